What follows belongs to an exercise in optimizing a design on an open flow for small area; a production flow would make more cautious choices.
Function was checked by simulation only, so behaviour that the tests miss may differ from the original.
Order is by start time. A run may have started before the one above it ended, and the first run may already hold edits.
The series may have gaps, and a smaller design here may also do less where the tests do not look.
In runs 5 to 9 the design's own scripts or RTL, not TritonCTS, make the clock network.
The clock input has no modelled driver; a real chip could not lean on it and would need a root buffer or a full tree.
Power and IR drop assume default switching activity.

===== flow/config.mk =====
export PLATFORM = sky130hd
export DESIGN_NAME = Signal_generator
export DESIGN_NICKNAME = Signal_generator
export VERILOG_FILES = /design/flow/design.v
export SDC_FILE = /design/flow/constraint.sdc
export NUM_CORES = 8
export LEC_CHECK = 0
export CAP_MARGIN = 20
export CORE_MARGIN = 2
export CORE_UTILIZATION = 30
export PLACE_DENSITY = 0.5
export SLEW_MARGIN = 20

===== flow/constraint.sdc =====
create_clock -name core_clock -period 5.0 [get_ports {CLOCK_50}]
set_input_delay 1.0000 -clock core_clock [delete_from_list [all_inputs] [get_ports {CLOCK_50}]]
set_output_delay 1.0000 -clock core_clock [all_outputs]
set_load 0.01 [all_outputs]

===== flow/design.v =====
module  Signal_generator(
CLOCK_50,
rst,
data,
signal	);
input CLOCK_50;
input rst;
input [7:0] data;
output [15:0] signal;
reg[7:0] sinAddr;
reg[15:0] sine; 
parameter integer nb=256;
integer nb_count;
reg[7:0] bit_ctl;
reg [15:0] signal;  
always@(posedge CLOCK_50)
begin
if(rst)
	begin
	nb_count<=0;
	bit_ctl<=8'd0;
	sinAddr<=8'd0;
	signal<=16'd32768;
	end
else if(bit_ctl<8'd8)
	begin
	if(nb_count==nb-1)
		begin
		nb_count<=0;
		bit_ctl<=bit_ctl +1;
		end
	else
		begin
		nb_count=nb_count + 1;
		end
	if(data[bit_ctl]==1'b1)
		begin
		sinAddr <= sinAddr + 1;
		end
	if(data[bit_ctl]==1'b0)
		begin
		sinAddr <= sinAddr + 2;
		end
		signal<= sine;
	end
else
	begin
	signal<= 16'd32768;
	if(nb_count==nb-1)
		begin
		nb_count<=0;
		bit_ctl<=0;
		end
	else
		begin
		nb_count<= nb_count +1;
		end
	end
end
always@(sinAddr)
	begin
		case(sinAddr)
			8'd0: sine = 16'd32768 ;
			8'd1: sine = 16'd33572 ;
			8'd2: sine = 16'd34376 ;
			8'd3: sine = 16'd35179 ;
			8'd4: sine = 16'd35980 ;
			8'd5: sine = 16'd36779 ;
			8'd6: sine = 16'd37576 ;
			8'd7: sine = 16'd38370 ;
			8'd8: sine = 16'd39161;
			8'd9: sine = 16'd39948 ;
			8'd10: sine = 16'd40730 ;
			8'd11: sine = 16'd41508 ;
			8'd12: sine = 16'd42280 ;
			8'd13: sine = 16'd43047 ;
			8'd14: sine = 16'd43807 ;
			8'd15: sine = 16'd44561 ;
			8'd16: sine = 16'd45308 ;
			8'd17: sine = 16'd46047 ;
			8'd18: sine = 16'd46778 ;
			8'd19: sine = 16'd47501;
			8'd20: sine = 16'd48215;
			8'd21: sine = 16'd48919 ;
			8'd22: sine = 16'd49614 ;
			8'd23: sine = 16'd50299 ;	
			8'd24: sine = 16'd50973 ;
			8'd25: sine = 16'd51636 ;
			8'd26: sine = 16'd52288 ;
			8'd27: sine = 16'd52928 ;
			8'd28: sine = 16'd53556 ;
			8'd29: sine = 16'd54171 ;
			8'd30: sine = 16'd54774 ;
			8'd31: sine = 16'd55363 ;			
			8'd32: sine = 16'd55938;
			8'd33: sine = 16'd56500 ;
			8'd34: sine = 16'd57047 ;
			8'd35: sine = 16'd57580 ;
			8'd36: sine = 16'd58098 ;
			8'd37: sine = 16'd58601 ;
			8'd38: sine = 16'd59088 ;
			8'd39: sine = 16'd59559 ;		
			8'd40: sine = 16'd60014;
			8'd41: sine = 16'd60452 ;
			8'd42: sine = 16'd60874 ;
			8'd43: sine = 16'd61279;
			8'd44: sine = 16'd61667;
			8'd45: sine = 16'd62037 ;
			8'd46: sine = 16'd62390 ;
			8'd47: sine = 16'd62725 ;	
			8'd48: sine = 16'd63042 ;
			8'd49: sine = 16'd63340 ;
			8'd50: sine = 16'd63621 ;
			8'd51: sine = 16'd63882 ;
			8'd52: sine = 16'd64125 ;
			8'd53: sine = 16'd64349 ;
			8'd54: sine = 16'd64554 ;
			8'd55: sine = 16'd64740 ;
			8'd56: sine = 16'd64906;
			8'd57: sine = 16'd65054 ;
			8'd58: sine = 16'd65181 ;
			8'd59: sine = 16'd65290 ;
			8'd60: sine = 16'd65378 ;
			8'd61: sine = 16'd65447 ;
			8'd62: sine = 16'd65497 ;
			8'd63: sine = 16'd65526 ;
			8'd64: sine = 16'd65535 ;
			8'd65: sine = 16'd65526 ;
			8'd66: sine = 16'd65497 ;
			8'd67: sine = 16'd65447;
			8'd68: sine = 16'd65378;
			8'd69: sine = 16'd65290 ;
			8'd70: sine = 16'd65181 ;
			8'd71: sine = 16'd65054 ;
			8'd72: sine = 16'd64906 ;
			8'd73: sine = 16'd64740 ;
			8'd74: sine = 16'd64554 ;
			8'd75: sine = 16'd64349 ;
			8'd76: sine = 16'd64125 ;
			8'd77: sine = 16'd63882 ;
			8'd78: sine = 16'd63621 ;
			8'd79: sine = 16'd63340 ;
			8'd80: sine = 16'd63042;
			8'd81: sine = 16'd62725;
			8'd82: sine = 16'd62390 ;
			8'd83: sine = 16'd62037 ;
			8'd84: sine = 16'd61667 ;
			8'd85: sine = 16'd61279 ;
			8'd86: sine = 16'd60874 ;
			8'd87: sine = 16'd60452 ;
			8'd88: sine = 16'd60014;
			8'd89: sine = 16'd59559 ;
			8'd90: sine = 16'd59088 ;		
			8'd91: sine = 16'd58601;
			8'd92: sine = 16'd58098;
			8'd93: sine = 16'd57580;
			8'd94: sine = 16'd57047 ;
			8'd95: sine = 16'd56500 ;
			8'd96: sine = 16'd55938 ;
			8'd97: sine = 16'd55363 ;
			8'd98: sine = 16'd54774 ;
			8'd99: sine = 16'd54171 ;
			8'd100: sine =16'd53556 ;
			8'd101: sine =16'd52928 ;
			8'd102: sine =16'd52288 ;
			8'd103: sine =16'd51636 ;
			8'd104: sine =16'd50973;
			8'd105: sine =16'd50299 ;
			8'd106: sine =16'd49614 ;
			8'd107: sine = 16'd48919 ;	
			8'd108: sine = 16'd48215 ;
			8'd109: sine = 16'd47501 ;
			8'd110: sine = 16'd46778 ;
			8'd111: sine = 16'd46047 ;
			8'd112: sine = 16'd45308 ;
			8'd113: sine = 16'd44561 ;
			8'd114: sine = 16'd43807 ;
			8'd115: sine = 16'd43047;
			8'd116: sine = 16'd42280;
			8'd117: sine = 16'd41508 ;
			8'd118: sine = 16'd40730 ;
			8'd119: sine = 16'd39948 ;
			8'd120: sine = 16'd39161 ;
			8'd121: sine = 16'd38370 ;
			8'd122: sine = 16'd37576 ;
			8'd123: sine = 16'd36779 ;
			8'd124: sine = 16'd35980 ;
			8'd125: sine = 16'd35179 ;
			8'd126: sine = 16'd34376 ;
			8'd127: sine = 16'd33572 ;
			8'd128: sine = 16'd32768;
			8'd129: sine = 16'd31964 ;
			8'd130: sine = 16'd31160 ;
			8'd131: sine = 16'd30357 ;
			8'd132: sine = 16'd29556 ;
			8'd133: sine = 16'd28757 ;
			8'd134: sine = 16'd27960 ;
			8'd135: sine = 16'd27166 ;
			8'd136: sine = 16'd26375;
			8'd137: sine = 16'd25588 ;
			8'd138: sine = 16'd24806 ;
			8'd139: sine = 16'd24028;
			8'd140: sine = 16'd23256;
			8'd141: sine = 16'd22489 ;
			8'd142: sine = 16'd21729 ;
			8'd143: sine = 16'd20975 ;
			8'd144: sine = 16'd20228 ;
			8'd145: sine = 16'd19489 ;
			8'd146: sine = 16'd18758 ;
			8'd147: sine = 16'd18035 ;
			8'd148: sine = 16'd17321 ;
			8'd149: sine = 16'd16617 ;
			8'd150: sine = 16'd15922 ;
			8'd151: sine = 16'd15237 ;	
			8'd152: sine = 16'd14563;
			8'd153: sine = 16'd13900 ;
			8'd154: sine = 16'd13248 ;
			8'd155: sine = 16'd12608 ;
			8'd156: sine = 16'd11980 ;
			8'd157: sine = 16'd11365 ;
			8'd158: sine = 16'd10762 ;
			8'd159: sine = 16'd10173 ;
			8'd160: sine = 16'd9598 ;
			8'd161: sine = 16'd9036 ;
			8'd162: sine = 16'd8489 ;
			8'd163: sine = 16'd7956;
			8'd164: sine = 16'd7438;
			8'd165: sine = 16'd6935 ;
			8'd166: sine = 16'd6448 ;
			8'd167: sine = 16'd5977 ;
			8'd168: sine = 16'd5522 ;
			8'd169: sine = 16'd5084 ;
			8'd170: sine = 16'd4662 ;
			8'd171: sine = 16'd4257 ;
			8'd172: sine = 16'd3869 ;
			8'd173: sine = 16'd3499 ;
			8'd174: sine = 16'd3146 ;
			8'd175: sine = 16'd2811 ;
			8'd176: sine = 16'd2494;
			8'd177: sine = 16'd2196;
			8'd178: sine = 16'd1915 ;
			8'd179: sine = 16'd1654 ;
			8'd180: sine = 16'd1411 ;
			8'd181: sine = 16'd1187 ;
			8'd182: sine = 16'd982 ;
			8'd183: sine = 16'd796 ;	
			8'd184: sine = 16'd630;
			8'd185: sine = 16'd482 ;
			8'd186: sine = 16'd355 ;		
			8'd187: sine = 16'd246;
			8'd188: sine = 16'd158;
			8'd189: sine = 16'd89;
			8'd190: sine = 16'd39 ;
			8'd191: sine = 16'd10 ;	
			8'd192: sine = 16'd0 ;
			8'd193: sine = 16'd10 ;
			8'd194: sine = 16'd39 ;
			8'd195: sine = 16'd89 ;
			8'd196: sine = 16'd158 ;
			8'd197: sine = 16'd246 ;
			8'd198: sine = 16'd355 ;
			8'd199: sine = 16'd482 ;
			8'd200: sine = 16'd630;
			8'd201: sine = 16'd796 ;
			8'd202: sine = 16'd982 ;
			8'd203: sine = 16'd1187 ;
			8'd204: sine = 16'd1411 ;
			8'd205: sine = 16'd1654 ;
			8'd206: sine = 16'd1915 ;
			8'd207: sine = 16'd2196 ;
			8'd208: sine = 16'd2494 ;
			8'd209: sine = 16'd2811 ;
			8'd210: sine = 16'd3146 ;
			8'd211: sine = 16'd3499;
			8'd212: sine = 16'd3869;
			8'd213: sine = 16'd4257 ;
			8'd214: sine = 16'd4662 ;
			8'd215: sine = 16'd5084 ;
			8'd216: sine = 16'd5522 ;
			8'd217: sine = 16'd5977 ;
			8'd218: sine = 16'd6448 ;
			8'd219: sine = 16'd6935;
			8'd220: sine = 16'd7438 ;
			8'd221: sine = 16'd7956 ;
			8'd222: sine = 16'd8489 ;
			8'd223: sine = 16'd9036 ;	
			8'd224: sine = 16'd9598;
			8'd225: sine = 16'd10173 ;
			8'd226: sine = 16'd10762;
			8'd227: sine = 16'd11365 ;
			8'd228: sine = 16'd11980 ;
			8'd229: sine = 16'd12608 ;
			8'd230: sine = 16'd13248 ;
			8'd231: sine = 16'd13900 ;
			8'd232: sine = 16'd14563;
			8'd233: sine = 16'd15237 ;
			8'd234: sine = 16'd15922 ;
			8'd235: sine = 16'd16617;
			8'd236: sine = 16'd17321;
			8'd237: sine = 16'd18035 ;
			8'd238: sine = 16'd18758 ;
			8'd239: sine = 16'd19489 ;	
			8'd240: sine = 16'd20228 ;
			8'd241: sine = 16'd20975 ;
			8'd242: sine = 16'd21729 ;
			8'd243: sine = 16'd22489 ;
			8'd244: sine = 16'd23256 ;
			8'd245: sine = 16'd24028 ;
			8'd246: sine = 16'd24806 ;
			8'd247: sine = 16'd25588 ;
			8'd248: sine = 16'd26375;
			8'd249: sine = 16'd27166 ;
			8'd250: sine = 16'd27960 ;
			8'd251: sine = 16'd28757 ;
			8'd252: sine = 16'd29556 ;
			8'd253: sine = 16'd30357 ;
			8'd254: sine = 16'd31160 ;
			8'd255: sine = 16'd31964 ;
			default: sine = 16'd0;
		endcase
	end	
endmodule

===== flow/run.sh =====
#!/bin/bash
# synth_recipe.tcl (not shown) runs the flow's synth.tcl, then flattens the netlist and writes it again
# the make line also repeats each setting of config.mk as NAME=value (left out here)
make -C /OpenROAD-flow-scripts/flow DESIGN_CONFIG=/design/flow/config.mk WORK_HOME=/design/flow/orfs CLKGATE_MAP_FILE= SYNTH_SCRIPT=/design/flow/synth_recipe.tcl finish

==> results by group, run 1 <==
Run status
  • Status: complete, no violations

STA
  • Worst Tran Pin Value: 0.9771 ns
  • Final setup viols: 0
  • Max Transition Viols Final: 0
  • Final Cycle Share: 0.7013
  • Max_slew headroom: 0.3473
  • Setup Skew: 0.009939 ns
  • Max Clk Rate: 285.2 MHz
  • Min Tclk post-route: 3.507 ns
  • Unrepaired setup endpoints after global routing: false
  • Setup Total Neg Slack: 0 ns
  • Hold Fails Final Rpt: 0

Routing
  • DRT Wirelength: 36300 um
  • DRC Markers: 0
  • WL per Instance: 26.61 um
  • Detailed router's first-iteration violation count: 1852
  • Post-DRT Antenna Nets: 0
  • Detailed-route via count: 9184
  • Initial DRT Pass Iterations: 7
  • Via density: 6.733

Yosys
  • Synth cell types: 74
  • Synth Area in Compound Gates: 0.3600
  • Post-Syn Instances: 1077
  • Primary FF master, synth: dfxtp_1
  • Multiplexer area fraction after synthesis: 0.02646
  • Synth top area cells: dfxtp_1, o21ai_0, nor2_1
  • Area leader, netlist: dfxtp_1
  • Yosys warnings: 1
  • Number of synthesized flops with an enable pin: 0
  • Top-count cell post-synth: nor2_1
  • Adder-Cell Fraction of Synth Area: 0.04268
  • Top-area cell type share of the netlist area: 0.1748
  • Syn nets: 1112
  • Async set or reset register ratio after synthesis: 0
  • Post-synthesis cell area: 7330 um^2
  • Synth Area in XOR/XNOR: 0.03465
  • Mean area per synthesized cell: 6.806 um^2
  • Post-synthesis simple-gate area fraction: 0.2818
  • Seq cells post-synth: 64
  • Main combinational cell family by area after synthesis: compound AO/OA/AOI/OAI gates
  • Sequential area share after synthesis: 0.1748
  • Post-synth top cells: nor2_1, nand2_1, o21ai_0, a21oi_1, dfxtp_1

Critical path
  • Crit end category: flip-flop
  • Setup crit start kind: flip-flop
  • Req. time, crit path: 5.28 ns
  • Critical path class: flip-flop to flip-flop
  • CP Max Fanout: 20
  • Crit path DAT: 3.78 ns

Floorplanning
  • Die Width: 160.3 um
  • Core Region: 24180 um^2
  • Die ar.: 25700 um^2
  • Starting density of the core: 0.3032
  • Die H: 160.3 um
  • Top Ports: 26
  • Placement row count: 57

Worst hold path
  • Worst hold path class: flip-flop to flip-flop

Finish
  • Final instance area: 8103 um^2
  • Antenna fix cells: 0
  • Filler cell count: 2630
  • Area delta synth->final: 10.55%
  • Final net count: 1070
  • Layout cell share with drive strength beyond 1: 0.07500

Global route
  • First-pass GRT wire length: 54830 um
  • Global route overflow: 0
  • Vias in the first global route: 8370
  • GRT Total Usage: 0.2774
  • Antenna violations before repair: 1
  • Pin count of the biggest net entering global routing: 95

Clocking
  • Skew-Pair Late Insertion Delay: 0.34 ns
  • CTS resizes: 0
  • Clk slew on worst S/H paths: 0.06 ns
  • H-tree depth: 3
  • # hold bufs at CTS: 0
  • Num CTS Buffers: 9
  • Longest Clk Path Bufs: 2
  • Root Driver: clkbuf_16
  • Clock sink total: 64
  • Post-CTS Setup Inserts: 0
  • CTS tree: built

Pwr
  • Power Density: 255.7 nW/um^2
  • Lkg Pwr: 2.596 nW
  • Worst vdd ir: 0.1736 mV

Place
  • # port buffers: 25
  • Instance area after placement: 7772 um^2
  • HPWL Detailed: 24900 um
  • Placer Congestion: 1.044

Flow run
  • MaxCap Viol Count: 0
-- worst max-delay path: stages (launching register included) --
cell and delay [ns]:
dfxtp_1 0.31, inv_1 0.37, ha_1 0.87, and2_1 0.42
nor3_1 0.08, a311oi_1 0.79, a2111oi_0 0.18, nor3_1 0.26
a31o_2 0.15
-- metal layers --
metal	up-vias	GRT usage	wire length [um]
met1	4192	0.3782	14250
met3	203	0.09427	5453
met4	0	0.1609	2654
met2	832	0.3762	13940
met5	-	0	0
li1	3957	-	-
-- metrics by stage --
stage          worst slack (ns)  cells  hold slack [ns]  utilization  total power, W
3_3_place_gp              1.548   1348           0.4357       0.3212        0.001345
6_report                  1.493   1364           0.4458       0.3351        0.002072
5_1_grt                   1.434   1364           0.4789       0.3351        0.002144
4_1_cts                   1.858   1364           0.4486       0.3350        0.002039
3_5_place_dp              1.555   1348           0.4383       0.3215        0.001320
2_1_floorplan             2.255   1077           0.4176            -        0.001059
-- logic make-up after synthesis --
group,Yosys count
xor+xnor,29
compound gates,393
buf+inv,133
simple gates,420
flops,64
fa+ha+maj,25
mux,13
-- flip-flops by register name, summed over array words and instances (netlist names) --
name	cells
nb_count	32
signal	16
bit_ctl	8
sinAddr	8
-- worst paths after layout --
kind | start | endpoint | slack (ns) | depth (start not counted)
min | nb_count[0] | nb_count[0] | 0.45 | 1
min reg2reg | nb_count[0] | nb_count[0] | 0.45 | 1
max reg2reg | sinAddr[1] | signal[11] | 1.49 | 8
max | sinAddr[1] | signal[11] | 1.49 | 8
-- placed cells by master (no fill, tap or decap), types with 7 or more instances in the layout --
| master | n |
|---|---|
| o21ai_0 | 100 |
| o211ai_1 | 19 |
| clkbuf_16 | 9 |
| nand4_1 | 11 |
| nor2_1 | 106 |
| xor2_1 | 14 |
| a311o_1 | 7 |
| and2_1 | 16 |
| o31ai_1 | 8 |
| dfxtp_1 | 61 |
| a21oi_1 | 79 |
| buf_4 | 35 |
| nand2b_1 | 32 |
| nand3_1 | 32 |
| inv_1 | 19 |
| o221ai_1 | 8 |
| o311ai_0 | 14 |
| a211oi_1 | 23 |
| a311oi_1 | 18 |
| nor2b_1 | 29 |
| or3_1 | 13 |
| ha_1 | 25 |
| a31oi_1 | 28 |
| a2111oi_0 | 12 |
| nand2_1 | 100 |
| a221oi_1 | 16 |
| and3_1 | 7 |
| nor3_1 | 34 |
| xnor2_1 | 15 |
| o22ai_1 | 7 |
| clkdlybuf4s50_1 | 25 |
| nor4_1 | 12 |
-- final cells by class --
class	instances	area [um^2]	share of cell area
clock buffer	9	225.2	0.02779
clock inverter	7	102.6	0.01266
inverter	19	71.32	0.008802
multi-input combinational	880	5475	0.6757
sequential	64	1290	0.1592
tap	324	405.4	0.05003
timing repair buffer	61	533.0	0.06578
-- power by group --
group	total (W)	leakage, nW	switching, W	internal (W)
Sequential	0.000562	0.520	0.0000368	0.000526
Combinational	0.000801	1.92	0.000538	0.000263
Clock	0.000708	0.157	0.000266	0.000442
==> run 2, diff against run 1 <==
==> flow/design.v (replaced) <==
module Signal_generator(
CLOCK_50,
rst,
data,
signal	);
input CLOCK_50;
input rst;
input [7:0] data;
output [15:0] signal;
reg [15:0] signal;
reg [7:0] nb_count;    
reg [3:0] bit_ctl;     
reg [7:0] sinAddr;
wire idle = bit_ctl[3];
wire bit_val = data[bit_ctl[2:0]];
wire half = sinAddr[7];
wire [6:0] q = sinAddr[6:0];
wire [6:0] k = q[6] ? (7'd0 - q) : q;
reg [14:0] s;
always @(*)
	begin
	case (k)
		7'd0: s = 15'd0;
		7'd1: s = 15'd804;
		7'd2: s = 15'd1608;
		7'd3: s = 15'd2411;
		7'd4: s = 15'd3212;
		7'd5: s = 15'd4011;
		7'd6: s = 15'd4808;
		7'd7: s = 15'd5602;
		7'd8: s = 15'd6393;
		7'd9: s = 15'd7180;
		7'd10: s = 15'd7962;
		7'd11: s = 15'd8740;
		7'd12: s = 15'd9512;
		7'd13: s = 15'd10279;
		7'd14: s = 15'd11039;
		7'd15: s = 15'd11793;
		7'd16: s = 15'd12540;
		7'd17: s = 15'd13279;
		7'd18: s = 15'd14010;
		7'd19: s = 15'd14733;
		7'd20: s = 15'd15447;
		7'd21: s = 15'd16151;
		7'd22: s = 15'd16846;
		7'd23: s = 15'd17531;
		7'd24: s = 15'd18205;
		7'd25: s = 15'd18868;
		7'd26: s = 15'd19520;
		7'd27: s = 15'd20160;
		7'd28: s = 15'd20788;
		7'd29: s = 15'd21403;
		7'd30: s = 15'd22006;
		7'd31: s = 15'd22595;
		7'd32: s = 15'd23170;
		7'd33: s = 15'd23732;
		7'd34: s = 15'd24279;
		7'd35: s = 15'd24812;
		7'd36: s = 15'd25330;
		7'd37: s = 15'd25833;
		7'd38: s = 15'd26320;
		7'd39: s = 15'd26791;
		7'd40: s = 15'd27246;
		7'd41: s = 15'd27684;
		7'd42: s = 15'd28106;
		7'd43: s = 15'd28511;
		7'd44: s = 15'd28899;
		7'd45: s = 15'd29269;
		7'd46: s = 15'd29622;
		7'd47: s = 15'd29957;
		7'd48: s = 15'd30274;
		7'd49: s = 15'd30572;
		7'd50: s = 15'd30853;
		7'd51: s = 15'd31114;
		7'd52: s = 15'd31357;
		7'd53: s = 15'd31581;
		7'd54: s = 15'd31786;
		7'd55: s = 15'd31972;
		7'd56: s = 15'd32138;
		7'd57: s = 15'd32286;
		7'd58: s = 15'd32413;
		7'd59: s = 15'd32522;
		7'd60: s = 15'd32610;
		7'd61: s = 15'd32679;
		7'd62: s = 15'd32729;
		7'd63: s = 15'd32758;
		7'd64: s = 15'd32767;
		default: s = 15'bx;
	endcase
	end
wire [15:0] sine = half ? ((k == 7'd64) ? 16'd0 : (16'd32768 - {1'b0, s})) : {1'b1, s};
always @(posedge CLOCK_50)
begin
if (rst)
	begin
	nb_count <= 8'd0;
	bit_ctl <= 4'd0;
	sinAddr <= 8'd0;
	signal <= 16'd32768;
	end
else
	begin
	nb_count <= nb_count + 8'd1;
	if (&nb_count)
		bit_ctl <= idle ? 4'd0 : bit_ctl + 4'd1;
	if (idle)
		signal <= 16'd32768;
	else
		begin
		signal <= sine;
		sinAddr <= sinAddr + (bit_val ? 8'd1 : 8'd2);
		end
	end
end
endmodule
--- a/flow/config.mk
+++ b/flow/config.mk
@@ -7,6 +7,7 @@
 export LEC_CHECK = 0
+export ABC_AREA = 1
 export CAP_MARGIN = 20
 export CORE_MARGIN = 2
-export CORE_UTILIZATION = 30
-export PLACE_DENSITY = 0.5
+export CORE_UTILIZATION = 60
+export PLACE_DENSITY = 0.7
 export SLEW_MARGIN = 20
==> run 2 against run 1 <==
Sequential power fell by 44%. Via count fell by 54%. Combinational power fell by about 40%. Routed wire length fell by 70%. Worst hold slack improved by 0.021 ns. Synthesized cell count fell by 43%. Global-route usage rose by 6.9 points. Die area fell by 75%. Non-clock buffer count fell by 34. Synthesized area fell by 53%. Largest cell class unchanged. Highest routed layer unchanged.
==> results by group, run 2 <==
Yosys
  • Number of synthesized flops with an enable pin: 0 (unchanged)
  • Sequential area share after synthesis: 0.2075 (+0.03269)
  • Area leader, netlist: nand2_1
  • Mean area per synthesized cell: 5.657 um^2 (-17%)
  • Post-synth top cells: nand2_1, nand3_1, nor2_1, inv_1, dfxtp_1
  • Synth top area cells: nand2_1, dfxtp_1, nand3_1
  • Seq cells post-synth: 36 (-44%)
  • Synth cell types: 32 (-57%)
  • Top-area cell type share of the netlist area: 0.2194 (+0.04458)
  • Yosys warnings: 1 (unchanged)
  • Syn nets: 645 (-42%)
  • Top-count cell post-synth: nand2_1
  • Post-Syn Instances: 614 (-43%)
  • Async set or reset register ratio after synthesis: 0 (unchanged)
  • Primary FF master, synth: dfxtp_1
  • Post-synthesis cell area: 3473 um^2 (-53%)

Floorplanning
  • Die H: 80.09 um (-50%)
  • Die Width: 80.09 um (-50%)
  • Top Ports: 26 (unchanged)
  • Core Region: 5540 um^2 (-77%)
  • Starting density of the core: 0.6269 (+0.3238)
  • Die ar.: 6414 um^2 (-75%)
  • Placement row count: 27 (-53%)

Global route
  • First-pass GRT wire length: 17540 um (-68%)
  • GRT Total Usage: 0.3459 (+0.06854)
  • Global route overflow: 0 (unchanged)
  • Vias in the first global route: 3940 (-53%)
  • Pin count of the biggest net entering global routing: 50 (-47%)
  • Antenna violations before repair: 0 (-1)

Critical path
  • Crit path DAT: 4.32 ns (+0.54 ns)
  • Req. time, crit path: 5.20 ns (-0.08 ns)
  • Setup crit start kind: flip-flop
  • Critical path class: flip-flop to flip-flop
  • CP Max Fanout: 24 (+20%)
  • Crit end category: flip-flop

Finish
  • Most common cell after layout, fill and taps aside: nand2_1
  • Max reg flops: 16 (-50%)
  • Layout cell share with drive strength beyond 1: 0.06061 (-0.01439)
  • Final net count: 657 (-39%)
  • Final core occ: 0.6872 (+0.3521)
  • Most flops, register: signal
  • Top flop regs: signal: 16 flops, nb_count: 8 flops, sinAddr: 8 flops
  • Most frequent cells in the layout: nand2_1, nand3_1, nor2_1
  • Filler cell count: 532 (-80%)
  • Antenna fix cells: 0 (unchanged)
  • Area delta synth->final: 9.618%

STA
  • Max_slew headroom: 0.4379 (+0.09058)
  • Final setup viols: 0 (unchanged)
  • Setup Skew: 0.008394 ns (-0.001545 ns)
  • Max Clk Rate: 242.6 MHz (-15%)
  • Max Transition Viols Final: 0 (unchanged)
  • Setup Total Neg Slack: 0 ns (unchanged)
  • Fin worst setup slack: 0.8783 ns (-0.6151 ns)
  • Hold Fails Final Rpt: 0 (unchanged)
  • Min Tclk post-route: 4.122 ns (+0.6151 ns)
  • Worst Tran Pin Value: 0.8412 ns (-0.1359 ns)
  • Final Cycle Share: 0.8243 (+0.1230)
  • Unrepaired setup endpoints after global routing: false

Clocking
  • Root Driver: clkbuf_8
  • Skew-Pair Late Insertion Delay: 0.30 ns (-0.04 ns)
  • # hold bufs at CTS: 0 (unchanged)
  • CTS tree: built
  • Clk slew on worst S/H paths: 0.08 ns (+0.02 ns)
  • Post-CTS Setup Inserts: 0 (unchanged)
  • H-tree depth: 2 (-1)
  • Num CTS Buffers: 5 (-4)
  • CTS resizes: 0 (unchanged)
  • Clock sink total: 36 (-44%)
  • Longest Clk Path Bufs: 2 (unchanged)

Place
  • HPWL Detailed: 8119 um (-67%)
  • Placer Congestion: 1.037 (-0.64%)
  • Place WS: 1.049 ns (-0.5061 ns)
  • # port buffers: 25 (unchanged)

Routing
  • Post-DRT Antenna Nets: 0 (unchanged)
  • Detailed-route via count: 4214 (-54%)
  • Detailed router's first-iteration violation count: 508 (-73%)
  • Initial DRT Pass Iterations: 5 (-2)
  • Via density: 6.029 (-10%)
  • DRC Markers: 0 (unchanged)
  • WL per Instance: 15.40 um (-42%)
  • DRT Wirelength: 10760 um (-70%)

Worst hold path
  • Worst hold path class: flip-flop to flip-flop

Flow run
  • MaxCap Viol Count: 0 (unchanged)

Pwr
  • Pwr Total: 0.001054 W (-49%)
  • Lkg Pwr: 1.925 nW (-26%)
  • Power Density: 276.7 nW/um^2 (+8.2%)
  • Worst vdd ir: 0.1803 mV (+3.8%)

Run status
  • Status: complete, no violations
## run 2: metal layers
layer / share of wire / GRT usage / vias up
met4: 0.040 / 0.1661 / 0
met1: 0.40 / 0.4038 / 1921
met3: 0.075 / 0.07079 / 48
li1: - / - / 2013
met2: 0.48 / 0.6008 / 232
met5: 0 / 0 / -
## run 2: layout make-up
type / count / area, um^2 / share of cell area
Multi-Input combinational cell: 496 / 2399 / 0.6300
Tap cell: 72 / 90.09 / 0.02366
Clock inverter: 2 / 35.03 / 0.009201
Sequential cell: 36 / 720.7 / 0.1893
Inverter: 60 / 225.2 / 0.05915
Timing Repair Buffer: 27 / 265.3 / 0.06967
Clock buffer: 6 / 72.57 / 0.01906
## run 2: critical path, stage by stage, from the launching register on
cell and delay (ns):
dfxtp_1 0.55, inv_2 0.19, ha_1 0.25, inv_1 0.08, nand2_1 0.06, nand2_1 0.31
nand2_1 0.60, nand2_1 0.41, nand2_1 0.08, nand2_1 0.09, nand2_1 0.06, o21ai_1 0.19
nand2_1 0.09, a21oi_2 0.19, ha_1 0.21, nand3_1 0.14, nor2_4 0.19, nand3_1 0.12
a21oi_1 0.14, nor2_1 0.07
## run 2: power breakdown
group / switching (W) / internal, W
logic: 0.000320 / 0.000159
clock network: 0.000112 / 0.000148
registers: 0.0000117 / 0.000304
## run 2: through the flow
| step | instances | hold slack (ns) | instance area [um^2] |
|---|---|---|---|
| floorplan | 614 | 0.4175 | 3473 |
| global placement | 691 | 0.4289 | 3700 |
| detailed placement | 691 | 0.4527 | 3700 |
| CTS | 699 | 0.4657 | 3807 |
| global route | 699 | 0.4789 | 3807 |
| finish | 699 | 0.4669 | 3807 |
## run 2: worst paths after layout
kind	cells past startpoint	endpoint	slack, ns	from
setup / recovery	19	signal[14]	0.88	sinAddr[0]
setup reg to reg	19	signal[14]	0.88	sinAddr[0]
hold / removal	1	nb_count[0]	0.47	nb_count[0]
hold reg to reg	1	nb_count[0]	0.47	nb_count[0]
## run 2: logic make-up (layout without fill, tap and decap cells)
| group | Yosys count | count (layout) | synth area share |
|---|---|---|---|
| adders and majority gates | 21 | 21 | 0.07781 |
| buffers and inverters | 82 | 95 | 0.1019 |
| AOI/OAI and AO/OA | 71 | 71 | 0.1102 |
| and+or+nand+nor | 402 | 402 | 0.4975 |
| DFF | 36 | 36 | 0.2075 |
| xor gates and xnor gates | 2 | 2 | 0.005044 |
==> run 3, diff against run 2 <==
==> flow/flow/run.sh (new file) <==
#!/bin/bash
# Own flow: the standard flow, with a stronger ABC script in synthesis (no
# adder extraction) and single-strength port buffers. Each tool's output goes to
# a log file of its own in this folder.
set -euo pipefail
W=$PWD
rm -rf "$W/scripts_mod"
cp -r "$FLOW_HOME/scripts" "$W/scripts_mod"
cp "$W/flow/abc.script" "$W/scripts_mod/abc_area.script"
bash standard.sh SCRIPTS_DIR="$W/scripts_mod" ADDER_MAP_FILE= synth > "$W/synth.log" 2>&1
bash standard.sh BUFFER_PORTS_ARGS="-buffer_cell sky130_fd_sc_hd__buf_1" > "$W/layout.log" 2>&1
==> flow/flow/abc.script (new file) <==
strash
&get -n
&deepsyn -T 60
&dch
&nf -p
&put
print_stats
==> flow/standard.sh (new file) <==
#!/bin/bash
# synth_recipe.tcl (not shown) runs the flow's synth.tcl, then flattens the netlist and writes it again
# the make line also repeats each setting of config.mk as NAME=value (left out here)
make -C /OpenROAD-flow-scripts/flow DESIGN_CONFIG=/design/flow/config.mk WORK_HOME=/design/flow/orfs CLKGATE_MAP_FILE= SYNTH_SCRIPT=/design/flow/synth_recipe.tcl "${@:-finish}"
--- a/flow/config.mk
+++ b/flow/config.mk
@@ -10,4 +10,5 @@
 export CORE_MARGIN = 2
-export CORE_UTILIZATION = 60
-export PLACE_DENSITY = 0.7
+export CORE_UTILIZATION = 70
+export GPL_TIMING_DRIVEN = 0
+export PLACE_DENSITY = 0.8
 export SLEW_MARGIN = 20
removed: flow/run.sh
==> run 3 against run 2 <==
Combinational power fell by 55%. Sequential share of layout area grew 8.3 points. Worst hold slack improved by 0.026 ns. Cell count is 43% lower. Clock skew down 0.0026 ns. Maximum frequency decreased by 13%. Final area down 30%. Largest cell class unchanged. Clock power fell by 36%. Sequential cell count did not move. First-iteration DRC count decreased by 1.2%. Global-route usage is 2.5 points higher.
==> results by group, run 3 <==
Run status
  • Status: complete, no violations

Yosys
  • Async set or reset register ratio after synthesis: 0 (unchanged)
  • Post-synthesis cell area: 2313 um^2 (-33%)
  • Syn nets: 331 (-49%)
  • Sequential area share after synthesis: 0.3115 (+0.1040)
  • Top-area cell type share of the netlist area: 0.3115 (+0.09214)
  • Number of synthesized flops with an enable pin: 0 (unchanged)
  • Seq cells post-synth: 36 (unchanged)
  • Primary FF master, synth: dfxtp_1
  • Post-synth top cells: nor2_1, dfxtp_1, a21oi_1, nand2_1, o21ai_0
  • Top-count cell post-synth: nor2_1
  • Post-Syn Instances: 321 (-48%)
  • Yosys warnings: 1 (unchanged)
  • Area leader, netlist: dfxtp_1
  • Mean area per synthesized cell: 7.207 um^2 (+27%)
  • Synth cell types: 36 (+13%)
  • Synth top area cells: dfxtp_1, nor2_1, a21oi_1

Critical path
  • CP Max Fanout: 19 (-21%)
  • Crit path DAT: 5.02 ns (+0.70 ns)
  • Critical path origin: sinAddr[0]
  • Req. time, crit path: 5.26 ns (+0.06 ns)
  • Setup crit start kind: flip-flop
  • Critical path class: flip-flop to flip-flop
  • R2r startpoint: sinAddr[0]
  • Crit end category: flip-flop

Floorplanning
  • Die H: 61.49 um (-23%)
  • Top Ports: 26 (unchanged)
  • Core Region: 3103 um^2 (-44%)
  • Die Width: 61.49 um (-23%)
  • Starting density of the core: 0.7456 (+0.1186)
  • Placement row count: 20 (-26%)
  • Die ar.: 3781 um^2 (-41%)

STA
  • Final setup viols: 0 (unchanged)
  • Final Cycle Share: 0.9507 (+0.1264)
  • Max_slew headroom: 0.2948 (-0.1430)
  • Hold Fails Final Rpt: 0 (unchanged)
  • Fin worst setup slack: 0.2465 ns (-0.6318 ns)
  • Unrepaired setup endpoints after global routing: false
  • WHS: 0.4926 ns (+0.02569 ns)
  • Max Transition Viols Final: 0 (unchanged)
  • Setup Total Neg Slack: 0 ns (unchanged)
  • Setup Skew: 0.005806 ns (-0.002588 ns)
  • Max Clk Rate: 210.4 MHz (-13%)
  • Min Tclk post-route: 4.753 ns (+0.6318 ns)
  • Worst Tran Pin Value: 1.047 ns (+0.2055 ns)

Global route
  • First-pass GRT wire length: 10480 um (-40%)
  • GRT Total Usage: 0.3712 (+0.02529)
  • Vias in the first global route: 2340 (-41%)
  • Antenna violations before repair: 0 (unchanged)
  • Pin count of the biggest net entering global routing: 21 (-58%)
  • Global route overflow: 0 (unchanged)

Clocking
  • # hold bufs at CTS: 0 (unchanged)
  • H-tree depth: 2 (unchanged)
  • Clk slew on worst S/H paths: 0.11 ns (+0.03 ns)
  • CTS tree: built
  • Num CTS Buffers: 5 (unchanged)
  • Clock sink total: 36 (unchanged)
  • Longest Clk Path Bufs: 2 (unchanged)
  • Skew-Pair Late Insertion Delay: 0.34 ns (+0.04 ns)
  • Root Driver: clkbuf_4

Place
  • Place WS: -0.6505 ns (-1.699 ns)
  • HPWL Detailed: 4434 um (-45%)
  • Placer Congestion: 1.118 (+7.8%)
  • # port buffers: 25 (unchanged)

Pwr
  • P_int: 0.0004464 W (-27%)
  • Pwr Total: 0.0006999 W (-34%)
  • Sw Pwr: 0.0002535 W (-43%)
  • Worst vdd ir: 0.1775 mV (-1.5%)
  • Power Density: 263.7 nW/um^2 (-4.7%)
  • Sw frac: 0.3622 (-0.05845)
  • Lkg Pwr: 0.9572 nW (-50%)
  • Clock power share: 0.237 (-0.010)
  • Comb pwr share: 0.305 (-0.149)
  • Reg power frac: 0.458 (+0.159)

Finish
  • Filler cell count: 186 (-65%)
  • Most common cell after layout, fill and taps aside: nor2_1
  • Most frequent cells in the layout: nor2_1, dfxtp_1, a21oi_1
  • Antenna fix cells: 0 (unchanged)
  • Area delta synth->final: 14.71%
  • Multi-input logic area: 1687 um^2 (-30%)
  • Register Area: 721.9 um^2 (+0.17%)
  • Most flops, register: signal
  • Max reg flops: 16 (unchanged)
  • Top flop regs: signal: 16 flops, nb_count: 8 flops, sinAddr: 8 flops
  • Layout cell share with drive strength beyond 1: 0.06162 (+0.001019)
  • Final net count: 366 (-44%)

Routing
  • Post-DRT Antenna Nets: 0 (unchanged)
  • Detailed-route via count: 2763 (-34%)
  • WL per Instance: 17.02 um (+11%)
  • Initial DRT Pass Iterations: 12 (+7)
  • Via density: 6.890 (+14%)
  • DRT Wirelength: 6826 um (-37%)
  • DRC Markers: 0 (unchanged)
  • Detailed router's first-iteration violation count: 502 (-1.2%)

Worst hold path
  • Hold_sp: nb_count[6]
  • Worst hold path class: flip-flop to flip-flop

Flow run
  • MaxCap Viol Count: 0 (unchanged)
==> run 3: area by class of cell <==
| type | instances | share of cell area |
|---|---|---|
| Multi-Input combinational cell | 281 | 0.6355 |
| Tap cell | 44 | 0.02074 |
| Sequential cell | 36 | 0.2720 |
| Inverter | 5 | 0.007072 |
| Clock buffer | 7 | 0.02074 |
| Clock inverter | 1 | 0.002829 |
| Timing Repair Buffer | 27 | 0.04102 |
==> run 3: repair_timing <==
item                                    4_1_cts  5_1_grt
endpoints found under the setup margin       11       11
resized for setup                             4        8
pin swaps                                     2        0
cloned                                        1        0
buffers inserted                              2        0
==> run 3: path summary, 6_finish.rpt <==
| path | end | slack (ns) | cells after the start |
|---|---|---|---|
| worst min-delay path | nb_count[6] | 0.49 | 2 |
| worst max-delay path | signal[14] | 0.25 | 12 |
| worst max register to register | signal[14] | 0.25 | 12 |
| worst min register to register | nb_count[6] | 0.49 | 2 |
==> run 3: layer usage <==
layer  GRT usage  up-vias  wire length, um
met5           0        -                0
met4      0.1702        0              351
met3      0.1282       70              920
met2      0.5579      232             2995
met1      0.4783     1197             2558
li1            -     1264                -
==> run 3: power groups by stage <==
stage               sequential [W]  clock (W)  combinational (W)
CTS                       0.000318   0.000163           0.000197
finish                    0.000320   0.000166           0.000214
floorplan                 0.000326          0           0.000138
detailed placement        0.000324          0           0.000192
global placement          0.000323          0           0.000188
global route              0.000323   0.000177           0.000228
==> run 3: metrics by stage <==
| step | cell area (um^2) | instances | utilization |
|---|---|---|---|
| 2_1_floorplan | 2313 | 321 | - |
| 3_3_place_gp | 2462 | 390 | 0.7935 |
| 3_5_place_dp | 2485 | 390 | 0.8008 |
| 4_1_cts | 2600 | 401 | 0.8379 |
| 5_1_grt | 2654 | 401 | 0.8552 |
| 6_report | 2654 | 401 | 0.8552 |
==> run 3: worst max-delay path: stages (launching register included) <==
cell	delay, ns
dfxtp_2	0.46
nor3_1	0.63
nand3b_1	0.29
o21ai_0	0.45
xnor2_1	0.51
a221oi_1	0.17
a311o_1	0.42
a21oi_1	0.23
o2111ai_1	0.20
o21ai_0	0.58
a31oi_4	0.33
xor2_1	0.25
nor3_1	0.16
==> run 3: cells by family (layout without fill, tap and decap cells) <==
group | after synthesis | after routing | share of synthesized area
xor+xnor | 23 | 24 | 0.09302
buf+inv | 5 | 40 | 0.008113
mux | 1 | 1 | 0.004327
flops | 36 | 36 | 0.3115
simple gates | 143 | 143 | 0.2764
compound gates | 113 | 113 | 0.3067
==> run 4, diff against run 3 <==
--- a/flow/design.v
+++ b/flow/design.v
@@ -15,5 +15,15 @@
 wire bit_val = data[bit_ctl[2:0]];
-wire half = sinAddr[7];
+wire slot_end = &nb_count;
+wire [7:0] nb_next = nb_count + 8'd1;
+wire z = rst | idle;
 wire [6:0] q = sinAddr[6:0];
-wire [6:0] k = q[6] ? (7'd0 - q) : q;
+wire [6:0] below;      
+assign below[0] = 1'b0;
+genvar j;
+generate for (j = 1; j < 7; j = j + 1) begin : g_below
+	assign below[j] = below[j-1] | q[j-1];
+end endgenerate
+wire [6:0] kf = {q[6] & ~below[6], q[5:0] ^ ({6{q[6]}} & below[5:0])};
+wire [6:0] k = kf & {7{~z}};
+wire h = sinAddr[7] & ~z;
 reg [14:0] s;
@@ -90,5 +100,13 @@
 	end
-wire [15:0] sine = half ? ((k == 7'd64) ? 16'd0 : (16'd32768 - {1'b0, s})) : {1'b1, s};
+wire k26_27 = (k[6:1] == 6'd13);
+wire c7 = |k;
+wire c5 = c7 & ~k26_27;
+wire c4 = c5 & (k != 7'd38);
+wire c3 = c4 & (k != 7'd2) & (k != 7'd6) & (k != 7'd12);
+wire c2 = s[0] | s[1];
+wire [14:0] flip = {{8{h & c7}}, h & c5, h & c5, h & c4, h & c3, h & c2, h & s[0], 1'b0};
+wire [15:0] sine = {~(h & c7), (s ^ flip) & {14'h3fff, ~(h & k[6])}};
 always @(posedge CLOCK_50)
 begin
+signal <= sine;
 if (rst)
@@ -98,3 +116,2 @@
 	sinAddr <= 8'd0;
-	signal <= 16'd32768;
 	end
@@ -102,12 +119,7 @@
 	begin
-	nb_count <= nb_count + 8'd1;
-	if (&nb_count)
+	nb_count <= nb_next;
+	if (slot_end)
 		bit_ctl <= idle ? 4'd0 : bit_ctl + 4'd1;
-	if (idle)
-		signal <= 16'd32768;
-	else
-		begin
-		signal <= sine;
+	if (!idle)
 		sinAddr <= sinAddr + (bit_val ? 8'd1 : 8'd2);
-		end
 	end
==> flow/flow/run.sh (replaced) <==
#!/bin/bash
# Own flow: the standard flow (standard.sh), with two changes:
#  - synthesis uses flow/abc.script (a deepsyn-based ABC script) instead of
#    ORFS's area script, with no adder extraction; it is run for several
#    deepsyn seeds and the smallest netlist with enough setup slack is kept;
#  - the port buffers are sky130_fd_sc_hd__buf_1.
# Each tool's output goes to a log file of its own in this folder.
set -euo pipefail
W=$PWD
export PLATFORM_DIR="$FLOW_HOME/platforms/sky130hd"
SEEDS="1 2 3 4 5 6 7 8"
MIN_WNS=1.0e-9

mkdir -p "$W/cand"
for s in $SEEDS; do
  (
    C="$W/cand/s$s"
    rm -rf "$C"; mkdir -p "$C"
    cp -r "$FLOW_HOME/scripts" "$C/scripts_mod"
    sed "s/@SEED@/$s/" "$W/flow/abc.script" > "$C/scripts_mod/abc_area.script"
    bash standard.sh WORK_HOME="$C/orfs" SCRIPTS_DIR="$C/scripts_mod" ADDER_MAP_FILE= NUM_CORES=1 synth > "$W/synth_s$s.log" 2>&1 || true
  ) &
done
wait

best=""; best_area=""
for s in $SEEDS; do
  NET="$W/cand/s$s/orfs/results/sky130hd/Signal_generator/base/1_2_yosys.v"
  [[ -f "$NET" ]] || continue
  area=$(grep -A3 "Chip area" "$W/cand/s$s/orfs/reports/sky130hd/Signal_generator/base/synth_stat.txt" | grep -o "Chip area for module[^:]*: [0-9.]*" | awk '{print $NF}' | head -1)
  CAND_NETLIST="$NET" openroad -no_init -exit "$W/flow/sta.tcl" > "$W/sta_s$s.log" 2>&1 || true
  wns=$(grep "^CAND_WNS" "$W/sta_s$s.log" | awk '{print $2}')
  echo "seed $s area $area wns $wns" >> "$W/candidates.log"
  [[ -n "$area" && -n "$wns" ]] || continue
  if python3 -c "import sys; sys.exit(0 if float('$wns') >= $MIN_WNS else 1)"; then
    if [[ -z "$best" ]] || python3 -c "import sys; sys.exit(0 if float('$area') < float('$best_area') else 1)"; then
      best=$s; best_area=$area
    fi
  fi
done
[[ -n "$best" ]] || best=1
echo "chosen seed $best area $best_area" >> "$W/candidates.log"

rm -rf "$W/scripts_mod"
cp -r "$FLOW_HOME/scripts" "$W/scripts_mod"
sed "s/@SEED@/$best/" "$W/flow/abc.script" > "$W/scripts_mod/abc_area.script"
bash standard.sh SCRIPTS_DIR="$W/scripts_mod" ADDER_MAP_FILE= synth > "$W/synth.log" 2>&1
rm -rf "$W/cand"
bash standard.sh BUFFER_PORTS_ARGS="-buffer_cell sky130_fd_sc_hd__buf_1" > "$W/layout.log" 2>&1
==> flow/flow/abc.script (replaced) <==
strash
&get -n
&deepsyn -J 100 -S @SEED@
&nf -p -R 100
&put
==> flow/flow/sta.tcl (new file) <==
# Pre-layout setup slack of a synthesized netlist (no wires), for choosing among candidates.
read_lef $::env(PLATFORM_DIR)/lef/sky130_fd_sc_hd.tlef
read_lef $::env(PLATFORM_DIR)/lef/sky130_fd_sc_hd_merged.lef
read_liberty $::env(PLATFORM_DIR)/lib/sky130_fd_sc_hd__tt_025C_1v80.lib
read_verilog $::env(CAND_NETLIST)
link_design $::env(FLOW_TOP)
read_sdc $::env(FLOW_SDC)
puts "CAND_WNS [sta::worst_slack_cmd max]"
--- a/flow/config.mk
+++ b/flow/config.mk
@@ -10,5 +10,5 @@
 export CORE_MARGIN = 2
-export CORE_UTILIZATION = 70
+export CORE_UTILIZATION = 60
 export GPL_TIMING_DRIVEN = 0
-export PLACE_DENSITY = 0.8
+export PLACE_DENSITY = 0.7
 export SLEW_MARGIN = 20
==> run 4 against run 3 <==
Setup slack better by 0.20 ns. Clock skew hardly changed. Sequential share of layout area increased by 1.6 points. Largest cell class unchanged. Largest power group unchanged.
==> results by group, run 4 <==
Clocking
  • Post-CTS Setup Inserts: 0 (-2)
  • H-tree depth: 2 (unchanged)
  • CTS tree: built
  • Num CTS Buffers: 5 (unchanged)
  • Skew-Pair Late Insertion Delay: 0.30 ns (-0.04 ns)
  • Clock sink total: 36 (unchanged)
  • CTS resizes: 0 (-4)
  • Longest Clk Path Bufs: 2 (unchanged)
  • Root Driver: clkbuf_8
  • Clk slew on worst S/H paths: 0.07 ns (-0.04 ns)
  • # hold bufs at CTS: 0 (unchanged)

Pwr
  • Lkg Pwr: 0.9655 nW (+0.86%)
  • Worst vdd ir: 0.1699 mV (-4.3%)
  • Power Density: 256.4 nW/um^2 (-2.8%)

Routing
  • WL per Instance: 17.90 um (+5.2%)
  • DRC Markers: 0 (unchanged)
  • Met3 WL post-DR: 908 um (-1.3%)
  • Via density: 6.879 (-0.17%)
  • DRT Wirelength: 6947 um (+1.8%)
  • Wire length on met1: 2693 um (+5.3%)
  • Initial DRT Pass Iterations: 7 (-5)
  • Detailed-route via count: 2669 (-3.4%)
  • Detailed router's first-iteration violation count: 369 (-26%)
  • Post-DRT Antenna Nets: 0 (unchanged)
  • Max Used Layer: met4
  • Metal2 WL: 2963 um (-1.1%)

STA
  • Setup Total Neg Slack: 0 ns (unchanged)
  • Setup Skew: 0.005909 ns (+0.0001029 ns)
  • Max Clk Rate: 219.5 MHz (+4.3%)
  • WHS: 0.4913 ns (-0.001307 ns)
  • Worst Tran Pin Value: 1.008 ns (-0.03872 ns)
  • Hold Fails Final Rpt: 0 (unchanged)
  • Final setup viols: 0 (unchanged)
  • Final Cycle Share: 0.9113 (-0.03938)
  • Max_slew headroom: 0.3209 (+0.02609)
  • Fin worst setup slack: 0.4434 ns (+0.1969 ns)
  • Unrepaired setup endpoints after global routing: false
  • Max Transition Viols Final: 0 (unchanged)
  • Min Tclk post-route: 4.557 ns (-0.1969 ns)

Worst hold path
  • Hold_sp: nb_count[0]
  • Worst hold path class: flip-flop to flip-flop
  • Min-Delay Endpoint: nb_count[0]
  • WHS Path Cells: 1 (-1)

Finish
  • Multi-input logic area: 1519 um^2 (-9.9%)
  • Area delta synth->final: 12.18%
  • Antenna fix cells: 0 (unchanged)
  • Max reg flops: 16 (unchanged)
  • Final net count: 349 (-4.6%)
  • Most frequent cells in the layout: nor2_1, dfxtp_1, a21oi_1
  • Most flops, register: signal
  • Filler cell count: 318 (+71%)
  • Most common cell after layout, fill and taps aside: nor2_1
  • Layout cell share with drive strength beyond 1: 0.04412 (-0.01751)
  • Top flop regs: signal: 16 flops, nb_count: 8 flops, sinAddr: 8 flops
  • Register Area: 720.7 um^2 (-0.17%)

Yosys
  • Post-synth top cells: nor2_1, dfxtp_1, a21oi_1, nand2_1, o21ai_0
  • Yosys warnings: 1 (unchanged)
  • Seq cells post-synth: 36 (unchanged)
  • Area leader, netlist: dfxtp_1
  • Synth cell types: 40 (+11%)
  • Top-count cell post-synth: nor2_1
  • Number of synthesized flops with an enable pin: 0 (unchanged)
  • Mean area per synthesized cell: 7.306 um^2 (+1.4%)
  • Async set or reset register ratio after synthesis: 0 (unchanged)
  • Sequential area share after synthesis: 0.3234 (+0.01189)
  • Post-Syn Instances: 305 (-5.0%)
  • Top-area cell type share of the netlist area: 0.3234 (+0.01189)
  • Primary FF master, synth: dfxtp_1
  • Syn nets: 315 (-4.8%)
  • Post-synthesis cell area: 2228 um^2 (-3.7%)
  • Synth top area cells: dfxtp_1, nor2_1, a21oi_1

Place
  • HPWL Detailed: 5058 um (+14%)
  • # port buffers: 25 (unchanged)
  • Place WS: 0.3892 ns (+1.040 ns)
  • Placer Congestion: 1.108 (-0.95%)

Critical path
  • Critical-path top delay cell: nor2_1
  • CP cell instances: buf_1 > nor2_1 > o21ai_0 > nor2_1 > nor2_1 > o21ai_0 > nor2_1 > nor3_1 > nor3_1 > o311ai_0 > xor2_1
  • CP Max Fanout: 22 (+3)
  • Reg2reg end: signal[2]
  • Worst path bufs/invs: 1 (+1)
  • Worst path most repeated cell: nor2_1
  • Cell count along the critical path: 11 (-1)
  • Worst path max stage delay: 0.68 ns (+0.05 ns)
  • R2R cell count: 11 (-1)
  • Req. time, crit path: 5.16 ns (-0.10 ns)
  • Crit path DAT: 4.72 ns (-0.30 ns)
  • R2R setup slack: 0.70 ns (+0.45 ns)
  • CP delay by family, top: simple AND/OR/NAND/NOR gates
  • Crit end category: flip-flop
  • Setup crit start kind: primary input
  • R2r startpoint: sinAddr[0]
  • Critical path class: primary input to flip-flop

Global route
  • First-pass GRT wire length: 11410 um (+8.8%)
  • Pin count of the biggest net entering global routing: 25 (+19%)
  • Global route overflow: 0 (unchanged)
  • Vias in the first global route: 2361 (+0.90%)
  • GRT Total Usage: 0.3548 (-0.01639)
  • Antenna violations before repair: 0 (unchanged)

Floorplanning
  • Top Ports: 26 (unchanged)
  • Placement row count: 22 (+10%)
  • Die Width: 64.94 um (+5.6%)
  • Die H: 64.94 um (+5.6%)
  • Die ar.: 4217 um^2 (+12%)
  • Core Region: 3606 um^2 (+16%)
  • Starting density of the core: 0.6180 (-0.1276)

Run status
  • Status: complete, no violations

Flow run
  • MaxCap Viol Count: 0 (unchanged)
run 4: cell count changes in the layout (fill, tap and decap cells not counted), sizes merged, moves of 4 or more:
cell | previous run | this run
a211oi | 7 | 1
a22o | 4 | 0
nand2b | 1 | 5
nand3 | 3 | 8
nor2 | 58 | 47
o21a | 9 | 5
xnor2 | 14 | 9
run 4: worst max path at each step:
stage	start	endpoint
3_3_place_gp	rst	signal[3]
3_5_place_dp	rst	signal[2]
2_1_floorplan	rst	signal[3]
4_1_cts	rst	signal[2]
6_report	rst	signal[2]
5_1_grt	rst	signal[2]
run 4: worst register-to-register path, cell delays in order, from the launching register on:
cell and delay (ns):
dfxtp_1 0.79, or3_1 0.26, nand2_1 0.10, xnor2_1 0.68, nand2_1 0.57, a21oi_1 0.54, o21ai_0 0.22, nor2_1 0.29
nor3_1 0.12, nor3_1 0.18, o311ai_0 0.21, xor2_1 0.21
run 4: kinds of logic (layout without fill, tap and decap cells):
logic type / Yosys count / after routing / share of synthesized area
AOI/OAI and AO/OA: 101 / 101 / 0.2723
xor gates and xnor gates: 20 / 20 / 0.07861
buffers and inverters: 1 / 36 / 0.001683
DFF: 36 / 36 / 0.3234
muxes: 4 / 4 / 0.02976
and+or+nand+nor: 143 / 143 / 0.2942
run 4: power by group:
group	total (W)	switching [W]	internal (W)
Combinational	0.000118	0.0000783	0.0000401
Sequential	0.000312	0.0000112	0.000301
Clock	0.000211	0.000114	0.0000970
Total	0.000641	0.000203	0.000438
run 4: through the flow:
| stage | power, W | area, um^2 | instances | utilization |
|---|---|---|---|---|
| 2_1_floorplan | 0.0003958 | 2228 | 305 | - |
| 3_3_place_gp | 0.0004297 | 2382 | 378 | 0.6607 |
| 3_5_place_dp | 0.0004312 | 2412 | 380 | 0.6690 |
| 4_1_cts | 0.0006380 | 2500 | 388 | 0.6933 |
| 5_1_grt | 0.0006678 | 2500 | 388 | 0.6933 |
| 6_report | 0.0006410 | 2500 | 388 | 0.6933 |
run 4: layout make-up:
cell class              instances  share of cell area
clock buffers                   5             0.02753
clock inverters                 3            0.007508
inverters                       1            0.001502
multi-input cells             268              0.6076
flip-flops and latches         36              0.2883
well taps                      48             0.02402
repair buffers                 27             0.04354
run 4: per-layer routing:
layer | global-route usage | vias up
met3 | 0.08507 | 51
li1 | - | 1204
met4 | 0.2207 | 0
met5 | 0 | -
met2 | 0.5335 | 216
met1 | 0.4547 | 1198
==> run 5, diff against run 4 <==
--- a/flow/flow/run.sh
+++ b/flow/flow/run.sh
@@ -5,3 +5,5 @@
 #    deepsyn seeds and the smallest netlist with enough setup slack is kept;
-#  - the port buffers are sky130_fd_sc_hd__buf_1.
+#  - the port buffers are sky130_fd_sc_hd__buf_1;
+#  - clock distribution is one clock buffer driving all registers
+#    (flow/clock_buffer.tcl, run in place of TritonCTS in ORFS's cts step).
 # Each tool's output goes to a log file of its own in this folder.
@@ -48,2 +50,10 @@
 rm -rf "$W/cand"
-bash standard.sh BUFFER_PORTS_ARGS="-buffer_cell sky130_fd_sc_hd__buf_1" > "$W/layout.log" 2>&1
+PORTBUF="-buffer_cell sky130_fd_sc_hd__buf_1"
+export CLOCK_BUFFER_CELL=${CLOCK_BUFFER_CELL:-sky130_fd_sc_hd__clkbuf_16} CLOCK_BUFFER_GROUPS=${CLOCK_BUFFER_GROUPS:-1}
+bash standard.sh BUFFER_PORTS_ARGS="$PORTBUF" place > "$W/place.log" 2>&1
+rm -rf "$W/scripts_cts"
+cp -r "$FLOW_HOME/scripts" "$W/scripts_cts"
+sed -i "s#^log_cmd clock_tree_synthesis .*#source $W/flow/clock_buffer.tcl#" "$W/scripts_cts/cts.tcl"
+grep -q "flow/clock_buffer.tcl" "$W/scripts_cts/cts.tcl"
+bash standard.sh BUFFER_PORTS_ARGS="$PORTBUF" SCRIPTS_DIR="$W/scripts_cts" cts > "$W/cts.log" 2>&1
+bash standard.sh BUFFER_PORTS_ARGS="$PORTBUF" > "$W/layout.log" 2>&1
==> flow/flow/clock_buffer.tcl (new file) <==
# Clock distribution in place of TritonCTS: the register clock pins are split
# into CLOCK_BUFFER_GROUPS groups by position (bisection along x, then y), and
# one clock buffer (CLOCK_BUFFER_CELL), placed at its group's centroid, drives
# each group. The clock port drives only these buffers.
set block [ord::get_db_block]
set db [ord::get_db]
set clk_port [lindex [get_property [lindex [all_clocks] 0] sources] 0]
set clk_net [$block findNet [get_full_name $clk_port]]
set cell sky130_fd_sc_hd__clkbuf_16
if {[info exists ::env(CLOCK_BUFFER_CELL)]} { set cell $::env(CLOCK_BUFFER_CELL) }
set ngroups 1
if {[info exists ::env(CLOCK_BUFFER_GROUPS)]} { set ngroups $::env(CLOCK_BUFFER_GROUPS) }
set master [$db findMaster $cell]

# sinks as {iterm x y}
set sinks {}
foreach it [$clk_net getITerms] {
  set box [[$it getInst] getBBox]
  lappend sinks [list $it [expr {([$box xMin] + [$box xMax]) / 2}] [expr {([$box yMin] + [$box yMax]) / 2}]]
}

# split a list of sinks into n groups: bisect along x at depth 0, y at depth 1, ...
proc split_sinks {sinks n depth} {
  if {$n <= 1} { return [list $sinks] }
  set idx [expr {$depth % 2 == 0 ? 1 : 2}]
  set sorted [lsort -integer -index $idx $sinks]
  set n1 [expr {$n / 2}]
  set cut [expr {[llength $sorted] * $n1 / $n}]
  set a [lrange $sorted 0 [expr {$cut - 1}]]
  set b [lrange $sorted $cut end]
  return [concat [split_sinks $a $n1 [expr {$depth + 1}]] [split_sinks $b [expr {$n - $n1}] [expr {$depth + 1}]]]
}

set g 0
foreach group [split_sinks $sinks $ngroups 0] {
  set n [llength $group]
  if {$n == 0} { continue }
  set sx 0
  set sy 0
  foreach s $group {
    set sx [expr {$sx + [lindex $s 1]}]
    set sy [expr {$sy + [lindex $s 2]}]
  }
  set name [$clk_net getName]
  set buf [odb::dbInst_create $block $master clkbuf_${g}_$name]
  set net [odb::dbNet_create $block clknet_${g}_$name]
  $net setSigType CLOCK
  foreach s $group {
    set it [lindex $s 0]
    $it disconnect
    $it connect $net
  }
  [$buf findITerm A] connect $clk_net
  [$buf findITerm X] connect $net
  $buf setLocation [expr {$sx / $n}] [expr {$sy / $n}]
  $buf setPlacementStatus PLACED
  puts "clock_buffer: $cell $g drives $n clock sinks"
  incr g
}
global_connect
set_propagated_clock [all_clocks]
--- a/flow/config.mk
+++ b/flow/config.mk
@@ -10,5 +10,5 @@
 export CORE_MARGIN = 2
-export CORE_UTILIZATION = 60
+export CORE_UTILIZATION = 70
 export GPL_TIMING_DRIVEN = 0
-export PLACE_DENSITY = 0.7
+export PLACE_DENSITY = 0.8
 export SLEW_MARGIN = 20
==> run 5 against run 4 <==
Still clean. Total power shrank 16%. Global-route usage rose by 1.2 points. Register-to-register slack improved by 0.15 ns. Via count fell by 3.9%. Combinational power is essentially flat. Sequential cell count unchanged. Sequential share of layout area grew 0.89 points. Routed wire length fell by 7.0%. Maximum frequency decreased by 3.6%. Critical path type unchanged.
==> results by group, run 5 <==
Run status
  • Status: complete, no violations

STA
  • Max Clk Rate: 211.5 MHz (-3.6%)
  • Min Tclk post-route: 4.728 ns (+0.1717 ns)
  • Hold Fails Final Rpt: 0 (unchanged)
  • WHS: 0.5032 ns (+0.01189 ns)
  • Max_slew headroom: 0.3087 (-0.01221)
  • Setup Skew: 0.005282 ns (-0.0006272 ns)
  • Unrepaired setup endpoints after global routing: false
  • Final Cycle Share: 0.9457 (+0.03434)
  • Setup Total Neg Slack: 0 ns (unchanged)
  • Max Transition Viols Final: 0 (unchanged)
  • Final setup viols: 0 (unchanged)
  • Worst Tran Pin Value: 1.026 ns (+0.01812 ns)

Global route
  • Pin count of the biggest net entering global routing: 37 (+48%)
  • Antenna violations before repair: 0 (unchanged)
  • First-pass GRT wire length: 10420 um (-8.6%)
  • Global route overflow: 0 (unchanged)
  • GRT Total Usage: 0.3670 (+0.01217)
  • Vias in the first global route: 2203 (-6.7%)

Clocking
  • CTS resizes: 0 (unchanged)
  • Clk slew on worst S/H paths: 0.12 ns (+0.05 ns)
  • Skew-Pair Late Insertion Delay: 0.18 ns (-0.12 ns)
  • # hold bufs at CTS: 0 (unchanged)
  • Post-CTS Setup Inserts: 0 (unchanged)

Routing
  • Wire length on met1: 2531 um (-6.0%)
  • Post-DRT Antenna Nets: 0 (unchanged)
  • Met3 WL post-DR: 887 um (-2.3%)
  • WL per Instance: 17.19 um (-4.0%)
  • Max Used Layer: met4
  • DRC Markers: 0 (unchanged)
  • Metal2 WL: 2748 um (-7.3%)
  • Via density: 6.819 (-0.87%)
  • DRT Wirelength: 6462 um (-7.0%)
  • Detailed-route via count: 2564 (-3.9%)
  • Detailed router's first-iteration violation count: 385 (+4.3%)
  • Initial DRT Pass Iterations: 8 (+1)

Floorplanning
  • Die H: 60.42 um (-7.0%)
  • Placement row count: 20 (-9.1%)
  • Die ar.: 3651 um^2 (-13%)
  • Starting density of the core: 0.7299 (+0.1119)
  • Core Region: 3053 um^2 (-15%)
  • Top Ports: 26 (unchanged)
  • Die Width: 60.42 um (-7.0%)

Finish
  • Max reg flops: 16 (unchanged)
  • Area delta synth->final: 8.815%
  • Most flops, register: signal
  • Top flop regs: signal: 16 flops, nb_count: 8 flops, sinAddr: 8 flops
  • Antenna fix cells: 0 (unchanged)
  • Final net count: 344 (-1.4%)
  • Layout cell share with drive strength beyond 1: 0.02108 (-0.02303)
  • Most frequent cells in the layout: nor2_1, dfxtp_1, a21oi_1
  • Most common cell after layout, fill and taps aside: nor2_1

Yosys
  • Seq cells post-synth: 36 (unchanged)
  • Area leader, netlist: dfxtp_1
  • Syn nets: 315 (unchanged)
  • Number of synthesized flops with an enable pin: 0 (unchanged)
  • Post-Syn Instances: 305 (unchanged)
  • Synth top area cells: dfxtp_1, nor2_1, a21oi_1
  • Primary FF master, synth: dfxtp_1
  • Top-count cell post-synth: nor2_1
  • Synth cell types: 40 (unchanged)
  • Post-synth top cells: nor2_1, dfxtp_1, a21oi_1, nand2_1, o21ai_0
  • Sequential area share after synthesis: 0.3234 (unchanged)
  • Async set or reset register ratio after synthesis: 0 (unchanged)
  • Mean area per synthesized cell: 7.306 um^2 (unchanged)
  • Top-area cell type share of the netlist area: 0.3234 (unchanged)
  • Yosys warnings: 1 (unchanged)
  • Post-synthesis cell area: 2228 um^2 (unchanged)

Place
  • # port buffers: 25 (unchanged)
  • HPWL Detailed: 4787 um (-5.4%)
  • Placer Congestion: 1.206 (+8.9%)

Flow run
  • MaxCap Viol Count: 0 (unchanged)

Critical path
  • Crit end category: flip-flop
  • Setup crit start kind: primary input
  • Req. time, crit path: 5.04 ns (-0.12 ns)
  • CP Max Fanout: 22 (unchanged)
  • Crit path DAT: 4.77 ns (+0.05 ns)
  • Critical path class: primary input to flip-flop

Pwr
  • Power Density: 222.3 nW/um^2 (-13%)
  • Lkg Pwr: 0.9245 nW (-4.2%)
  • Worst vdd ir: 0.2021 mV (+19%)

Worst hold path
  • Worst hold path class: flip-flop to flip-flop
## run 5: cell counts after synthesis
Identical to the previous run, type by type.
## run 5: worst paths after layout
check	end	slack, ns	start	cells after the start
max	signal[2]	0.27	rst	12
min reg2reg	nb_count[7]	0.50	nb_count[7]	2
max reg2reg	signal[2]	0.85	sinAddr[0]	11
min	nb_count[7]	0.50	nb_count[7]	2
## run 5: cell families after synthesis
group | synth area share
simple gates | 0.2942
buf+inv | 0.001683
compound gates | 0.2723
mux | 0.02976
xor+xnor | 0.07861
flops | 0.3234
## run 5: layout make-up
| class | count | area [um^2] |
|---|---|---|
| plain buffers | 1 | 25.02 |
| flip-flops and latches | 36 | 720.7 |
| inverters | 1 | 3.754 |
| fillers | 248 | 628.1 |
| repair buffers | 26 | 101.3 |
| well taps | 44 | 55.05 |
| multi-input cells | 268 | 1519 |
## run 5: power by group
group          total, W  leakage [nW]  internal (W)  switching [W]
Sequential     0.000313         0.294      0.000301      0.0000118
Combinational  0.000120         0.619     0.0000402      0.0000801
Clock          0.000106        0.0123     0.0000376      0.0000685
Total          0.000539         0.924      0.000379       0.000160
## run 5: layer usage
metal / GRT usage / vias up
li1: - / 1188
met1: 0.5105 / 1109
met2: 0.5854 / 217
met3: 0.07463 / 50
met4: 0.09627 / 0
met5: 0 / -
## run 5: stage by stage
step | worst slack, ns | instances | cell area, um^2 | power, W | util
finish | 0.2717 | 376 | 2425 | 0.0005390 | 0.7943
floorplan | 1.091 | 305 | 2228 | 0.0003958 | -
global route | 0.1415 | 376 | 2425 | 0.0005616 | 0.7943
CTS | 0.5740 | 376 | 2420 | 0.0005307 | 0.7926
detailed placement | 0.4082 | 375 | 2395 | 0.0004316 | 0.7844
global placement | -0.2635 | 374 | 2377 | 0.0004271 | 0.7787
## run 5: worst max-delay path: stages
cell and delay (ns):
buf_1 0.74, nor2_1 0.41, o21ai_0 0.41, nor2_1 0.33, a21oi_1 0.33, nand2_1 0.16, o21ai_0 0.16, nor2_1 0.13
nor3_1 0.29, nor3_1 0.09, o311ai_0 0.54, xor2_1 0.17
==> run 6, diff against run 5 <==
--- a/flow/config.mk
+++ b/flow/config.mk
@@ -10,5 +10,5 @@
 export CORE_MARGIN = 2
-export CORE_UTILIZATION = 70
+export CORE_UTILIZATION = 65
 export GPL_TIMING_DRIVEN = 0
-export PLACE_DENSITY = 0.8
+export PLACE_DENSITY = 0.75
 export SLEW_MARGIN = 20
==> run 6 against run 5 <==
First-iteration DRC count shrank 5.2%. Sequential share of layout area shrank 0.20 points. Core utilization shrank 5.7 points. Die area grew 7.2%. Sequential cell count is the same. Critical path type unchanged. Critical endpoint unchanged.
==> results by group, run 6 <==
Run status
  • Status: complete, no violations

Place
  • Placer Congestion: 1.071 (-11%)
  • # port buffers: 25 (unchanged)
  • HPWL Detailed: 5046 um (+5.4%)
  • Instance area after placement: 2397 um^2 (+0.10%)

Finish
  • Multi-input logic area: 1526 um^2 (+0.49%)
  • Final net count: 344 (unchanged)
  • Filler cell count: 267 (+7.7%)
  • Area delta synth->final: 9.545%
  • Final core occ: 0.7373 (-0.05692)
  • Most flops, register: signal
  • Antenna fix cells: 0 (unchanged)
  • Register Area: 720.7 um^2 (unchanged)
  • Layout cell share with drive strength beyond 1: 0.02410 (+0.003012)
  • Most common cell after layout, fill and taps aside: nor2_1
  • Most frequent cells in the layout: nor2_1, dfxtp_1, a21oi_1
  • Max reg flops: 16 (unchanged)
  • Top flop regs: signal: 16 flops, nb_count: 8 flops, sinAddr: 8 flops
  • Final instance area: 2441 um^2 (+0.67%)

Pwr
  • Comb pwr share: 0.226 (+0.003)
  • Clock power share: 0.194 (-0.003)
  • Power Density: 220.2 nW/um^2 (-0.95%)
  • Sw frac: 0.2948 (-0.002842)
  • Reg power frac: 0.581 (about the same)
  • Worst vdd ir: 0.1744 mV (-14%)
  • P_int: 0.0003790 W (+0.12%)
  • Sw Pwr: 0.0001584 W (-1.2%)
  • Lkg Pwr: 0.9307 nW (+0.67%)

Critical path
  • Cell count along the critical path: 11 (-1)
  • CP cell instances: clkdlybuf4s15_1 > nor2_4 > o21ai_0 > nor2_1 > nor2_1 > o21ai_0 > nor2_1 > nor3_1 > nor3_1 > o311ai_0 > xor2_1
  • Crit end category: flip-flop
  • End of the critical path: signal[2]
  • Reg2reg end: signal[2]
  • Crit path DAT: 4.80 ns (+0.03 ns)
  • CP Max Fanout: 22 (unchanged)
  • R2r startpoint: sinAddr[0]
  • Req. time, crit path: 5.04 ns (about the same)
  • Critical path origin: rst
  • R2R setup slack: 0.69 ns (-0.16 ns)
  • Setup crit start kind: primary input
  • Worst path most repeated cell: nor2_1
  • Worst path bufs/invs: 1 (unchanged)
  • R2R cell count: 11 (unchanged)
  • Critical-path top delay cell: clkdlybuf4s15_1
  • Critical path class: primary input to flip-flop
  • CP delay by family, top: simple AND/OR/NAND/NOR gates
  • Worst path max stage delay: 0.63 ns (-0.11 ns)

Routing
  • Detailed-route via count: 2580 (+0.62%)
  • Post-DRT Antenna Nets: 0 (unchanged)
  • Detailed router's first-iteration violation count: 365 (-5.2%)
  • WL per Instance: 17.81 um (+3.6%)
  • Via density: 6.825 (about the same)
  • DRT Wirelength: 6732 um (+4.2%)
  • DRC Markers: 0 (unchanged)
  • Initial DRT Pass Iterations: 7 (-1)

Yosys
  • Synth top area cells: dfxtp_1, nor2_1, a21oi_1
  • Async set or reset register ratio after synthesis: 0 (unchanged)
  • Syn nets: 315 (unchanged)
  • Seq cells post-synth: 36 (unchanged)
  • Number of synthesized flops with an enable pin: 0 (unchanged)
  • Post-synth top cells: nor2_1, dfxtp_1, a21oi_1, nand2_1, o21ai_0
  • Post-synthesis cell area: 2228 um^2 (unchanged)
  • Top-area cell type share of the netlist area: 0.3234 (unchanged)
  • Top-count cell post-synth: nor2_1
  • Primary FF master, synth: dfxtp_1
  • Mean area per synthesized cell: 7.306 um^2 (unchanged)
  • Area leader, netlist: dfxtp_1
  • Yosys warnings: 1 (unchanged)
  • Sequential area share after synthesis: 0.3234 (unchanged)
  • Synth cell types: 40 (unchanged)
  • Post-Syn Instances: 305 (unchanged)

STA
  • Max Transition Viols Final: 0 (unchanged)
  • Setup Skew: 0.005473 ns (+0.0001906 ns)
  • Unrepaired setup endpoints after global routing: false
  • Final setup viols: 0 (unchanged)
  • Final Cycle Share: 0.9527 (+0.007041)
  • Max_slew headroom: 0.3198 (+0.01111)
  • Hold Fails Final Rpt: 0 (unchanged)
  • Worst Tran Pin Value: 1.014 ns (-0.01192 ns)
  • Min Tclk post-route: 4.763 ns (+0.03521 ns)
  • Max Clk Rate: 209.9 MHz (-0.74%)

Floorplanning
  • Core Region: 3311 um^2 (+8.4%)
  • Placement row count: 21 (+5.0%)
  • Starting density of the core: 0.6731 (-0.05683)
  • Die Width: 62.55 um (+3.5%)
  • Die ar.: 3913 um^2 (+7.2%)
  • Top Ports: 26 (unchanged)
  • Die H: 62.55 um (+3.5%)

Clocking
  • Clk slew on worst S/H paths: 0.12 ns (about the same)
  • # hold bufs at CTS: 0 (unchanged)
  • Skew-Pair Late Insertion Delay: 0.18 ns (about the same)
  • Post-CTS Setup Inserts: 0 (unchanged)

Flow run
  • MaxCap Viol Count: 0 (unchanged)

Global route
  • Global route overflow: 0 (unchanged)
  • GRT Total Usage: 0.3438 (-0.02321)
  • Antenna violations before repair: 0 (unchanged)
  • Vias in the first global route: 2378 (+7.9%)
  • Pin count of the biggest net entering global routing: 37 (unchanged)
  • First-pass GRT wire length: 11100 um (+6.5%)

Worst hold path
  • Worst hold path class: flip-flop to flip-flop
## run 6: final cells by class
| class | count | share of cell area |
|---|---|---|
| buffer | 1 | 0.01025 |
| multi-input combinational | 268 | 0.6253 |
| tap | 46 | 0.02358 |
| timing repair buffer | 26 | 0.04408 |
| sequential | 36 | 0.2952 |
| inverter | 1 | 0.001538 |
## run 6: worst min path at each step
| stage | depth (start not counted) | slack (ns) | to | from |
|---|---|---|---|---|
| floorplan | 1 | 0.43 | nb_count[0] | nb_count[0] |
| global placement | 1 | 0.45 | nb_count[0] | nb_count[0] |
| detailed placement | 1 | 0.47 | nb_count[0] | nb_count[0] |
| CTS | 1 | 0.50 | nb_count[0] | nb_count[0] |
| global route | 1 | 0.53 | nb_count[0] | nb_count[0] |
| finish | 1 | 0.50 | nb_count[0] | nb_count[0] |
## run 6: cell families (layout without fill, tap and decap cells)
family / Yosys count / in the layout / share of synthesized area
buf+inv: 1 / 28 / 0.001683
mux: 4 / 4 / 0.02976
flops: 36 / 36 / 0.3234
simple gates: 143 / 143 / 0.2942
xor+xnor: 20 / 20 / 0.07861
compound gates: 101 / 101 / 0.2723
## run 6: layer usage
metal,wire (um),vias up,global-route usage,part of all wire
li1,-,1185,-,-
met1,2513,1111,0.4518,0.37
met2,2992,235,0.5793,0.44
met3,948,49,0.06486,0.14
met4,278,0,0.09167,0.041
met5,0,-,0,0
## run 6: power groups by stage
stage	combinational [W]	clock, W	sequential (W)
after floorplan	0.0000747	0	0.000321
after global placement	0.000112	0	0.000317
after detailed placement	0.000114	0	0.000318
after CTS	0.000114	0.000107	0.000312
after global routing	0.000129	0.000117	0.000314
final	0.000121	0.000104	0.000312
## run 6: repair_timing
item / 4_1_cts / 5_1_grt
hold endpoints to repair: 0 / 0
resized for setup: 0 / 3
setup endpoints to repair: 0 / 2
## run 6: through the flow
stage | setup TNS, ns | worst slack, ns | std cells | power (W) | hold slack (ns)
global route | 0 | 0.1162 | 378 | 0.0005604 | 0.5330
detailed placement | 0 | 0.1084 | 377 | 0.0004321 | 0.4690
CTS | 0 | 0.2514 | 378 | 0.0005330 | 0.4976
global placement | -0.1940 | -0.1940 | 376 | 0.0004290 | 0.4487
finish | 0 | 0.2365 | 378 | 0.0005374 | 0.5020
floorplan | 0 | 1.091 | 305 | 0.0003958 | 0.4339
==> run 7, diff against run 6 <==
--- a/flow/flow/run.sh
+++ b/flow/flow/run.sh
@@ -1,6 +1,7 @@
 #!/bin/bash
-# Own flow: the standard flow (standard.sh), with two changes:
+# Own flow: the standard flow (standard.sh), with these changes:
 #  - synthesis uses flow/abc.script (a deepsyn-based ABC script) instead of
 #    ORFS's area script, with no adder extraction; it is run for several
-#    deepsyn seeds and the smallest netlist with enough setup slack is kept;
+#    deepsyn seeds and the smallest netlist whose pre-layout setup slack is
+#    at least MIN_WNS is kept;
 #  - the port buffers are sky130_fd_sc_hd__buf_1;
@@ -12,3 +13,3 @@
 export PLATFORM_DIR="$FLOW_HOME/platforms/sky130hd"
-SEEDS="1 2 3 4 5 6 7 8"
+SEEDS="$(seq 1 16)"
 MIN_WNS=1.0e-9
@@ -16,3 +17,6 @@
 mkdir -p "$W/cand"
+running=0
 for s in $SEEDS; do
+  if (( running >= ${NUM_CORES:-8} )); then wait -n || true; running=$((running - 1)); fi
+  running=$((running + 1))
   (
==> run 7 against run 6 <==
Final area did not move. Register-to-register slack barely moved. First-iteration DRC count did not move. Combinational power barely moved. Clock skew did not move. Total power did not move. Worst hold slack did not move. Clock power barely moved. Critical endpoint unchanged.
==> results by group, run 7 <==
STA
  • Final Cycle Share: 0.9527 (unchanged)
  • Final setup viols: 0 (unchanged)
  • Worst Tran Pin Value: 1.014 ns (unchanged)
  • WHS: 0.5020 ns (unchanged)
  • Min Tclk post-route: 4.763 ns (unchanged)
  • Hold Fails Final Rpt: 0 (unchanged)
  • Unrepaired setup endpoints after global routing: false
  • Max Clk Rate: 209.9 MHz (unchanged)
  • Max Transition Viols Final: 0 (unchanged)
  • Max_slew headroom: 0.3198 (unchanged)
  • Setup Skew: 0.005473 ns (unchanged)

Critical path
  • Crit path DAT: 4.80 ns (about the same)
  • Worst path max stage delay: 0.63 ns (about the same)
  • CP delay by family, top: simple AND/OR/NAND/NOR gates
  • R2R setup slack: 0.69 ns (about the same)
  • R2R cell count: 11 (unchanged)
  • R2r startpoint: sinAddr[0]
  • Reg2reg end: signal[2]
  • Req. time, crit path: 5.04 ns (about the same)
  • Setup crit start kind: primary input
  • Worst path bufs/invs: 1 (unchanged)
  • CP cell instances: clkdlybuf4s15_1 > nor2_4 > o21ai_0 > nor2_1 > nor2_1 > o21ai_0 > nor2_1 > nor3_1 > nor3_1 > o311ai_0 > xor2_1
  • Crit end category: flip-flop
  • Critical-path top delay cell: clkdlybuf4s15_1
  • Worst path most repeated cell: nor2_1
  • Critical path class: primary input to flip-flop
  • CP Max Fanout: 22 (unchanged)

Floorplanning
  • Die H: 62.55 um (unchanged)
  • Starting density of the core: 0.6731 (unchanged)
  • Die Width: 62.55 um (unchanged)
  • Placement row count: 21 (unchanged)
  • Top Ports: 26 (unchanged)
  • Die ar.: 3913 um^2 (unchanged)
  • Core Region: 3311 um^2 (unchanged)

Yosys
  • Synth top area cells: dfxtp_1, nor2_1, a21oi_1
  • Primary FF master, synth: dfxtp_1
  • Mean area per synthesized cell: 7.306 um^2 (unchanged)
  • Post-synth top cells: nor2_1, dfxtp_1, a21oi_1, nand2_1, o21ai_0
  • Yosys warnings: 1 (unchanged)
  • Number of synthesized flops with an enable pin: 0 (unchanged)
  • Top-area cell type share of the netlist area: 0.3234 (unchanged)
  • Async set or reset register ratio after synthesis: 0 (unchanged)
  • Area leader, netlist: dfxtp_1
  • Top-count cell post-synth: nor2_1
  • Syn nets: 315 (unchanged)
  • Post-Syn Instances: 305 (unchanged)
  • Post-synthesis cell area: 2228 um^2 (unchanged)
  • Synth cell types: 40 (unchanged)
  • Sequential area share after synthesis: 0.3234 (unchanged)
  • Seq cells post-synth: 36 (unchanged)

Place
  • Dpl cells: 377 (unchanged)
  • # port buffers: 25 (unchanged)
  • HPWL Detailed: 5046 um (unchanged)
  • Instance area after placement: 2397 um^2 (unchanged)
  • Placer Congestion: 1.071 (unchanged)

Pwr
  • Reg power frac: 0.581 (about the same)
  • Worst vdd ir: 0.1744 mV (unchanged)
  • P_int: 0.0003790 W (unchanged)
  • Clock power share: 0.194 (about the same)
  • Comb pwr share: 0.226 (about the same)
  • Sw Pwr: 0.0001584 W (unchanged)
  • Lkg Pwr: 0.9307 nW (unchanged)
  • Sw frac: 0.2948 (unchanged)
  • Power Density: 220.2 nW/um^2 (unchanged)
  • Pwr Total: 0.0005374 W (unchanged)

Finish
  • Most frequent cells in the layout: nor2_1, dfxtp_1, a21oi_1
  • Most common cell after layout, fill and taps aside: nor2_1
  • Final core occ: 0.7373 (unchanged)
  • Most flops, register: signal
  • Finished Layout Cells: 378 (unchanged)
  • Final net count: 344 (unchanged)
  • Max reg flops: 16 (unchanged)
  • Antenna fix cells: 0 (unchanged)
  • Layout cell share with drive strength beyond 1: 0.02410 (unchanged)
  • Top flop regs: signal: 16 flops, nb_count: 8 flops, sinAddr: 8 flops
  • Final instance area: 2441 um^2 (unchanged)
  • Area delta synth->final: 9.545% (unchanged)

Clocking
  • # hold bufs at CTS: 0 (unchanged)
  • Clk slew on worst S/H paths: 0.12 ns (about the same)
  • Skew-Pair Late Insertion Delay: 0.18 ns (about the same)

Global route
  • GRT Total Usage: 0.3438 (unchanged)
  • Antenna violations before repair: 0 (unchanged)
  • Pin count of the biggest net entering global routing: 37 (unchanged)
  • First-pass GRT wire length: 11100 um (unchanged)
  • Grt met3 use: 0.06486 (unchanged)
  • GR Util met2: 0.5793 (unchanged)
  • Global route overflow: 0 (unchanged)
  • Met1 Track Usage GR: 0.4518 (unchanged)
  • Vias in the first global route: 2378 (unchanged)
  • Most Crowded Layer GR: met2

Worst hold path
  • Worst hold path class: flip-flop to flip-flop
  • Hold_sp: nb_count[0]
  • Min-Delay Endpoint: nb_count[0]
  • WHS Path Cells: 1 (unchanged)

Run status
  • Status: complete, no violations

Routing
  • Via density: 6.825 (unchanged)
  • Detailed-route via count: 2580 (unchanged)
  • Post-DRT Antenna Nets: 0 (unchanged)
  • Detailed router's first-iteration violation count: 365 (unchanged)
  • WL per Instance: 17.81 um (unchanged)
  • DRC Markers: 0 (unchanged)
  • Initial DRT Pass Iterations: 7 (unchanged)
  • DRT Wirelength: 6732 um (unchanged)

Flow run
  • MaxCap Viol Count: 0 (unchanged)
run 7: stage by stage:
step	setup WS, ns	setup TNS, ns
finish	0.2365	0
global route	0.1162	0
CTS	0.2514	0
detailed placement	0.1084	0
global placement	-0.1940	-0.1940
floorplan	1.091	0
run 7: timing repair:
item	4_1_cts	5_1_grt
setup buffers	0	0
endpoints found under the setup margin	0	2
resized for setup	0	3
run 7: worst max path at each step:
| stage | from | endpoint | cells past startpoint |
|---|---|---|---|
| after detailed placement | rst | signal[3] | 10 |
| after global routing | rst | signal[2] | 11 |
| after floorplan | rst | signal[3] | 9 |
| after global placement | rst | signal[3] | 10 |
| after CTS | rst | signal[3] | 10 |
| final | rst | signal[2] | 11 |
run 7: layout make-up:
| type | instances | area, um^2 |
|---|---|---|
| repair buffers | 26 | 107.6 |
| inverters | 1 | 3.754 |
| fillers | 267 | 869.6 |
| multi-input cells | 268 | 1526 |
| flip-flops and latches | 36 | 720.7 |
| well taps | 46 | 57.56 |
| plain buffers | 1 | 25.02 |
run 7: kinds of logic (layout without fill, tap and decap cells):
logic type,count (synthesis),count (layout),synth area share
buf+inv,1,28,0.001683
mux,4,4,0.02976
flops,36,36,0.3234
compound gates,101,101,0.2723
xor+xnor,20,20,0.07861
simple gates,143,143,0.2942
run 7: routing by layer:
layer,up-vias,share of wire,wire length [um]
met5,-,0,0
met4,0,0.041,278
met3,49,0.14,948
met2,235,0.44,2992
met1,1111,0.37,2513
li1,1185,-,-
run 7: power groups by stage:
| stage | Combinational [W] | Clock, W | Sequential (W) |
|---|---|---|---|
| 6_report | 0.000121 | 0.000104 | 0.000312 |
| 5_1_grt | 0.000129 | 0.000117 | 0.000314 |
| 4_1_cts | 0.000114 | 0.000107 | 0.000312 |
| 3_5_place_dp | 0.000114 | 0 | 0.000318 |
| 3_3_place_gp | 0.000112 | 0 | 0.000317 |
| 2_1_floorplan | 0.0000747 | 0 | 0.000321 |
==> run 8, diff against run 7 <==
==> flow/design.v (replaced) <==
module Signal_generator(CLOCK_50, rst, data, signal);
input CLOCK_50;
input rst;
input [7:0] data;
output [15:0] signal;
reg [3:0] bit_ctl;
reg [7:0] nb_count;
reg [15:0] signal;
reg [7:0] sinAddr;
wire n0;
wire n1;
wire n2;
wire n3;
wire n4;
wire n5;
wire n6;
wire n7;
wire n8;
wire n9;
wire n10;
wire n11;
wire n12;
wire n13;
wire n14;
wire n15;
wire n16;
wire n17;
wire n18;
wire n19;
wire n20;
wire n21;
wire n22;
wire n23;
wire n24;
wire n25;
wire n26;
wire n27;
wire n28;
wire n29;
wire n30;
wire n31;
wire n32;
wire n33;
wire n34;
wire n35;
wire n36;
wire n37;
wire n38;
wire n39;
wire n40;
wire n41;
wire n42;
wire n43;
wire n44;
wire n45;
wire n46;
wire n47;
wire n48;
wire n49;
wire n50;
wire n51;
wire n52;
wire n53;
wire n54;
wire n55;
wire n56;
wire n57;
wire n58;
wire n59;
wire n60;
wire n61;
wire n62;
wire n63;
wire n64;
wire n65;
wire n66;
wire n67;
wire n68;
wire n69;
wire n70;
wire n71;
wire n72;
wire n73;
wire n74;
wire n75;
wire n76;
wire n77;
wire n78;
wire n79;
wire n80;
wire n81;
wire n82;
wire n83;
wire n84;
wire n85;
wire n86;
wire n87;
wire n88;
wire n89;
wire n90;
wire n91;
wire n92;
wire n93;
wire n94;
wire n95;
wire n96;
wire n97;
wire n98;
wire n99;
wire n100;
wire n101;
wire n102;
wire n103;
wire n104;
wire n105;
wire n106;
wire n107;
wire n108;
wire n109;
wire n110;
wire n111;
wire n112;
wire n113;
wire n114;
wire n115;
wire n116;
wire n117;
wire n118;
wire n119;
wire n120;
wire n121;
wire n122;
wire n123;
wire n124;
wire n125;
wire n126;
wire n127;
wire n128;
wire n129;
wire n130;
wire n131;
wire n132;
wire n133;
wire n134;
wire n135;
wire n136;
wire n137;
wire n138;
wire n139;
wire n140;
wire n141;
wire n142;
wire n143;
wire n144;
wire n145;
wire n146;
wire n147;
wire n148;
wire n149;
wire n150;
wire n151;
wire n152;
wire n153;
wire n154;
wire n155;
wire n156;
wire n157;
wire n158;
wire n159;
wire n160;
wire n161;
wire n162;
wire n163;
wire n164;
wire n165;
wire n166;
wire n167;
wire n168;
wire n169;
wire n170;
wire n171;
wire n172;
wire n173;
wire n174;
wire n175;
wire n176;
wire n177;
wire n178;
wire n179;
wire n180;
wire n181;
wire n182;
wire n183;
wire n184;
wire n185;
wire n186;
wire n187;
wire n188;
wire n189;
wire n190;
wire n191;
wire n192;
wire n193;
wire n194;
wire n195;
wire n196;
wire n197;
wire n198;
wire n199;
wire n200;
wire n201;
wire n202;
wire n203;
wire n204;
wire n205;
wire n206;
wire n207;
wire n208;
wire n209;
wire n210;
wire n211;
wire n212;
wire n213;
wire n214;
wire n215;
wire n216;
wire n217;
wire n218;
wire n219;
wire n220;
wire n221;
wire n222;
wire n223;
wire n224;
wire n225;
wire n226;
wire n227;
wire n228;
wire n229;
wire n230;
wire n231;
wire n232;
wire n233;
wire n234;
wire n235;
wire n236;
wire n237;
wire n238;
wire n239;
wire n240;
wire n241;
wire n242;
wire n243;
wire n244;
wire n245;
wire n246;
wire n247;
wire n248;
wire n249;
wire n250;
wire n251;
wire n252;
wire n253;
wire n254;
wire n255;
wire n256;
wire n257;
wire n258;
wire n259;
wire n260;
wire n261;
wire n262;
assign n0 = (~sinAddr[0]);
assign n1 = (~data[6]);
assign n2 = (~data[3]);
assign n3 = (nb_count[0]&nb_count[1]&nb_count[2]);
assign n4 = (nb_count[3]&nb_count[4]&n3);
assign n5 = (nb_count[6]&nb_count[5]&n4);
assign n6 = (~nb_count[5]&~nb_count[6]) | (~n4&~nb_count[6]);
assign n7 = (~rst&~n5&~n6);
assign n8 = (nb_count[7]&n5);
assign n9 = (~bit_ctl[1]) | (~bit_ctl[0]) | (~n8);
assign n10 = (~n9&bit_ctl[2]);
assign n11 = (~bit_ctl[3]&~n10);
assign n12 = (~rst&~n8);
assign n13 = (~bit_ctl[3]&~rst);
assign n14 = (~n12&~n13);
assign n15 = (~bit_ctl[3]&~rst) | (~n8&~rst);
assign n16 = (~n11&~n14);
assign n17 = (~nb_count[3]&~nb_count[4]) | (~n3&~nb_count[4]);
assign n18 = (~rst&~n4&~n17);
assign n19 = (~nb_count[0]&~nb_count[2]) | (~nb_count[1]&~nb_count[2]);
assign n20 = (~rst&~n3&~n19);
assign n21 = (~bit_ctl[0]&~bit_ctl[1]) | (~n8&~bit_ctl[1]);
assign n22 = (~n9) | (~n15);
assign n23 = (~n21&~n22);
assign n24 = (~bit_ctl[0]&~n8) | (bit_ctl[0]&n8);
assign n25 = (~n14&~n24);
assign n26 = (~bit_ctl[1]&~bit_ctl[0]) | (~n1&~bit_ctl[0]);
assign n27 = (~bit_ctl[1]&~data[4]) | (~n26);
assign n28 = (data[7]) | (~bit_ctl[1]);
assign n29 = (~bit_ctl[1]&~data[5]) | (~n28) | (~bit_ctl[0]);
assign n30 = (~bit_ctl[1]&~data[1]) | (~bit_ctl[0]);
assign n31 = (~bit_ctl[1]&~n30) | (~n2&~n30);
assign n32 = (~data[2]&bit_ctl[1]);
assign n33 = (~bit_ctl[1]&~data[0]);
assign n34 = (~bit_ctl[0]&~n32&~n33);
assign n35 = (~bit_ctl[2]&~n31&~n34);
assign n36 = (~bit_ctl[2]&~n35&~bit_ctl[3]) | (~n27&~n35&~bit_ctl[3]) | (~n29&~n35&~bit_ctl[3]);
assign n37 = (~n0&~bit_ctl[3]) | (~n36&~bit_ctl[3]);
assign n38 = (sinAddr[1]&n37);
assign n39 = (sinAddr[2]&sinAddr[1]&n37);
assign n40 = (sinAddr[3]&n39);
assign n41 = (sinAddr[5]&sinAddr[4]&n40);
assign n42 = (~sinAddr[6]&~n41);
assign n43 = (sinAddr[6]&n41);
assign n44 = (~rst&~n42&~n43);
assign n45 = (~sinAddr[4]&~sinAddr[5]) | (~n40&~sinAddr[5]);
assign n46 = (~rst&~n41&~n45);
assign n47 = (~sinAddr[2]&~n38);
assign n48 = (~rst&~n39&~n47);
assign n49 = (~sinAddr[1]&~n37);
assign n50 = (~rst&~n38&~n49);
assign n51 = (~bit_ctl[1]&~bit_ctl[2]) | (~bit_ctl[0]&~bit_ctl[2]) | (~n8&~bit_ctl[2]);
assign n52 = (~n10&~n14&~n51);
assign n53 = (~nb_count[7]&~n5);
assign n54 = (~rst&~n8&~n53);
assign n55 = (~sinAddr[0]&~n36) | (sinAddr[0]&n36);
assign n56 = (~rst&~n55);
assign n57 = (~sinAddr[4]&~rst) | (~n40&~rst);
assign n58 = (sinAddr[4]&n57) | (n40&n57);
assign n59 = (~sinAddr[3]&~n39);
assign n60 = (~rst&~n40&~n59);
assign n61 = (~sinAddr[1]&~sinAddr[0]);
assign n62 = (sinAddr[2]) | (sinAddr[1]) | (sinAddr[0]);
assign n63 = (~sinAddr[3]&~n62) | (~sinAddr[6]);
assign n64 = (~sinAddr[4]&~sinAddr[3]&~n62) | (~sinAddr[6]);
assign n65 = (sinAddr[5]) | (~n13) | (~n64) | (~sinAddr[6]);
assign n66 = (~n65);
assign n67 = (~sinAddr[5]&~n64) | (sinAddr[5]&n64);
assign n68 = (n13&n67);
assign n69 = (~n13) | (~n67);
assign n70 = (~n66&~n68);
assign n71 = (~n65) | (~n69);
assign n72 = (~sinAddr[6]) | (~n62);
assign n73 = (sinAddr[3]&~n72) | (~sinAddr[3]&n72);
assign n74 = (~sinAddr[3]&~n72) | (sinAddr[3]&n72);
assign n75 = (~bit_ctl[3]&~rst&~n73);
assign n76 = (~n13) | (~n74);
assign n77 = (~sinAddr[1]&~sinAddr[0]) | (~sinAddr[6]);
assign n78 = (sinAddr[2]&~n77) | (~sinAddr[2]&n77);
assign n79 = (~sinAddr[2]&~n77) | (sinAddr[2]&n77);
assign n80 = (~bit_ctl[3]&~rst&~n78);
assign n81 = (~n13) | (~n79);
assign n82 = (~sinAddr[1]) | (~n0);
assign n83 = (~bit_ctl[3]&~rst&~n82);
assign n84 = (~sinAddr[0]) | (~n13);
assign n85 = (~sinAddr[6]&~sinAddr[1]) | (sinAddr[6]&sinAddr[1]);
assign n86 = (~n84&~n85);
assign n87 = (~n83&~n86);
assign n88 = (n83) | (n86);
assign n89 = (~n81) | (~n87);
assign n90 = (~n76) | (~n81) | (~n87);
assign n91 = (sinAddr[4]&~n63) | (~sinAddr[4]&n63);
assign n92 = (~bit_ctl[3]&~rst&~n91);
assign n93 = (n91) | (~n13);
assign n94 = (~n74&~n84) | (~n93);
assign n95 = (~n71&~n90&~n94) | (~sinAddr[7]);
assign n96 = (~n95);
assign n97 = (~n79) | (~n88);
assign n98 = (~n74&~n97) | (~n92);
assign n99 = (~n79&~n75) | (~n88&~n75);
assign n100 = (~n76) | (~n97);
assign n101 = (~n89) | (~n99);
assign n102 = (~sinAddr[0]) | (~n73) | (~n79) | (~n88);
assign n103 = (n86&n102) | (n101&n102);
assign n104 = (~sinAddr[0]) | (~n13) | (~n85);
assign n105 = (n83) | (~n104);
assign n106 = (~sinAddr[0]) | (~n81);
assign n107 = (~n75) | (~n106);
assign n108 = (~n75) | (~n105) | (~n106);
assign n109 = (~n103&~n98) | (~n108&~n98);
assign n110 = (~n76&~n79);
assign n111 = (~n87) | (~n110);
assign n112 = (~n93) | (~n111);
assign n113 = (~n76) | (~n78);
assign n114 = (~n81) | (~n105);
assign n115 = (~n75) | (~n114);
assign n116 = (~n75) | (~n97) | (~n114);
assign n117 = (~n116);
assign n118 = (~n82&~n113) | (~n116);
assign n119 = (~sinAddr[0]&~n118) | (~n113&~n118);
assign n120 = (~n112&~n119) | (~n68);
assign n121 = (~sinAddr[0]) | (~n89) | (~n99);
assign n122 = (~n93) | (~n121);
assign n123 = (~sinAddr[1]&~sinAddr[0]) | (~n80);
assign n124 = (~n73&~n123);
assign n125 = (~n122&~n124);
assign n126 = (~n81&~n74) | (~n104&~n74);
assign n127 = (n123&n126);
assign n128 = (~sinAddr[0]&~n127) | (~n73&~n127);
assign n129 = (~n78&~n84);
assign n130 = (~n93&~n129);
assign n131 = (~n128&~n125) | (~n130&~n125);
assign n132 = (~n62&~n76);
assign n133 = (~n71&~n131&~n132) | (~n109&~n120);
assign n134 = (~sinAddr[7]&~n133) | (~n66&~n133);
assign n135 = (~nb_count[0]&~rst);
assign n136 = (~n133&sinAddr[7]);
assign n137 = (~n92) | (~n100);
assign n138 = (~n103) | (~n114) | (~n130);
assign n139 = (~n137) | (~n138);
assign n140 = (~n102) | (~n108);
assign n141 = (n122&~n139) | (n122&~n123) | (n140&~n139) | (n140&~n123);
assign n142 = (~n74&~n87);
assign n143 = (~n0) | (~n80);
assign n144 = (~n0) | (~n80) | (~n142);
assign n145 = (~n83&~n126) | (~n144) | (~n92);
assign n146 = (~n68) | (~n91);
assign n147 = (~n104&~n146) | (~n110&~n146);
assign n148 = (~n74&~n97) | (~n0);
assign n149 = (~n102) | (~n147) | (~n148);
assign n150 = (~n145&~n70) | (~n149&~n70);
assign n151 = (~n71&~n141) | (n150);
assign n152 = (~n136&~n151) | (n136&n151);
assign n153 = (~n84&~n85) | (~n81);
assign n154 = (~n75) | (~n153);
assign n155 = (~n93) | (~n154);
assign n156 = (~n67) | (~n75);
assign n157 = (~n65) | (~n156);
assign n158 = (~n68&~n155&~n157) | (~n68&~n137&~n157) | (~n153&~n155&~n157) | (~n153&~n137&~n157);
assign n159 = (~n96&~n158) | (n96&n158);
assign n160 = (~n76&~n110) | (~n153&~n110);
assign n161 = (~n155&~n99) | (~n98&~n110);
assign n162 = (~n161&~n71) | (~n146&~n160);
assign n163 = (~n96&~n162) | (n96&n162);
assign n164 = (~n125&~n146) | (~n125&~n90) | (~n143&~n146) | (~n143&~n90);
assign n165 = (~n80&~n107) | (~n87&~n107);
assign n166 = (~n61&~n76);
assign n167 = (~n81&~n86) | (~n166);
assign n168 = (~n92) | (~n167);
assign n169 = (n112&n168) | (n124&n168) | (n165&n168);
assign n170 = (~n99&~n169&~n71) | (~n153&~n169&~n71);
assign n171 = (~n164&~n170);
assign n172 = (~n95&~n171) | (n95&n171);
assign n173 = (~n86&~n123);
assign n174 = (n107&n111) | (n173);
assign n175 = (~n174&n62);
assign n176 = (~n93) | (~n175);
assign n177 = (~n74) | (~n88);
assign n178 = (~n107) | (~n177);
assign n179 = (~n79) | (~n82);
assign n180 = (~n92&~n71) | (~n178&~n71) | (~n179&~n71);
assign n181 = (~n67) | (~n92);
assign n182 = (~n73) | (~n105);
assign n183 = (~n167) | (~n182);
assign n184 = (~n183&~n146) | (~n101&~n181);
assign n185 = (~n103&~n184) | (~n176&~n184) | (~n180&~n184);
assign n186 = (~n95&~n185) | (n95&n185);
assign n187 = (~n76&~n124&~n175) | (~n114&~n124&~n175);
assign n188 = (~n85&~n187&~n91) | (~n129&~n187&~n91);
assign n189 = (~n93&~n188) | (~n177&~n188) | (~n182&~n188);
assign n190 = (~n132&~n142);
assign n191 = (n91) | (n132) | (n142);
assign n192 = (~n68) | (~n191);
assign n193 = (~n94&~n175);
assign n194 = (~n192&~n193) | (~n71&~n189);
assign n195 = (~n96&~n194) | (n96&n194);
assign n196 = (~sinAddr[0]&~n76);
assign n197 = (~n89&~n94) | (~n196&~n94);
assign n198 = (~sinAddr[0]&~n93) | (~n99&~n93);
assign n199 = (~n75&~n173) | (~n87&~n173);
assign n200 = (~n198&~n197) | (~n199&~n197);
assign n201 = (~n93&~n198) | (~n93&~n115) | (~n177&~n198) | (~n177&~n115);
assign n202 = (~n201&~n69) | (~n71&~n200);
assign n203 = (~n96&~n202) | (n96&n202);
assign n204 = (~n81&~n86) | (~n106);
assign n205 = (~n166) | (~n204);
assign n206 = (~n92) | (~n113) | (~n144) | (~n205);
assign n207 = (~n81&~n74) | (~n62&~n76) | (~n93);
assign n208 = (~n206&~n71) | (~n207&~n71);
assign n209 = (~n142&~n165&~n181&~n124) | (~n143&~n165&~n181&~n124);
assign n210 = (~n67&~n208&~n209) | (~n75&~n208&~n209) | (~n197&~n208&~n209);
assign n211 = (~n95&~n210) | (n95&n210);
assign n212 = (~n92) | (~n97);
assign n213 = (~n190&~n212) | (~n199&~n212);
assign n214 = (~n93&~n213) | (~n190&~n213);
assign n215 = (~n101) | (~n144);
assign n216 = (n97&n178) | (n215) | (n146);
assign n217 = (~n79&~n76) | (~n104&~n76);
assign n218 = (~n142&~n217) | (~n102);
assign n219 = (~n218&~n181) | (~n71&~n214) | (~n216);
assign n220 = (~n71&~n177&~n212) | (~n96);
assign n221 = (n219&~n220) | (~n219&n220);
assign n222 = (~n76) | (~n204);
assign n223 = (~n143&n222) | (~n178&n222);
assign n224 = (~n223&~n93) | (~n94&~n117) | (~n69);
assign n225 = (~n89&~n73) | (~n143&~n73);
assign n226 = (~n225&n128);
assign n227 = (~n75) | (~n179);
assign n228 = (~n75&~n181) | (~n179&~n181);
assign n229 = (~n100&~n127) | (~n228);
assign n230 = (~n146&~n226) | (~n229) | (~n224) | (~n65);
assign n231 = (~n220&~n230) | (n220&n230);
assign n232 = (~n144&~n146) | (n220);
assign n233 = (~n87&~n223) | (~n92);
assign n234 = (~n91&~n71) | (~n165&~n71);
assign n235 = (~n206) | (~n227);
assign n236 = (~n116&~n181) | (~n235&~n181);
assign n237 = (~n76) | (~n114) | (~n143);
assign n238 = (~n174&~n192) | (~n237&~n192);
assign n239 = (~n233&~n236&~n238) | (~n234&~n236&~n238);
assign n240 = (~n232&~n239) | (n232&n239);
assign n241 = (n191) | (~n235);
assign n242 = (~n112&~n196&~n215) | (~n241);
assign n243 = (~n121&~n222&~n242) | (~n121&~n222&~n70) | (~n121&~n228&~n242) | (~n147&~n222&~n242) | (~n121&~n228&~n70) | (~n147&~n222&~n70) | (~n147&~n228&~n242) | (~n147&~n228&~n70);
assign n244 = (~n93&~n232) | (~n170&~n232);
assign n245 = (~n232&~n243) | (~n244&n243);
assign n246 = (~n133&sinAddr[7]) | (~n151&sinAddr[7]);
assign n247 = (~n93) | (~n205);
assign n248 = (~n86&~n187&~n247) | (~n138) | (~n68);
assign n249 = (~n89) | (~n143) | (~n198);
assign n250 = (~n127&~n247) | (~n249) | (~n69);
assign n251 = (~n65) | (~n248) | (~n250);
assign n252 = (n246&~n251) | (~n246&n251);
assign n253 = (~n70) | (~n137);
assign n254 = (~n95&~n253) | (n95&n253);
assign n255 = (~sinAddr[7]&~n43) | (rst);
assign n256 = (~sinAddr[7]&~n255) | (~n43&~n255);
assign n257 = (~nb_count[5]&~rst) | (~n4&~rst);
assign n258 = (nb_count[5]&n257) | (n4&n257);
assign n259 = (~nb_count[3]&~rst) | (~n3&~rst);
assign n260 = (nb_count[3]&n259) | (n3&n259);
assign n261 = (~nb_count[0]&~rst) | (~nb_count[1]&~rst);
assign n262 = (nb_count[0]&n261) | (nb_count[1]&n261);
always @(posedge CLOCK_50)
begin
	bit_ctl[0] <= n25;
	bit_ctl[1] <= n23;
	bit_ctl[2] <= n52;
	bit_ctl[3] <= n16;
	nb_count[0] <= n135;
	nb_count[1] <= n262;
	nb_count[2] <= n20;
	nb_count[3] <= n260;
	nb_count[4] <= n18;
	nb_count[5] <= n258;
	nb_count[6] <= n7;
	nb_count[7] <= n54;
	signal[0] <= n134;
	signal[10] <= n186;
	signal[11] <= n172;
	signal[12] <= n163;
	signal[13] <= n159;
	signal[14] <= n254;
	signal[15] <= n95;
	signal[1] <= n152;
	signal[2] <= n252;
	signal[3] <= n245;
	signal[4] <= n240;
	signal[5] <= n231;
	signal[6] <= n221;
	signal[7] <= n211;
	signal[8] <= n203;
	signal[9] <= n195;
	sinAddr[0] <= n56;
	sinAddr[1] <= n50;
	sinAddr[2] <= n48;
	sinAddr[3] <= n60;
	sinAddr[4] <= n58;
	sinAddr[5] <= n46;
	sinAddr[6] <= n44;
	sinAddr[7] <= n256;
end
endmodule
==> flow/flow/run.sh (replaced) <==
#!/bin/bash
# Own flow: the standard flow (standard.sh), with these changes:
#  - synthesis is ORFS's synthesis (synth_recipe.tcl) with a deepsyn-based ABC
#    script (flow/abc_nf.script or flow/abc_amap.script) in place of ORFS's
#    area script, and no adder extraction. It is run for several deepsyn seeds
#    with each script, and the smallest netlist whose pre-layout setup slack
#    is at least MIN_WNS is kept;
#  - the port buffers are sky130_fd_sc_hd__buf_1;
#  - clock distribution is one level of clock buffers, each driving a group
#    of registers (flow/clock_buffer.tcl, run in place of TritonCTS in ORFS's
#    cts step).
# Each tool's output goes to a log file of its own in this folder.
set -euo pipefail
W=$PWD
export PLATFORM_DIR="$FLOW_HOME/platforms/sky130hd"
SEEDS="$(seq 1 16)"
SCRIPTS="nf amap"
MIN_WNS=1.0e-9
JOBS=${NUM_CORES:-8}

synth_candidate() {  # $1 = script, $2 = seed
  local C="$W/cand/$1_s$2"
  rm -rf "$C"; mkdir -p "$C"
  cp -r "$FLOW_HOME/scripts" "$C/scripts_mod"
  sed "s/@SEED@/$2/" "$W/flow/abc_$1.script" > "$C/scripts_mod/abc_area.script"
  bash standard.sh WORK_HOME="$C/orfs" SCRIPTS_DIR="$C/scripts_mod" ADDER_MAP_FILE= NUM_CORES=1 synth > "$W/synth_$1_s$2.log" 2>&1 || true
}

mkdir -p "$W/cand"
running=0
for sc in $SCRIPTS; do
  for s in $SEEDS; do
    if (( running >= JOBS )); then wait -n || true; running=$((running - 1)); fi
    running=$((running + 1))
    synth_candidate "$sc" "$s" &
  done
done
wait

best=""; best_area=""
for sc in $SCRIPTS; do
  for s in $SEEDS; do
    C="$W/cand/${sc}_s$s"
    NET="$C/orfs/results/sky130hd/Signal_generator/base/1_2_yosys.v"
    [[ -f "$NET" ]] || continue
    area=$(grep -o "Chip area for module[^:]*: [0-9.]*" "$C/orfs/reports/sky130hd/Signal_generator/base/synth_stat.txt" | awk '{print $NF}' | head -1)
    CAND_NETLIST="$NET" openroad -no_init -exit "$W/flow/sta.tcl" > "$W/sta_${sc}_s$s.log" 2>&1 || true
    wns=$(grep "^CAND_WNS" "$W/sta_${sc}_s$s.log" | awk '{print $2}')
    echo "$sc seed $s area $area wns $wns" >> "$W/candidates.log"
    [[ -n "$area" && -n "$wns" ]] || continue
    if python3 -c "import sys; sys.exit(0 if float('$wns') >= $MIN_WNS else 1)"; then
      if [[ -z "$best" ]] || python3 -c "import sys; sys.exit(0 if float('$area') < float('$best_area') else 1)"; then
        best="$sc $s"; best_area=$area
      fi
    fi
  done
done
[[ -n "$best" ]] || best="nf 1"
set -- $best
echo "chosen $1 seed $2 area $best_area" >> "$W/candidates.log"
for d in "$W"/cand/*; do rm -rf "$d/scripts_mod" "$d/orfs/results" "$d/orfs/objects"; done

rm -rf "$W/scripts_mod"
cp -r "$FLOW_HOME/scripts" "$W/scripts_mod"
sed "s/@SEED@/$2/" "$W/flow/abc_$1.script" > "$W/scripts_mod/abc_area.script"
bash standard.sh SCRIPTS_DIR="$W/scripts_mod" ADDER_MAP_FILE= synth > "$W/synth.log" 2>&1

PORTBUF="-buffer_cell sky130_fd_sc_hd__buf_1"
export CLOCK_SLEW_TARGET_PS=105
bash standard.sh BUFFER_PORTS_ARGS="$PORTBUF" place > "$W/place.log" 2>&1
rm -rf "$W/scripts_cts"
cp -r "$FLOW_HOME/scripts" "$W/scripts_cts"
sed -i "s#^log_cmd clock_tree_synthesis .*#source $W/flow/clock_buffer.tcl#" "$W/scripts_cts/cts.tcl"
grep -q "flow/clock_buffer.tcl" "$W/scripts_cts/cts.tcl"
bash standard.sh BUFFER_PORTS_ARGS="$PORTBUF" SCRIPTS_DIR="$W/scripts_cts" cts > "$W/cts.log" 2>&1
bash standard.sh BUFFER_PORTS_ARGS="$PORTBUF" > "$W/layout.log" 2>&1
==> flow/flow/abc_amap.script (new file) <==
strash
&get -n
&deepsyn -J 100 -S @SEED@
&put
dch -f
amap
topo
==> flow/flow/abc_nf.script (new file) <==
strash
&get -n
&deepsyn -J 100 -S @SEED@
&nf -p -R 100
&put
==> flow/flow/clock_buffer.tcl (replaced) <==
# Clock distribution in place of TritonCTS. The register clock pins are split
# into groups by position (bisection along x, then y); one clock buffer, placed
# at its group's centroid, drives each group, and the clock port drives only
# these buffers. The configurations in CLOCK_BUFFER_CONFIGS ({cell groups}
# pairs, smallest area first) are tried in turn, and the first one whose
# clock-pin slews, estimated from the placement, are all at most
# CLOCK_SLEW_TARGET_PS is kept (else the last one).
set block [ord::get_db_block]
set db [ord::get_db]
set clk_port [lindex [get_property [lindex [all_clocks] 0] sources] 0]
set clk_net [$block findNet [get_full_name $clk_port]]
set configs {{sky130_fd_sc_hd__clkbuf_16 1} {sky130_fd_sc_hd__clkbuf_8 3} {sky130_fd_sc_hd__clkbuf_16 2} {sky130_fd_sc_hd__clkbuf_16 3}}
if {[info exists ::env(CLOCK_BUFFER_CONFIGS)]} { set configs $::env(CLOCK_BUFFER_CONFIGS) }
set slew_target 105
if {[info exists ::env(CLOCK_SLEW_TARGET_PS)]} { set slew_target $::env(CLOCK_SLEW_TARGET_PS) }

# sinks as {iterm x y}
set sinks {}
foreach it [$clk_net getITerms] {
  set box [[$it getInst] getBBox]
  lappend sinks [list $it [expr {([$box xMin] + [$box xMax]) / 2}] [expr {([$box yMin] + [$box yMax]) / 2}]]
}
set sink_pins {}
foreach s $sinks {
  set it [lindex $s 0]
  lappend sink_pins "[[$it getInst] getName]/[[$it getMTerm] getName]"
}

# split a list of sinks into n groups: bisect along x at depth 0, y at depth 1, ...
proc split_sinks {sinks n depth} {
  if {$n <= 1} { return [list $sinks] }
  set idx [expr {$depth % 2 == 0 ? 1 : 2}]
  set sorted [lsort -integer -index $idx $sinks]
  set n1 [expr {$n / 2}]
  set cut [expr {[llength $sorted] * $n1 / $n}]
  set a [lrange $sorted 0 [expr {$cut - 1}]]
  set b [lrange $sorted $cut end]
  return [concat [split_sinks $a $n1 [expr {$depth + 1}]] [split_sinks $b [expr {$n - $n1}] [expr {$depth + 1}]]]
}

proc insert_clock_buffers {cell ngroups} {
  global block db clk_net sinks
  set master [$db findMaster $cell]
  set made {}
  set g 0
  foreach group [split_sinks $sinks $ngroups 0] {
    set n [llength $group]
    if {$n == 0} { continue }
    set sx 0
    set sy 0
    foreach s $group {
      set sx [expr {$sx + [lindex $s 1]}]
      set sy [expr {$sy + [lindex $s 2]}]
    }
    set name [$clk_net getName]
    set buf [odb::dbInst_create $block $master clkbuf_${g}_$name]
    set net [odb::dbNet_create $block clknet_${g}_$name]
    $net setSigType CLOCK
    foreach s $group {
      set it [lindex $s 0]
      $it disconnect
      $it connect $net
    }
    [$buf findITerm A] connect $clk_net
    [$buf findITerm X] connect $net
    $buf setLocation [expr {$sx / $n}] [expr {$sy / $n}]
    $buf setPlacementStatus PLACED
    lappend made [list $buf $net]
    incr g
  }
  return $made
}

proc remove_clock_buffers {made} {
  global clk_net sinks
  foreach s $sinks {
    set it [lindex $s 0]
    $it disconnect
    $it connect $clk_net
  }
  foreach m $made {
    odb::dbInst_destroy [lindex $m 0]
    odb::dbNet_destroy [lindex $m 1]
  }
}

set_propagated_clock [all_clocks]
set last [lindex $configs end]
foreach cfg $configs {
  lassign $cfg cell ngroups
  set made [insert_clock_buffers $cell $ngroups]
  global_connect
  estimate_parasitics -placement
  set worst 0
  foreach p $sink_pins {
    foreach edge {rise fall} {
      set s [expr {[sta::time_ui_sta [get_property [get_pins $p] slew_max_$edge]] * 1e12}]
      set worst [expr {max($worst, $s)}]
    }
  }
  puts "clock_buffer: $ngroups x $cell, estimated worst clock-pin slew [format %.1f $worst] ps"
  if {$worst <= $slew_target || $cfg eq $last} { break }
  remove_clock_buffers $made
}
puts "clock_buffer: kept $ngroups x $cell"
removed: flow/flow/abc.script
==> run 8 against run 7 <==
First-iteration DRC count is 3.3% higher. Clock power increased by 25%. Cell count is 10% higher. Die area fell by 1.9%. Total power up 2.4%. Final area down 1.8%. Sequential cell count unchanged. Critical path depth up 5. Register-to-register slack got worse by 0.33 ns.
==> results by group, run 8 <==
Routing
  • Post-DRT Antenna Nets: 0 (unchanged)
  • Initial DRT Pass Iterations: 11 (+4)
  • DRT Wirelength: 6389 um (-5.1%)
  • WL per Instance: 15.36 um (-14%)
  • Via density: 6.428 (-5.8%)
  • DRC Markers: 0 (unchanged)
  • Detailed router's first-iteration violation count: 377 (+3.3%)
  • Detailed-route via count: 2674 (+3.6%)

Critical path
  • Req. time, crit path: 5.03 ns (about the same)
  • Reg2reg end: signal[2]
  • Crit end category: flip-flop
  • End of the critical path: signal[2]
  • Setup crit start kind: primary input
  • Crit path DAT: 4.81 ns (about the same)
  • Critical path class: primary input to flip-flop
  • R2r startpoint: sinAddr[0]
  • R2R cell count: 16 (+5)
  • CP Max Fanout: 15 (-32%)
  • Critical path origin: rst
  • R2R setup slack: 0.36 ns (-0.33 ns)

Yosys
  • Multiplexer area fraction after synthesis: 0 (-0.02976)
  • Top-area cell type share of the netlist area: 0.3301 (+0.006672)
  • Sequential area share after synthesis: 0.3301 (+0.006672)
  • Post-Syn Instances: 342 (+12%)
  • Syn nets: 352 (+12%)
  • Synth top area cells: dfxtp_1, nor2_1, o21ai_0
  • Area leader, netlist: dfxtp_1
  • Adder-Cell Fraction of Synth Area: 0 (unchanged)
  • Mean area per synthesized cell: 6.384 um^2 (-13%)
  • Synth Area in XOR/XNOR: 0 (-0.07861)
  • Main combinational cell family by area after synthesis: simple AND/OR/NAND/NOR gates
  • Post-synth top cells: nor2_1, o21ai_0, dfxtp_1, clkinv_1, nand2_1
  • Number of synthesized flops with an enable pin: 0 (unchanged)
  • Seq cells post-synth: 36 (unchanged)
  • Synth cell types: 24 (-40%)
  • Post-synthesis simple-gate area fraction: 0.3123 (+0.01810)
  • Async set or reset register ratio after synthesis: 0 (unchanged)
  • Synth Area in Compound Gates: 0.2991 (+0.02682)
  • Yosys warnings: 1 (unchanged)
  • Top-count cell post-synth: nor2_1
  • Primary FF master, synth: dfxtp_1
  • Post-synthesis cell area: 2183 um^2 (-2.0%)

STA
  • Max Transition Viols Final: 0 (unchanged)
  • Max_slew headroom: 0.5132 (+0.1934)
  • Worst Tran Pin Value: 0.7275 ns (-0.2867 ns)
  • Setup Total Neg Slack: 0 ns (unchanged)
  • Setup Skew: 0.02313 ns (+0.01766 ns)
  • Unrepaired setup endpoints after global routing: false
  • Max Clk Rate: 209.2 MHz (-0.37%)
  • Hold Fails Final Rpt: 0 (unchanged)
  • Min Tclk post-route: 4.781 ns (+0.01766 ns)
  • Final setup viols: 0 (unchanged)
  • WHS: 0.4540 ns (-0.04800 ns)
  • Fin worst setup slack: 0.2189 ns (-0.01766 ns)
  • Final Cycle Share: 0.9562 (+0.003533)

Floorplanning
  • Core Region: 3284 um^2 (-0.79%)
  • Die H: 61.96 um (-0.95%)
  • Die Width: 61.96 um (-0.95%)
  • Starting density of the core: 0.6648 (-0.008330)
  • Placement row count: 21 (unchanged)
  • Top Ports: 26 (unchanged)
  • Die ar.: 3838 um^2 (-1.9%)

Place
  • # port buffers: 25 (unchanged)
  • Placer Congestion: 1.144 (+6.8%)
  • Dpl cells: 413 (+9.5%)
  • HPWL Detailed: 4670 um (-7.4%)
  • Place WS: -0.3364 ns (-0.4448 ns)
  • Instance area after placement: 2335 um^2 (-2.6%)

Global route
  • Vias in the first global route: 2283 (-4.0%)
  • First-pass GRT wire length: 10370 um (-6.5%)
  • Global route overflow: 0 (unchanged)
  • Pin count of the biggest net entering global routing: 17 (-54%)
  • Antenna violations before repair: 0 (unchanged)
  • GRT Total Usage: 0.3542 (+0.01040)

Flow run
  • MaxCap Viol Count: 0 (unchanged)

Finish
  • Top flop regs: signal: 16 flops, nb_count: 8 flops, sinAddr: 8 flops
  • Most flops, register: signal
  • Max reg flops: 16 (unchanged)
  • Final net count: 382 (+11%)
  • Most common cell after layout, fill and taps aside: nor2_1
  • Layout cell share with drive strength beyond 1: 0.02432 (+0.0002279)
  • Most frequent cells in the layout: nor2_1, o21ai_0, dfxtp_1
  • Finished Layout Cells: 416 (+10%)
  • Area delta synth->final: 9.742%
  • Filler cell count: 278 (+4.1%)
  • Final instance area: 2396 um^2 (-1.8%)
  • Antenna fix cells: 0 (unchanged)

Clocking
  • Clk slew on worst S/H paths: 0.08 ns (-0.04 ns)
  • Post-CTS Setup Inserts: 0 (unchanged)
  • Skew-Pair Late Insertion Delay: 0.15 ns (-0.03 ns)

Worst hold path
  • Hold_sp: nb_count[0]
  • Worst hold path class: flip-flop to flip-flop

Pwr
  • Power Density: 229.7 nW/um^2 (+4.3%)
  • Worst vdd ir: 0.2218 mV (+27%)
  • Lkg Pwr: 0.8178 nW (-12%)

Run status
  • Status: complete, no violations
run 8: changes by cell type after synthesis, sizes merged, moves of 7 or more:
cell / before / now
and3: 11 / 4
a21oi: 35 / 20
clkinv: 1 / 34
nor2: 47 / 99
o21ai: 31 / 44
xnor2: 9 / 0
a211oi: 1 / 8
xor2: 11 / 0
run 8: cell type report:
type                    instances  area, um^2  area share
well taps                      46       57.56     0.02402
inverters                      34       131.4     0.05483
plain buffers                   3       41.29     0.01723
repair buffers                 25       93.84     0.03916
flip-flops and latches         36       720.7      0.3008
multi-input cells             272        1351      0.5640
run 8: where the power goes:
part,internal (W),switching (W),total [W]
clock,0.0000551,0.0000750,0.000130
combinational,0.0000357,0.0000762,0.000112
sequential,0.000300,0.00000828,0.000308
total,0.000391,0.000160,0.000550
run 8: what timing repair did:
item	CTS	global route
hold buffers	0	0
pin swaps	0	0
setup endpoints to repair	4	9
gates resized for setup	2	6
run 8: layer usage:
layer	GRT usage	part of all wire	vias up
li1	-	-	1262
met2	0.5804	0.43	222
met1	0.4528	0.37	1120
met3	0.06211	0.12	70
met4	0.1581	0.077	0
met5	0	0	-
run 8: cells by family (layout without fill, tap and decap cells):
family,after synthesis,count (layout)
compound gates,107,107
buf+inv,34,62
simple gates,165,165
flops,36,36
run 8: how the worst min path moves through the flow:
stage,endpoint,cells past startpoint
floorplan,nb_count[0],1
global placement,nb_count[0],1
detailed placement,nb_count[0],1
global route,nb_count[0],1
finish,nb_count[0],1
CTS,nb_count[0],1
run 8: critical path, cell delays in order:
cell and delay (ns):
buf_1 0.46, or2_1 0.44, or2_0 0.22, nor2b_1 0.12
nor2_1 0.36, nor2_1 0.19, nor2_1 0.31, o21ai_0 0.27
o22ai_1 0.41, nor3_1 0.14, nor2_1 0.11, nor2_1 0.04
o32ai_1 0.38, o21ai_0 0.17, nor2_1 0.12, a21oi_1 0.04
run 8: per-stage QoR:
step                       power, W    util
after floorplan           0.0003896       -
after global placement    0.0004194  0.7109
after detailed placement  0.0004201  0.7109
after CTS                 0.0005471  0.7261
after global routing      0.0005765  0.7295
final                     0.0005504  0.7295
==> run 9, diff against run 8 <==
--- a/flow/flow/run.sh
+++ b/flow/flow/run.sh
@@ -15,3 +15,3 @@
 export PLATFORM_DIR="$FLOW_HOME/platforms/sky130hd"
-SEEDS="$(seq 1 16)"
+SEEDS="$(seq 1 24)"
 SCRIPTS="nf amap"
--- a/flow/flow/clock_buffer.tcl
+++ b/flow/flow/clock_buffer.tcl
@@ -11,3 +11,3 @@
 set clk_net [$block findNet [get_full_name $clk_port]]
-set configs {{sky130_fd_sc_hd__clkbuf_16 1} {sky130_fd_sc_hd__clkbuf_8 3} {sky130_fd_sc_hd__clkbuf_16 2} {sky130_fd_sc_hd__clkbuf_16 3}}
+set configs {{sky130_fd_sc_hd__clkbuf_16 1} {sky130_fd_sc_hd__clkbuf_8 2} {sky130_fd_sc_hd__clkbuf_8 3} {sky130_fd_sc_hd__clkbuf_16 2} {sky130_fd_sc_hd__clkbuf_16 3}}
 if {[info exists ::env(CLOCK_BUFFER_CONFIGS)]} { set configs $::env(CLOCK_BUFFER_CONFIGS) }
==> run 9 against run 8 <==
Global-route usage shrank 1.6 points. Critical path depth stayed put. Sequential cell count is the same. Combinational power about the same. Register-to-register slack got worse by 0.13 ns. Final area shrank 0.42%. Via count shrank 1.6%. Total power grew 0.49%. Clock power about the same. Routed wire length shrank 0.20%. Cell count unchanged. Critical path type is now flip-flop to flip-flop. Highest routed layer unchanged.
==> results by group, run 9 <==
STA
  • Min Tclk post-route: 4.765 ns (-0.01599 ns)
  • Final setup viols: 0 (unchanged)
  • Final Cycle Share: 0.9530 (-0.003198)
  • Max Transition Viols Final: 0 (unchanged)
  • Max_slew headroom: 0.3690 (-0.1442)
  • Setup Skew: 0.02118 ns (-0.001948 ns)
  • Setup Total Neg Slack: 0 ns (unchanged)
  • Worst Tran Pin Value: 0.9366 ns (+0.2091 ns)
  • Hold Fails Final Rpt: 0 (unchanged)
  • WHS: 0.4569 ns (+0.002971 ns)
  • Max Clk Rate: 209.9 MHz (+0.34%)

Global route
  • Global route overflow: 0 (unchanged)
  • Vias in the first global route: 2276 (-0.31%)
  • GRT Total Usage: 0.3380 (-0.01615)
  • Pin count of the biggest net entering global routing: 18 (+1)
  • Antenna violations before repair: 0 (unchanged)
  • First-pass GRT wire length: 9915 um (-4.4%)

Critical path
  • Worst path most repeated cell: nor2_1
  • R2r startpoint: sinAddr[0]
  • Worst path max stage delay: 0.78 ns (+0.32 ns)
  • Setup crit start kind: flip-flop
  • R2R setup slack: 0.23 ns (-0.13 ns)
  • Crit path DAT: 4.83 ns (+0.02 ns)
  • CP cell instances: nor2_1 > nand2_1 > clkinv_1 > nor2_1 > o21ai_1 > nor2_1 > clkinv_1 > nor2_1 > clkinv_1 > o21ai_0 > a31oi_1 > o32ai_1 > nor2_1 > a21oi_1 > nor2_1 > a21oi_1
  • Req. time, crit path: 5.07 ns (+0.04 ns)
  • CP Max Fanout: 12 (-3)
  • Crit end category: flip-flop
  • End of the critical path: signal[2]
  • Reg2reg end: signal[2]
  • Critical-path top delay cell: nor2_1
  • R2R cell count: 16 (unchanged)
  • Critical path class: flip-flop to flip-flop
  • Critical path origin: sinAddr[0]

Yosys
  • Number of synthesized flops with an enable pin: 0 (unchanged)
  • Top-area cell type share of the netlist area: 0.3305 (+0.0003788)
  • Synth cell types: 30 (+25%)
  • Seq cells post-synth: 36 (unchanged)
  • Syn nets: 352 (unchanged)
  • Multiplexer area fraction after synthesis: 0 (unchanged)
  • Primary FF master, synth: dfxtp_1
  • Synth Area in XOR/XNOR: 0 (unchanged)
  • Mean area per synthesized cell: 6.377 um^2 (-0.11%)
  • Area leader, netlist: dfxtp_1
  • Synth top area cells: dfxtp_1, nor2_1, o21ai_0
  • Post-Syn Instances: 342 (unchanged)
  • Yosys warnings: 1 (unchanged)
  • Async set or reset register ratio after synthesis: 0 (unchanged)
  • Top-count cell post-synth: nor2_1
  • Synth Area in Compound Gates: 0.3046 (+0.005507)
  • Post-synthesis simple-gate area fraction: 0.3046 (-0.007674)
  • Main combinational cell family by area after synthesis: simple AND/OR/NAND/NOR gates
  • Post-synthesis cell area: 2181 um^2 (-0.11%)
  • Sequential area share after synthesis: 0.3305 (+0.0003788)
  • Adder-Cell Fraction of Synth Area: 0 (unchanged)
  • Post-synth top cells: nor2_1, o21ai_0, dfxtp_1, clkinv_1, a21oi_1

Clocking
  • Clk slew on worst S/H paths: 0.10 ns (+0.02 ns)
  • # hold bufs at CTS: 0 (unchanged)
  • Skew-Pair Late Insertion Delay: 0.15 ns (about the same)
  • Post-CTS Setup Inserts: 0 (unchanged)

Finish
  • Antenna fix cells: 0 (unchanged)
  • Most flops, register: signal
  • Most frequent cells in the layout: nor2_1, o21ai_0, dfxtp_1
  • Top flop regs: signal: 16 flops, nb_count: 8 flops, sinAddr: 8 flops
  • Most common cell after layout, fill and taps aside: nor2_1
  • Final core occ: 0.7265 (-0.003048)
  • Area delta synth->final: 9.409%
  • Final net count: 382 (unchanged)
  • Max reg flops: 16 (unchanged)
  • Layout cell share with drive strength beyond 1: 0.01622 (-0.008108)

Routing
  • Via density: 6.325 (-1.6%)
  • Detailed-route via count: 2631 (-1.6%)
  • Detailed router's first-iteration violation count: 374 (-0.80%)
  • WL per Instance: 15.33 um (-0.20%)
  • Initial DRT Pass Iterations: 6 (-5)
  • Post-DRT Antenna Nets: 0 (unchanged)
  • DRC Markers: 0 (unchanged)
  • DRT Wirelength: 6376 um (-0.20%)

Pwr
  • Worst vdd ir: 0.1915 mV (-14%)
  • Power Density: 231.8 nW/um^2 (+0.91%)
  • Lkg Pwr: 0.8069 nW (-1.3%)

Floorplanning
  • Starting density of the core: 0.6640 (-0.0007618)
  • Die H: 61.93 um (about the same)
  • Die Width: 61.93 um (about the same)
  • Core Region: 3284 um^2 (unchanged)
  • Die ar.: 3835 um^2 (about the same)
  • Top Ports: 26 (unchanged)
  • Placement row count: 21 (unchanged)

Worst hold path
  • Worst hold path class: flip-flop to flip-flop

Place
  • HPWL Detailed: 4690 um (+0.43%)
  • Placer Congestion: 1.161 (+1.5%)
  • # port buffers: 25 (unchanged)

Run status
  • Status: complete, no violations

Flow run
  • MaxCap Viol Count: 0 (unchanged)
run 9: routing by layer:
layer | routed length, um | vias to the layer above | track usage
met3 | 719 | 68 | 0.07660
met2 | 2807 | 180 | 0.5308
met1 | 2446 | 1116 | 0.4307
li1 | - | 1267 | -
met5 | 0 | - | 0
met4 | 403 | 0 | 0.1824
run 9: final cells by class:
class / count / area, um^2
repair buffers: 25 / 95.09
flip-flops and latches: 36 / 720.7
fillers: 263 / 898.4
multi-input cells: 271 / 1336
well taps: 46 / 57.56
plain buffers: 3 / 41.29
inverters: 35 / 135.1
run 9: worst max-delay path, delay by kind of cell, from the launching register on:
kind                   cells  cell delay [ns]
DFF                        1             0.59
and+or+nand+nor            7             1.80
AOI/OAI and AO/OA          6             1.46
buffers and inverters      3             0.84
run 9: cells by family (layout without fill, tap and decap cells):
kind of cell / count (synthesis) / in the layout
flip-flops: 36 / 36
AND/OR/NAND/NOR: 162 / 162
AO/OA/AOI/OAI: 109 / 109
buffers and inverters: 35 / 63
run 9: worst min-delay path by stage:
stage / startpoint / to / slack (ns) / cells past startpoint
5_1_grt: nb_count[0] / nb_count[0] / 0.49 / 1
3_5_place_dp: nb_count[0] / nb_count[0] / 0.45 / 1
2_1_floorplan: nb_count[0] / nb_count[0] / 0.42 / 1
6_report: nb_count[0] / nb_count[0] / 0.46 / 1
4_1_cts: nb_count[0] / nb_count[0] / 0.46 / 1
3_3_place_gp: nb_count[0] / nb_count[0] / 0.43 / 1
run 9: where the power goes:
group | leakage (nW) | switching, W | internal [W]
clock network | 0.0216 | 0.0000746 | 0.0000551
logic | 0.492 | 0.0000796 | 0.0000359
registers | 0.293 | 0.00000765 | 0.000300
run 9: stage by stage:
| step | setup slack, ns | power [W] | instance area [um^2] | std cells |
|---|---|---|---|---|
| finish | 0.2348 | 0.0005531 | 2386 | 416 |
| detailed placement | -0.1186 | 0.0004226 | 2332 | 413 |
| global placement | -0.1878 | 0.0004227 | 2332 | 413 |
| global route | -0.002342 | 0.0005745 | 2386 | 416 |
| floorplan | 1.194 | 0.0003905 | 2181 | 342 |
| CTS | 0.03070 | 0.0005470 | 2374 | 416 |
run 9: repair_timing:
action / in CTS / in global routing
endpoints found under the setup margin: 0 / 5
endpoints found under the hold margin: 0 / 0
resized for setup: 0 / 4

static timing again, ports no longer ideal:
How much do the figures lean on ideal ports? The routed layouts below were timed once more, with nothing changed but the port constraints.
Step 1 (the two cells are an assumption about what drives the block):
set clk [get_ports {CLOCK_50}]
set_driving_cell -lib_cell sky130_fd_sc_hd__clkbuf_16 $clk
set_driving_cell -lib_cell sky130_fd_sc_hd__buf_2 [delete_from_list [all_inputs] $clk]
Step 2 also shifts input and output timing later by t, the mid clock arrival at the registers, as if the neighbouring blocks saw the same clock.
Three values: ideal, step 1, step 2; two values: the first two.
| run | shift t [ns] | setup WS [ns] | worst setup path at the end | clock arrival spread, ns | worst slew at a driven data input, ns |
|---|---|---|---|---|---|
| run 1 | 0.378 | 1.493 / 1.493 / 1.493 | register to register | 0.011 / 0.011 | 0.03 |
| run 2 | 0.325 | 0.878 / 0.878 / 0.878 | register to register | 0.010 / 0.009 | 0.04 |
| run 3 | 0.364 | 0.247 / 0.247 / 0.247 | register to register | 0.006 / 0.006 | 0.03 |
| run 4 | 0.326 | 0.443 / 0.449 / 0.123 | input to register | 0.007 / 0.006 | 0.03 |
| run 5 | 0.211 | 0.272 / 0.278 / 0.067 | input to register | 0.005 / 0.005 | 0.03 |
| run 6 | 0.210 | 0.237 / 0.237 / 0.027 | input to register | 0.006 / 0.005 | 0.04 |
| run 7 | 0.210 | 0.237 / 0.237 / 0.027 | input to register | 0.006 / 0.005 | 0.04 |
| run 8 | 0.184 | 0.219 / 0.237 / 0.053 | input to register | 0.024 / 0.023 | 0.03 |
| run 9 | 0.191 | 0.235 / 0.235 / 0.109 | input to register | 0.021 / 0.021 | 0.03 |
After both steps every run listed still meets setup and hold. For run 4, which loses most, drivers alone change the setup slack by +0.006 ns; drivers and shift together by -0.320 ns.
